Source: an optimization exercise on an open RTL-to-GDS flow (aim: a short achievable clock period and few clock cycles). Production flows keep margins and buffers that such runs may drop. Where RTL was checked, it was by simulation tests only, not by an equivalence proof against the original. The runs stand in the order in which they began. Some may have run side by side, so a run need not build on the results above it, and the first need not be the original design. Some runs may be left out. An edit can pass the tests and still lose a function that they never use. Only the layout flow was run in runs 1 and 2; the RTL was not checked for function there. The flow treats the clock pin as an ideal source, which a real chip does not have. Power is estimated from default activity; no workload was simulated.

**flow/run.sh**
```bash
#!/bin/bash
# synth_recipe.tcl (not shown) runs the flow's synth.tcl, then flattens the netlist and writes it again
# the make line also repeats each setting of config.mk as NAME=value (left out here)
make -C /OpenROAD-flow-scripts/flow DESIGN_CONFIG=/design/flow/config.mk WORK_HOME=/design/flow/orfs CLKGATE_MAP_FILE= SYNTH_SCRIPT=/design/flow/synth_recipe.tcl finish
```
**flow/config.mk**
```make
export PLATFORM = sky130hd
export DESIGN_NAME = RV32core
export DESIGN_NICKNAME = RV32core
export VERILOG_FILES = /design/flow/design.v
export SDC_FILE = /design/flow/constraint.sdc
export NUM_CORES = 4
export LEC_CHECK = 0
export CAP_MARGIN = 20
export CORE_MARGIN = 2
export CORE_UTILIZATION = 40
export PLACE_DENSITY = 0.6
export SLEW_MARGIN = 20
```
**flow/constraint.sdc**
```tcl
create_clock -name core_clock -period 10.0 [get_ports {clk}]
set_input_delay 2.0000 -clock core_clock [delete_from_list [all_inputs] [get_ports {clk}]]
set_output_delay 2.0000 -clock core_clock [all_outputs]
set_load 0.01 [all_outputs]
```
**flow/design.v**
```verilog
`timescale 1ns / 1ps
module REG32(
                    input clk,
					input rst,
					input CE,
					input [31:0]D,
					output reg[31:0]Q
					);
	always @(posedge clk)
		if (rst==1)  Q <= 32'h00000000;
		else if (CE) Q <= D;
endmodule
`timescale 1ns / 1ps
module add_32(    input [31:0] a, 
				  input [31:0] b, 
				  output [31:0]c
    );
    assign c=a+b;
endmodule
`timescale 1ns / 1ps
module MUX2T1_32(input[31:0]I0,
				 input[31:0]I1,
				 input s,
				 output[31:0]o
    );
    assign o = s ? I1 : I0;
endmodule
`timescale 1ns / 1ps
module MUX4T1_32(
    input [1:0]s,
    input [31:0]I0, I1, I2, I3,
    output [31:0]o
    );
    wire s0 = s == 2'b00;
    wire s1 = s == 2'b01;
    wire s2 = s == 2'b10;
    wire s3 = s == 2'b11;
    assign o =  {32{s0}} & I0 |
                {32{s1}} & I1 |
                {32{s2}} & I2 |
                {32{s3}} & I3 ;
endmodule
`timescale 1ns / 1ps
module cmp_32(  input [31:0] a,
                input [31:0] b,
                input [2:0] ctrl,
                output c
    );
    parameter cmp_EQ  = 3'b001;
    parameter cmp_NE  = 3'b010;
    parameter cmp_LT  = 3'b011;
    parameter cmp_LTU = 3'b100;
    parameter cmp_GE  = 3'b101;
    parameter cmp_GEU = 3'b110;
    wire res_EQ  = a == b;
    wire res_NE  = ~res_EQ;
    wire res_LT  = (a[31] & ~b[31]) || (~(a[31] ^ b[31]) && a < b);
    wire res_LTU = a < b;
    wire res_GE  = ~res_LT;
    wire res_GEU = ~res_LTU;
    wire EQ  = ctrl == cmp_EQ ; 
    wire NE  = ctrl == cmp_NE ; 
    wire LT  = ctrl == cmp_LT ; 
    wire LTU = ctrl == cmp_LTU;
    wire GE  = ctrl == cmp_GE ; 
    wire GEU = ctrl == cmp_GEU;
    assign c = EQ  & res_EQ  |
               NE  & res_NE  |
               LT  & res_LT  |
               LTU & res_LTU |
               GE  & res_GE  |
               GEU & res_GEU ;
endmodule
`timescale 1ns / 1ps
module ALU(
    input[31:0] A, B,
    input[3:0] Control,
    output[31:0] res,
    output zero, overflow
);
    parameter ALU_ADD  = 4'b0001;
    parameter ALU_SUB  = 4'b0010;
    parameter ALU_AND  = 4'b0011;
    parameter ALU_OR   = 4'b0100;
    parameter ALU_XOR  = 4'b0101;
    parameter ALU_SLL  = 4'b0110;
    parameter ALU_SRL  = 4'b0111;
    parameter ALU_SLT  = 4'b1000;
    parameter ALU_SLTU = 4'b1001;
    parameter ALU_SRA  = 4'b1010;
    parameter ALU_Ap4  = 4'b1011;
    parameter ALU_Bout = 4'b1100;
    wire[4:0] shamt = B[4:0];
    wire[32:0] res_subu = {1'b0,A} - {1'b0,B};
    wire[31:0] res_ADD  = A + B;
    wire[31:0] res_SUB  = A - B;
    wire[31:0] res_AND  = A & B;
    wire[31:0] res_OR   = A | B;
    wire[31:0] res_XOR  = A ^ B;
    wire[31:0] res_SLL  = A << shamt;
    wire[31:0] res_SRL  = A >> shamt;
    wire add_of = A[31] & B[31] & ~res_ADD[31] |  
                  ~A[31] & ~B[31] & res_ADD[31];  
    wire sub_of = ~A[31] & B[31] & res_SUB[31] |  
                  A[31] & ~B[31] & ~res_SUB[31];  
    wire[31:0] res_SLT  = {31'b0, res_SUB[31] ^ sub_of};
    wire[31:0] res_SLTU = {31'b0, res_subu[32]};
    wire[31:0] res_SRA  = {{32{A[31]}}, A} >> shamt;
    wire[31:0] res_Ap4  = A + 4;
    wire[31:0] res_Bout = B;
    wire ADD  = Control == ALU_ADD ;
    wire SUB  = Control == ALU_SUB ;
    wire AND  = Control == ALU_AND ;
    wire OR   = Control == ALU_OR  ;
    wire XOR  = Control == ALU_XOR ;
    wire SLL  = Control == ALU_SLL ;
    wire SRL  = Control == ALU_SRL ;
    wire SLT  = Control == ALU_SLT ;
    wire SLTU = Control == ALU_SLTU;
    wire SRA  = Control == ALU_SRA ;
    wire Ap4  = Control == ALU_Ap4 ;
    wire Bout = Control == ALU_Bout;
    assign zero = ~|res;
    assign overflow = (Control == ALU_ADD && add_of) | 
                    (Control == ALU_SUB && sub_of);
    assign res = {32{ADD }} & res_ADD  |
                 {32{SUB }} & res_SUB  |
                 {32{AND }} & res_AND  |
                 {32{OR  }} & res_OR   |
                 {32{XOR }} & res_XOR  |
                 {32{SLL }} & res_SLL  |
                 {32{SRL }} & res_SRL  |
                 {32{SLT }} & res_SLT  |
                 {32{SLTU}} & res_SLTU |
                 {32{SRA }} & res_SRA  |
                 {32{Ap4 }} & res_Ap4  |
                 {32{Bout}} & res_Bout ;
endmodule
`timescale 1ns / 1ps
module ImmGen(
            input  wire [2:0] ImmSel,
            input  wire [31:0] inst_field,
            output[31:0] Imm_out
    );
    parameter Imm_type_I = 3'b001;
    parameter Imm_type_B = 3'b010;
    parameter Imm_type_J = 3'b011;
    parameter Imm_type_S = 3'b100;
    parameter Imm_type_U = 3'b101;
    wire I = ImmSel == Imm_type_I;
    wire B = ImmSel == Imm_type_B;
    wire J = ImmSel == Imm_type_J;
    wire S = ImmSel == Imm_type_S;
    wire U = ImmSel == Imm_type_U;
    wire[31:0] Imm_I = {{20{inst_field[31]}}, inst_field[31:20]};
    wire[31:0] Imm_B = {{20{inst_field[31]}}, inst_field[7], inst_field[30:25], inst_field[11:8], 1'b0};
    wire[31:0] Imm_J = {{12{inst_field[31]}}, inst_field[19:12], inst_field[20], inst_field[30:21],1'b0};
    wire[31:0] Imm_S = {{20{inst_field[31]}}, inst_field[31:25], inst_field[11:7]};
    wire[31:0] Imm_U = {inst_field[31:12], 12'b0};
    assign Imm_out = {32{I}} & Imm_I |
                     {32{B}} & Imm_B |
                     {32{J}} & Imm_J |
                     {32{S}} & Imm_S |
                     {32{U}} & Imm_U ;
endmodule
`timescale 1ns / 1ps
module CtrlUnit(
    input[31:0] inst,
    input cmp_res,
    output Branch, ALUSrc_A, ALUSrc_B, DatatoReg, RegWrite, mem_w,
        MIO, rs1use, rs2use,
    output [1:0] hazard_optype,
    output [2:0] ImmSel, cmp_ctrl,
    output [3:0] ALUControl,
    output JALR
);
    wire[6:0] funct7 = inst[31:25];
    wire[2:0] funct3 = inst[14:12];
    wire[6:0] opcode = inst[6:0];
    wire Rop = opcode == 7'b0110011;
    wire Iop = opcode == 7'b0010011;
    wire Bop = opcode == 7'b1100011;
    wire Lop = opcode == 7'b0000011;
    wire Sop = opcode == 7'b0100011;
    wire funct7_0  = funct7 == 7'h0;
    wire funct7_32 = funct7 == 7'h20;
    wire funct3_0 = funct3 == 3'h0;
    wire funct3_1 = funct3 == 3'h1;
    wire funct3_2 = funct3 == 3'h2;
    wire funct3_3 = funct3 == 3'h3;
    wire funct3_4 = funct3 == 3'h4;
    wire funct3_5 = funct3 == 3'h5;
    wire funct3_6 = funct3 == 3'h6;
    wire funct3_7 = funct3 == 3'h7;
    wire ADD  = Rop & funct3_0 & funct7_0;
    wire SUB  = Rop & funct3_0 & funct7_32;
    wire SLL  = Rop & funct3_1 & funct7_0;
    wire SLT  = Rop & funct3_2 & funct7_0;
    wire SLTU = Rop & funct3_3 & funct7_0;
    wire XOR  = Rop & funct3_4 & funct7_0;
    wire SRL  = Rop & funct3_5 & funct7_0;
    wire SRA  = Rop & funct3_5 & funct7_32;
    wire OR   = Rop & funct3_6 & funct7_0;
    wire AND  = Rop & funct3_7 & funct7_0;
    wire ADDI  = Iop & funct3_0;	
    wire SLTI  = Iop & funct3_2;
    wire SLTIU = Iop & funct3_3;
    wire XORI  = Iop & funct3_4;
    wire ORI   = Iop & funct3_6;
    wire ANDI  = Iop & funct3_7;
    wire SLLI  = Iop & funct3_1 & funct7_0;
    wire SRLI  = Iop & funct3_5 & funct7_0;
    wire SRAI  = Iop & funct3_5 & funct7_32;
    wire BEQ = Bop & funct3_0;
    wire BNE = Bop & funct3_1;
    wire BLT = Bop & funct3_4;
    wire BGE = Bop & funct3_5;
    wire BLTU = Bop & funct3_6;
    wire BGEU = Bop & funct3_7;
    wire LB =  Lop & funct3_0;
    wire LH =  Lop & funct3_1;
    wire LW =  Lop & funct3_2;
    wire LBU = Lop & funct3_4;
    wire LHU = Lop & funct3_5;
    wire SB = Sop & funct3_0;
    wire SH = Sop & funct3_1;
    wire SW = Sop & funct3_2;
    wire LUI   = opcode == 7'b0110111;
    wire AUIPC = opcode == 7'b0010111;
    wire JAL  =  opcode == 7'b1101111;
    assign JALR = (opcode == 7'b1100111) && funct3_0;
    wire R_valid = AND | OR | ADD | XOR | SLL | SRL | SRA | SUB | SLT | SLTU;
    wire I_valid = ANDI | ORI | ADDI | XORI | SLLI | SRLI | SRAI | SLTI | SLTIU;
    wire B_valid = BEQ | BNE | BLT | BGE | BLTU | BGEU;
    wire L_valid = LW | LH | LB | LHU | LBU;
    wire S_valid = SW | SH | SB;
    assign Branch = JAL | JALR | B_valid & cmp_res;
    parameter Imm_type_I = 3'b001;
    parameter Imm_type_B = 3'b010;
    parameter Imm_type_J = 3'b011;
    parameter Imm_type_S = 3'b100;
    parameter Imm_type_U = 3'b101;
    assign ImmSel = {3{I_valid | JALR | L_valid}} & Imm_type_I |
                    {3{B_valid}}                  & Imm_type_B |
                    {3{JAL}}                      & Imm_type_J |
                    {3{S_valid}}                  & Imm_type_S |
                    {3{LUI | AUIPC}}              & Imm_type_U ;
    parameter cmp_EQ  = 3'b001;
    parameter cmp_NE  = 3'b010;
    parameter cmp_LT  = 3'b011;
    parameter cmp_LTU = 3'b100;
    parameter cmp_GE  = 3'b101;
    parameter cmp_GEU = 3'b110;
    assign cmp_ctrl = {3{BEQ }} & cmp_EQ  |
                      {3{BNE }} & cmp_NE  |
                      {3{BLT }} & cmp_LT  |
                      {3{BLTU}} & cmp_LTU |
                      {3{BGE }} & cmp_GE  |
                      {3{BGEU}} & cmp_GEU ;
    assign ALUSrc_A = JAL | JALR | AUIPC;
    assign ALUSrc_B = I_valid | L_valid | S_valid | LUI | AUIPC;
    parameter ALU_ADD  = 4'b0001;
    parameter ALU_SUB  = 4'b0010;
    parameter ALU_AND  = 4'b0011;
    parameter ALU_OR   = 4'b0100;
    parameter ALU_XOR  = 4'b0101;
    parameter ALU_SLL  = 4'b0110;
    parameter ALU_SRL  = 4'b0111;
    parameter ALU_SLT  = 4'b1000;
    parameter ALU_SLTU = 4'b1001;
    parameter ALU_SRA  = 4'b1010;
    parameter ALU_Ap4  = 4'b1011;
    parameter ALU_Bout = 4'b1100;
    assign ALUControl = {4{ADD | ADDI | L_valid | S_valid | AUIPC}} & ALU_ADD  |
                        {4{SUB}}                                    & ALU_SUB  |
                        {4{AND | ANDI}}                             & ALU_AND  |
                        {4{OR | ORI}}                               & ALU_OR   |
                        {4{XOR | XORI}}                             & ALU_XOR  |
                        {4{SLL | SLLI}}                             & ALU_SLL  |
                        {4{SRL | SRLI}}                             & ALU_SRL  |
                        {4{SLT | SLTI}}                             & ALU_SLT  |
                        {4{SLTU | SLTIU}}                           & ALU_SLTU |
                        {4{SRA | SRAI}}                             & ALU_SRA  |
                        {4{JAL | JALR}}                             & ALU_Ap4  |
                        {4{LUI}}                                    & ALU_Bout ;
    assign DatatoReg = L_valid;
    assign RegWrite = R_valid | I_valid | JAL | JALR | L_valid | LUI | AUIPC;
    assign mem_w = S_valid;
    assign MIO = L_valid | S_valid;
    assign rs1use = R_valid | I_valid | B_valid | JALR | L_valid | S_valid ;
    assign rs2use = R_valid | B_valid | S_valid;
    parameter hazard_optype_ALU = 2'd1;
    parameter hazard_optype_LOAD = 2'd2;
    parameter hazard_optype_STORE = 2'd3;
    assign hazard_optype = {2{R_valid | I_valid | JAL | JALR | LUI | AUIPC}} & hazard_optype_ALU  | 
                            {2{L_valid}}                                     & hazard_optype_LOAD |
                            {2{S_valid}}                                     & hazard_optype_STORE;
endmodule
`timescale 1ns / 1ps
module     Regs(input clk,
				input rst,
				input [4:0] R_addr_A, 
				input [4:0] R_addr_B, 
				input [4:0] Wt_addr, 
				input [31:0]Wt_data, 
				input L_S, 
				output [31:0] rdata_A, 
				output [31:0] rdata_B,
				input [4:0] Debug_addr,          
				output[31:0] Debug_regs         
			  );
reg [31:0] register [1:31]; 				 
integer i;
	wire wt_en = (Wt_addr != 0) && (L_S == 1);
	assign rdata_A = (R_addr_A == 0)? 0 : (wt_en && R_addr_A == Wt_addr) ? Wt_data : register[R_addr_A]; 	  
	assign rdata_B = (R_addr_B == 0)? 0 : (wt_en && R_addr_B == Wt_addr) ? Wt_data : register[R_addr_B];     
	always @(posedge clk )
      begin
		if (rst==1) 	 begin 			 
		    for (i=1; i<32; i=i+1)
		    register[i] <= 0;	 
		end
		else begin
		     if (wt_en) 	 
		     register[Wt_addr] <= Wt_data;
		end
	end
    assign Debug_regs = (Debug_addr == 0) ? 0 : register[Debug_addr];                
endmodule
`timescale 1ps/1ps
module HazardDetectionUnit(
    input clk,
    input Branch_ID, rs1use_ID, rs2use_ID,
    input[1:0] hazard_optype_ID,
    input[4:0] rd_EXE, rd_MEM, rs1_ID, rs2_ID, rs2_EXE,
    output PC_EN_IF, reg_FD_EN, reg_FD_stall, reg_FD_flush,
        reg_DE_EN, reg_DE_flush, reg_EM_EN, reg_EM_flush, reg_MW_EN,
    output forward_ctrl_ls,
    output[1:0] forward_ctrl_A, forward_ctrl_B
);
    assign reg_FD_EN = 1'b1;
    assign reg_DE_EN = 1'b1;
    assign reg_EM_EN = 1'b1;
    assign reg_MW_EN = 1'b1;
    assign reg_EM_flush = 0;
    reg[1:0] hazard_optype_EXE, hazard_optype_MEM;
    always@(posedge clk) begin
        hazard_optype_MEM <= hazard_optype_EXE & {2{~reg_EM_flush}};
        hazard_optype_EXE <= hazard_optype_ID & {2{~reg_DE_flush}};
    end
    parameter hazard_optype_ALU = 2'd1;
    parameter hazard_optype_LOAD = 2'd2;
    parameter hazard_optype_STORE = 2'd3;
    wire prod_EXE = hazard_optype_EXE == hazard_optype_ALU || hazard_optype_EXE == hazard_optype_LOAD;
    wire rs1_match_EXE     = rs1use_ID && rs1_ID == rd_EXE && rd_EXE && prod_EXE;
    wire rs1_forward_1     = rs1_match_EXE && hazard_optype_EXE == hazard_optype_ALU;
    wire rs1_forward_stall = rs1_match_EXE && hazard_optype_EXE == hazard_optype_LOAD;
    wire rs1_forward_2     = ~rs1_match_EXE && rs1use_ID && rs1_ID == rd_MEM && rd_MEM && hazard_optype_MEM == hazard_optype_ALU;
    wire rs1_forward_3     = ~rs1_match_EXE && rs1use_ID && rs1_ID == rd_MEM && rd_MEM && hazard_optype_MEM == hazard_optype_LOAD;
    wire rs2_match_EXE     = rs2use_ID && rs2_ID == rd_EXE && rd_EXE && prod_EXE;
    wire rs2_forward_1     = rs2_match_EXE && hazard_optype_EXE == hazard_optype_ALU;
    wire rs2_forward_stall = rs2_match_EXE && hazard_optype_EXE == hazard_optype_LOAD
                             && hazard_optype_ID != hazard_optype_STORE;
    wire rs2_forward_2     = ~rs2_match_EXE && rs2use_ID && rs2_ID == rd_MEM && rd_MEM && hazard_optype_MEM == hazard_optype_ALU;
    wire rs2_forward_3     = ~rs2_match_EXE && rs2use_ID && rs2_ID == rd_MEM && rd_MEM && hazard_optype_MEM == hazard_optype_LOAD;
    wire load_stall = rs1_forward_stall | rs2_forward_stall;
    assign PC_EN_IF = ~load_stall;
    assign reg_FD_stall = load_stall;
    assign reg_FD_flush = Branch_ID;
    assign reg_DE_flush = load_stall;
    assign forward_ctrl_A = {2{rs1_forward_1}} & 2'd1 |
                            {2{rs1_forward_2}} & 2'd2 |
                            {2{rs1_forward_3}} & 2'd3 ;
    assign forward_ctrl_B = {2{rs2_forward_1}} & 2'd1 |
                            {2{rs2_forward_2}} & 2'd2 |
                            {2{rs2_forward_3}} & 2'd3 ;
    assign forward_ctrl_ls = rs2_EXE == rd_MEM && rd_MEM && hazard_optype_EXE == hazard_optype_STORE
                            && hazard_optype_MEM == hazard_optype_LOAD;
endmodule
`timescale 1ns / 1ps
module    REG_IF_ID(input clk,                                       
                    input rst,
                    input EN,
                    input Data_stall,
                    input flush,
                    input [31:0] PCOUT,
                    input [31:0] IR,
                    output reg[31:0] IR_ID,
                    output reg[31:0] PCurrent_ID
                );
    always @(posedge clk) begin
        if(rst) begin
             IR_ID <= 32'h00000000;
             PCurrent_ID <= 32'h00000000;
            end
        else if(EN)begin
                if(Data_stall)begin
                    IR_ID <= IR_ID;                           
                    PCurrent_ID <= PCurrent_ID;  end          
                else if(flush)begin
                        IR_ID <= 32'h00000013;               
                        PCurrent_ID <= PCurrent_ID;  end     
                else begin
                        IR_ID <= IR;                        
                        PCurrent_ID <= PCOUT;  end          
            end
            else begin
                IR_ID <= IR_ID;
                PCurrent_ID <= PCurrent_ID;
            end
    end
endmodule
`timescale 1ns / 1ps
module    REG_ID_EX(input clk,                                          
                    input rst,
                    input EN,                                           
                    input flush,                                        
                    input [31:0] IR_ID,                                 
                    input [31:0] PCurrent_ID,                           
                    input [4:0] rs1_addr,                                
                    input [4:0] rs2_addr,                                
                    input [31:0] rs1_data,                              
                    input [31:0] rs2_data,                              
                    input [31:0] Imm32,                                 
                    input [4:0]  rd_addr,                               
                    input ALUSrc_A,                              
                    input ALUSrc_B,                              
                    input [3:0]  ALUC,                                  
                    input DatatoReg,                             
                    input RegWrite,                                     
                    input WR,
                    input [2:0] u_b_h_w,
                    input MIO,
                    output reg[31:0] PCurrent_EX,
                    output reg[31:0] IR_EX,                             
                    output reg[4:0]  rs1_EX,
                    output reg[4:0]  rs2_EX,
                    output reg[31:0] A_EX,                              
                    output reg[31:0] B_EX,                              
                    output reg[31:0] Imm32_EX,                           
                    output reg[4:0]  rd_EX,
                    output reg       ALUSrc_A_EX,                       
                    output reg       ALUSrc_B_EX,                       
                    output reg[3:0]  ALUC_EX,                           
                    output reg       DatatoReg_EX,                      
                    output reg       RegWrite_EX,
                    output reg       WR_EX,                             
                    output reg[2:0]  u_b_h_w_EX,
                    output reg       MIO_EX
                );
    always @(posedge clk ) begin                            
    if(rst) begin
        rd_EX        <= 0;
        RegWrite_EX  <= 0;
        WR_EX        <= 0;
        IR_EX        <= 32'h00000000;
        PCurrent_EX  <= 32'h00000000 ;
        rs1_EX       <= 0;
        rs2_EX       <= 0;
        ALUC_EX      <= 0;
        MIO_EX       <= 0;
    end
    else if(EN)begin
            if(flush)begin                                
                IR_EX       <= 32'h00000000;              
                rd_EX       <= 0;                         
                RegWrite_EX <= 0;                         
                WR_EX       <= 0;                         
                PCurrent_EX <= PCurrent_ID;               
                MIO_EX       <= 0;
            end
            else begin                                    
                PCurrent_EX <= PCurrent_ID;               
                IR_EX       <= IR_ID;                     
                A_EX        <= rs1_data;                  
                B_EX        <= rs2_data;                  
                Imm32_EX    <= Imm32;                     
                rd_EX       <= rd_addr;                   
                rs1_EX      <= rs1_addr;
                rs2_EX      <= rs2_addr;
                ALUSrc_A_EX <= ALUSrc_A;                  
                ALUSrc_B_EX <= ALUSrc_B;                  
                ALUC_EX     <= ALUC;                      
                DatatoReg_EX<= DatatoReg;                
                RegWrite_EX <= RegWrite;                  
                WR_EX       <= WR;                        
                u_b_h_w_EX    <= u_b_h_w;
                MIO_EX       <= MIO;
                end
        end
    end
endmodule
`timescale 1ns / 1ps
module   REG_EX_MEM(input clk,                                       
                    input rst,
                    input EN,                                        
                    input flush,                                     
                    input [31:0] IR_EX,                              
                    input [31:0] PCurrent_EX,                        
                    input [31:0] ALUO_EX,                            
                    input [31:0] B_EX,                               
                    input [4:0]  rd_EX,                              
                    input DatatoReg_EX,                       
                    input RegWrite_EX,                               
                    input WR_EX,                                     
                    input[2:0] u_b_h_w_EX,
                    input MIO_EX,
                    output reg[31:0] PCurrent_MEM,                   
                    output reg[31:0] IR_MEM,                         
                    output reg[31:0] ALUO_MEM,                       
                    output reg[31:0] Datao_MEM,                      
                    output reg[4:0]  rd_MEM,                         
                    output reg       DatatoReg_MEM,                  
                    output reg       RegWrite_MEM,                   
                    output reg       WR_MEM,                          
                    output reg[2:0]  u_b_h_w_MEM,
                    output reg       MIO_MEM
                );
    always @(posedge clk) begin
        if(rst) begin
            IR_MEM       <= 0;
            PCurrent_MEM <= 0;
            rd_MEM       <= 0;
            RegWrite_MEM <= 0;
            WR_MEM       <= 0;
            MIO_MEM      <= 0;
            ALUO_MEM     <= 0;
        end
        else if(EN) begin                                       
                IR_MEM       <= IR_EX;
                PCurrent_MEM <= PCurrent_EX;                   
                ALUO_MEM     <= ALUO_EX;                       
                Datao_MEM    <= B_EX;                          
                DatatoReg_MEM <= DatatoReg_EX;                       
                RegWrite_MEM  <= RegWrite_EX;                  
                WR_MEM        <= WR_EX;                        
                rd_MEM        <= rd_EX;                        
                u_b_h_w_MEM   <= u_b_h_w_EX;
                MIO_MEM       <= MIO_EX;
        end
    end
endmodule
`timescale 1ns / 1ps
module   REG_MEM_WB(input clk,                                       
                    input rst,
                    input EN,
                    input [31:0] IR_MEM,                              
                    input [31:0] PCurrent_MEM,
                    input [31:0] ALUO_MEM,                            
                    input [31:0] Datai,                               
                    input [4:0]  rd_MEM,
                    input DatatoReg_MEM,                       
                    input RegWrite_MEM,
                    output reg[31:0] PCurrent_WB,
                    output reg[31:0] IR_WB,                         
                    output reg[31:0] ALUO_WB,                       
                    output reg[31:0] MDR_WB,                        
                    output reg[4:0]  rd_WB,
                    output reg       DatatoReg_WB,                  
                    output reg       RegWrite_WB
                );
    always @(posedge clk) begin
        if(rst) begin
            rd_WB       <= 0;
            RegWrite_WB <= 0;
            IR_WB       <= 0;
            PCurrent_WB <= 0;
        end
        else if(EN)begin                                       
                IR_WB       <= IR_MEM;
                PCurrent_WB <= PCurrent_MEM;             
                ALUO_WB     <= ALUO_MEM;                     
                MDR_WB      <= Datai;
                rd_WB       <= rd_MEM;
                RegWrite_WB <= RegWrite_MEM;
                DatatoReg_WB <= DatatoReg_MEM;           
            end
    end
endmodule
`timescale 1ns / 1ps
module  RV32core(
        input clk,   
        input rst,   
        output[31:0] imem_addr,
        input [31:0] imem_rdata,
        output[31:0] dmem_addr,
        output[31:0] dmem_wdata,
        output[3:0]  dmem_wstrb,
        output       dmem_we,
        input [31:0] dmem_rdata,
        input [4:0]  debug_addr,   
        output[31:0] debug_data    
	);
	wire debug_clk = clk;
    wire Branch_ctrl, JALR, RegWrite_ctrl, mem_w_ctrl, MIO_ctrl,
        ALUSrc_A_ctrl, ALUSrc_B_ctrl, DatatoReg_ctrl, rs1use_ctrl, rs2use_ctrl;
    wire[1:0] hazard_optype_ctrl;
    wire[2:0] ImmSel_ctrl, cmp_ctrl;
    wire[3:0] ALUControl_ctrl;
    wire forward_ctrl_ls;
    wire[1:0] forward_ctrl_A, forward_ctrl_B;
	wire PC_EN_IF;
	wire [31:0] PC_IF, next_PC_IF, PC_4_IF, inst_IF;
    wire reg_FD_EN,reg_FD_stall,reg_FD_flush, cmp_res_ID;
    wire [31:0] jump_PC_ID, PC_ID, inst_ID, Debug_regs, rs1_data_reg, rs2_data_reg,
        Imm_out_ID, rs1_data_ID, rs2_data_ID, addA_ID;
    wire reg_DE_EN, reg_DE_flush, RegWrite_EXE, mem_w_EXE, MIO_EXE,
        ALUSrc_A_EXE, ALUSrc_B_EXE, ALUzero_EXE, ALUoverflow_EXE, DatatoReg_EXE;
    wire[2:0] u_b_h_w_EXE;
    wire[3:0] ALUControl_EXE;
    wire[4:0] rs1_EXE, rs2_EXE, rd_EXE;
    wire[31:0] ALUout_EXE, PC_EXE, inst_EXE, rs1_data_EXE, rs2_data_EXE, Imm_EXE,
        ALUA_EXE, ALUB_EXE, Dataout_EXE;
    wire reg_EM_EN, reg_EM_flush, RegWrite_MEM, DatatoReg_MEM, mem_w_MEM, MIO_MEM;
    wire[2:0] u_b_h_w_MEM;
    wire[4:0] rd_MEM;
    wire[31:0] ALUout_MEM, PC_MEM, inst_MEM, Dataout_MEM, Datain_MEM;
    wire reg_MW_EN, RegWrite_WB, DatatoReg_WB;
    wire[4:0] rd_WB;
    wire [31:0] wt_data_WB, PC_WB, inst_WB, ALUout_WB, Datain_WB;
	REG32 REG_PC(.clk(debug_clk),.rst(rst),.CE(PC_EN_IF),.D(next_PC_IF),.Q(PC_IF));
    add_32 add_IF(.a(PC_IF),.b(32'd4),.c(PC_4_IF));
    MUX2T1_32 mux_IF(.I0(PC_4_IF),.I1(jump_PC_ID),.s(Branch_ctrl),.o(next_PC_IF));
    assign imem_addr = PC_IF;
    assign inst_IF = imem_rdata;
    REG_IF_ID reg_IF_ID(.clk(debug_clk),.rst(rst),.EN(reg_FD_EN),.Data_stall(reg_FD_stall),
        .flush(reg_FD_flush),.PCOUT(PC_IF),.IR(inst_IF),
        .IR_ID(inst_ID),.PCurrent_ID(PC_ID));
    CtrlUnit ctrl(.inst(inst_ID),.cmp_res(cmp_res_ID),.Branch(Branch_ctrl),.ALUSrc_A(ALUSrc_A_ctrl),
        .ALUSrc_B(ALUSrc_B_ctrl),.DatatoReg(DatatoReg_ctrl),.RegWrite(RegWrite_ctrl),
        .mem_w(mem_w_ctrl),.MIO(MIO_ctrl),.rs1use(rs1use_ctrl),.rs2use(rs2use_ctrl),
        .hazard_optype(hazard_optype_ctrl),.ImmSel(ImmSel_ctrl),.cmp_ctrl(cmp_ctrl),
        .ALUControl(ALUControl_ctrl),.JALR(JALR));
    Regs register(.clk(debug_clk),.rst(rst),.L_S(RegWrite_WB),.R_addr_A(inst_ID[19:15]),
        .R_addr_B(inst_ID[24:20]),.rdata_A(rs1_data_reg),.rdata_B(rs2_data_reg),
        .Wt_addr(rd_WB),.Wt_data(wt_data_WB),
        .Debug_addr(debug_addr[4:0]),.Debug_regs(Debug_regs));
    ImmGen imm_gen(.ImmSel(ImmSel_ctrl),.inst_field(inst_ID),.Imm_out(Imm_out_ID));
    MUX4T1_32 mux_forward_A(.I0(rs1_data_reg),.I1(ALUout_EXE),.I2(ALUout_MEM),.I3(Datain_MEM),
        .s(forward_ctrl_A),.o(rs1_data_ID));
    MUX4T1_32 mux_forward_B(.I0(rs2_data_reg),.I1(ALUout_EXE),.I2(ALUout_MEM),.I3(Datain_MEM),
        .s(forward_ctrl_B),.o(rs2_data_ID));
    MUX2T1_32 mux_branch_ID(.I0(PC_ID),.I1(rs1_data_ID),.s(JALR),.o(addA_ID));
    add_32 add_branch_ID(.a(addA_ID),.b(Imm_out_ID),.c(jump_PC_ID));
    cmp_32 cmp_ID(.a(rs1_data_ID),.b(rs2_data_ID),.ctrl(cmp_ctrl),.c(cmp_res_ID));
    HazardDetectionUnit hazard_unit(.clk(debug_clk),.Branch_ID(Branch_ctrl),.rs1use_ID(rs1use_ctrl),
        .rs2use_ID(rs2use_ctrl),.hazard_optype_ID(hazard_optype_ctrl),.rd_EXE(rd_EXE),
        .rd_MEM(rd_MEM),.rs1_ID(inst_ID[19:15]),.rs2_ID(inst_ID[24:20]),.rs2_EXE(rs2_EXE),
        .PC_EN_IF(PC_EN_IF),.reg_FD_EN(reg_FD_EN),.reg_FD_stall(reg_FD_stall),
        .reg_FD_flush(reg_FD_flush),.reg_DE_EN(reg_DE_EN),.reg_DE_flush(reg_DE_flush),
        .reg_EM_EN(reg_EM_EN),.reg_EM_flush(reg_EM_flush),.reg_MW_EN(reg_MW_EN),
        .forward_ctrl_ls(forward_ctrl_ls),.forward_ctrl_A(forward_ctrl_A),
        .forward_ctrl_B(forward_ctrl_B));
    REG_ID_EX reg_ID_EX(.clk(debug_clk),.rst(rst),.EN(reg_DE_EN),.flush(reg_DE_flush),.IR_ID(inst_ID),
		.PCurrent_ID(PC_ID),.rs1_addr(inst_ID[19:15]),.rs2_addr(inst_ID[24:20]),.rs1_data(rs1_data_ID),
		.rs2_data(rs2_data_ID),.Imm32(Imm_out_ID),.rd_addr(inst_ID[11:7]),.ALUSrc_A(ALUSrc_A_ctrl),
		.ALUSrc_B(ALUSrc_B_ctrl),.ALUC(ALUControl_ctrl),.DatatoReg(DatatoReg_ctrl),
        .RegWrite(RegWrite_ctrl),.WR(mem_w_ctrl),.u_b_h_w(inst_ID[14:12]),.MIO(MIO_ctrl),
        .PCurrent_EX(PC_EXE),.IR_EX(inst_EXE),.rs1_EX(rs1_EXE),.rs2_EX(rs2_EXE),
        .A_EX(rs1_data_EXE),.B_EX(rs2_data_EXE),.Imm32_EX(Imm_EXE),.rd_EX(rd_EXE),
        .ALUSrc_A_EX(ALUSrc_A_EXE),.ALUSrc_B_EX(ALUSrc_B_EXE),.ALUC_EX(ALUControl_EXE),
        .DatatoReg_EX(DatatoReg_EXE),.RegWrite_EX(RegWrite_EXE),.WR_EX(mem_w_EXE),
        .u_b_h_w_EX(u_b_h_w_EXE),.MIO_EX(MIO_EXE));
    MUX2T1_32 mux_A_EXE(.I0(rs1_data_EXE),.I1(PC_EXE),.s(ALUSrc_A_EXE),.o(ALUA_EXE));
    MUX2T1_32 mux_B_EXE(.I0(rs2_data_EXE),.I1(Imm_EXE),.s(ALUSrc_B_EXE),.o(ALUB_EXE));
    ALU alu(.A(ALUA_EXE),.B(ALUB_EXE),.Control(ALUControl_EXE),
        .res(ALUout_EXE),.zero(ALUzero_EXE),.overflow(ALUoverflow_EXE));
    MUX2T1_32 mux_forward_EXE(.I0(rs2_data_EXE),.I1(Datain_MEM),.s(forward_ctrl_ls),.o(Dataout_EXE));
    REG_EX_MEM reg_EXE_MEM(.clk(debug_clk),.rst(rst),.EN(reg_EM_EN),.flush(reg_EM_flush),
        .IR_EX(inst_EXE),.PCurrent_EX(PC_EXE),.ALUO_EX(ALUout_EXE),.B_EX(Dataout_EXE),
        .rd_EX(rd_EXE),.DatatoReg_EX(DatatoReg_EXE),.RegWrite_EX(RegWrite_EXE),
        .WR_EX(mem_w_EXE),.u_b_h_w_EX(u_b_h_w_EXE),.MIO_EX(MIO_EXE),
        .PCurrent_MEM(PC_MEM),.IR_MEM(inst_MEM),.ALUO_MEM(ALUout_MEM),.Datao_MEM(Dataout_MEM),
        .rd_MEM(rd_MEM),.DatatoReg_MEM(DatatoReg_MEM),.RegWrite_MEM(RegWrite_MEM),
        .WR_MEM(mem_w_MEM),.u_b_h_w_MEM(u_b_h_w_MEM),.MIO_MEM(MIO_MEM));
    wire[1:0] byte_sel_MEM = ALUout_MEM[1:0];
    wire[7:0] ld_byte_MEM = dmem_rdata >> {byte_sel_MEM, 3'b000};
    wire[15:0] ld_half_MEM = byte_sel_MEM[1] ? dmem_rdata[31:16] : dmem_rdata[15:0];
    assign Datain_MEM =
        u_b_h_w_MEM[1] ? dmem_rdata :
        u_b_h_w_MEM[0] ? {u_b_h_w_MEM[2] ? 16'b0 : {16{ld_half_MEM[15]}}, ld_half_MEM} :
        {u_b_h_w_MEM[2] ? 24'b0 : {24{ld_byte_MEM[7]}}, ld_byte_MEM};
    assign dmem_addr = ALUout_MEM;
    assign dmem_we = mem_w_MEM;
    assign dmem_wdata =
        u_b_h_w_MEM[1] ? Dataout_MEM :
        u_b_h_w_MEM[0] ? {2{Dataout_MEM[15:0]}} : {4{Dataout_MEM[7:0]}};
    assign dmem_wstrb =
        u_b_h_w_MEM[1] ? 4'b1111 :
        u_b_h_w_MEM[0] ? (byte_sel_MEM[1] ? 4'b1100 : 4'b0011) :
        (4'b0001 << byte_sel_MEM);
    REG_MEM_WB reg_MEM_WB(.clk(debug_clk),.rst(rst),.EN(reg_MW_EN),.IR_MEM(inst_MEM),
        .PCurrent_MEM(PC_MEM),.ALUO_MEM(ALUout_MEM),.Datai(Datain_MEM),.rd_MEM(rd_MEM),
        .DatatoReg_MEM(DatatoReg_MEM),.RegWrite_MEM(RegWrite_MEM),
        .PCurrent_WB(PC_WB),.IR_WB(inst_WB),.ALUO_WB(ALUout_WB),.MDR_WB(Datain_WB),
        .rd_WB(rd_WB),.DatatoReg_WB(DatatoReg_WB),.RegWrite_WB(RegWrite_WB));
    MUX2T1_32 mux_WB(.I0(ALUout_WB),.I1(Datain_WB),.s(DatatoReg_WB),.o(wt_data_WB));
	assign debug_data = Debug_regs;
endmodule
```
==> summary.md, run 1 <==
| Metric | Value |
|---|---|
| Status | no timing/DRC/antenna violations |
| DIE AREA | 230100 um^2 |
| CTS tree | yes |
| Final setup fails | 0 |
| Area growth from synthesis to layout | 13.54% |
| CTS max path bufs | 3 |
| Met1 GRT Util | 0.4300 |
| Multi-input gate area | 47070 um^2 |
| Row count | around 170 |
| Synth area leader | edfxtp_1 |
| Die Ht | about 480 um |
| Pre-CTS setup slack | 1199 ps |
| GPL Wtd Cong | 1.046 |
| Vias in the first global route | 69350 |
| Critical hold path startpoint | hazard_unit.hazard_optype_EXE[1] |
| Post-synth EDFFs | 1227 |
| Initial Util | 0.4024 |
| Initial antenna violation count | 40 |
| Remaining antenna violation count | 0 |
| Crit path max fanout | 33 |
| Library cells used by synthesis | roughly 110 |
| Final Cycle Share | 0.8906 |
| First-pass GRT wire length | 573000 um |
| CTS Buf Count | 165 |
| Most used routing layer in global routing | met2 |
| GR Util All Layers | 0.3581 |
| Sequential fraction of the synthesis area | 0.4520 |
| CP arrival | a little under 10000 ps |
| FF/Latch Area | 40950 um^2 |
| Crit path time final | 8906 ps |
| Cell with the most instances after synthesis | nor2_1 |
| Core box area | 224900 um^2 |
| Nets | 7530 |
| Clock skew | 71.74 ps |
| Worst vdd ir | 0.1815 mV |
| Post-cts hold buffer count | 0 |
| Pre-antenna DRT Iters | 11 |
| Tightest Pin Transition | 1160 ps |
| Largest net degree at the start of global routing | about 90 |
| Static Leak | roughly 37 nW |
| Hpwl dp | 297500 um |
| Share of cells above drive strength 1 | 0.2504 |
| Layout fillers | around 20000 |
| Setup bufs post-CTS | 0 |
| Mapped Cells | between 7000 and 8000 |
| Number of synthesis warnings | 7 |
| CP endpoint kind | flop |
| Seq cells post-synth | 1430 |
| Reg2reg start | reg_ID_EX.ALUSrc_A_EX |
| Wire length per cell | 40.19 um |
| RSZ-0062 raised after global routing | no |
| Final WS setup | 1094 ps |
| GR Util met2 | 0.5708 |
| Mapped cell area | 90500 um^2 |
| PwrDens | 160.2 nW/um^2 |
| Clock-pin slew on the worst setup and hold paths | 60 ps |
| Vias | 71840 |
| Main area contributors after synthesis | edfxtp_1 (41%), mux4_2 (24%), nor2_1 (5.5%) |
| Critical Path Start | reg_ID_EX.ALUSrc_A_EX |
| Critical path's slowest cell | edfxtp_1 |
| TNS Setup | 0 ps |
| Ys flop type | edfxtp_1 |
| GRT Residual Overflow | 0 |
| Synthesized area per cell | between 10 and 15 um^2 |
| Initial DRC Count | between 10000 and 15000 |
| Critical setup path kind | reg -> reg |
| Post-CTS resize count | 0 |
| FFs w/ async S/R, synth | 0 |
| Vias/cell | 6.887 |
| Die Wd | 479.7 um |
| Final hold viol count | 0 |
| Drt drc | 0 |
| Fmax | 0.1123 GHz |
| Fin. max-slew vios | 0 |
| Setup crit start kind | flop |
| TritonCTS Sinks | 1430 |
| Yosys top cell area share | 0.4071 |
| Synth top cells by count | nor2_1 (1329), edfxtp_1 (1227), mux4_2 (963), clkbuf_1 (518), nand2_1 (340) |
| Root buffer cell | clkbuf_16 |
| Hold crit path type | reg -> reg |
| Clock latency at the later pin of the worst-skew pair | roughly 860 ps |
| WP data required | 10710 ps |
| Io pins | 204 |
| Routed Wire Length | roughly 420000 um |
| Largest stage delay on the critical path | 750 ps |
| Maximum Capacitance Violations | 0 |
| H-tree levels | 4 |
| Max-slew headroom | 0.2209 |
| Buffers on Ports | slightly above 200 |
| GR Util met3 | 0.08243 |
==> cells by family after synthesis <==
group | Yosys count | share of synthesized area
DFF | 1430 | 0.4520
xor gates and xnor gates | 86 | 0.008488
adders and majority gates | 169 | 0.02361
other | 1 | 0.00004143
muxes | 1289 | 0.2789
and+or+nand+nor | 2167 | 0.1035
AOI/OAI and AO/OA | 1227 | 0.09482
buffers and inverters | 876 | 0.03865
==> report_power, final <==
part | switching (mW) | internal [mW]
clock network | 2.70 | 3.35
registers | 0.319 | 6.75
logic | 2.09 | 1.27
total | 5.10 | 11.4
==> metrics by stage <==
step / instance area (um^2) / hold slack (ps) / instances / util / total power, mW
floorplan: 90620 / 370.7 / 7276 / - / 8.904
global placement: 97290 / 402.0 / 10110 / 0.4326 / 10.40
detailed placement: 97330 / 395.2 / 10110 / 0.4328 / 10.42
CTS: 102600 / 410.8 / 10420 / 0.4564 / 16.39
global route: 102700 / 417.3 / 10430 / 0.4569 / 16.83
finish: 102800 / 415.6 / 10430 / 0.4569 / 16.47
==> cell usage in the layout, fill, tap and decap left out, drive strengths merged, types with 166 or more instances in the layout <==
| master | n |
|---|---|
| a21oi | 262 |
| buf | 348 |
| clkbuf | 218 |
| clkdlybuf4s50 | 197 |
| dfxtp | 203 |
| edfxtp | 1227 |
| ha | 166 |
| inv | 180 |
| mux2i | 245 |
| mux4 | 963 |
| nand2 | 340 |
| nor2 | 1329 |
| o21ai | 211 |
==> path summary, 6_finish.rpt <==
kind / slack [ps] / depth (start not counted) / endpoint
hold reg to reg: 420 / 0 / hazard_unit.hazard_optype_MEM[1]
hold / removal: 420 / 0 / hazard_unit.hazard_optype_MEM[1]
setup / recovery: 1090 / 28 / reg_IF_ID.PCurrent_ID[28]
setup reg to reg: 1090 / 28 / reg_IF_ID.PCurrent_ID[28]
==> sequential cells by signal, summed over array words and instances, names as in the netlist, 2 cells and up, named ones only <==
signal,cells
reg_ID_EX.PCurrent_EX,32
reg_ID_EX.B_EX,32
hazard_unit.hazard_optype_EXE,2
reg_ID_EX.rd_EX,5
reg_ID_EX.rs2_EX,5
reg_IF_ID.IR_ID,32
reg_ID_EX.ALUC_EX,4
reg_ID_EX.A_EX,32
reg_EXE_MEM.ALUO_MEM,32
reg_EXE_MEM.Datao_MEM,32
reg_ID_EX.u_b_h_w_EX,3
register.register,1024
reg_EXE_MEM.rd_MEM,5
reg_MEM_WB.MDR_WB,32
reg_ID_EX.Imm32_EX,32
reg_IF_ID.PCurrent_ID,32
reg_MEM_WB.ALUO_WB,32
reg_EXE_MEM.u_b_h_w_MEM,3
reg_MEM_WB.rd_WB,5
REG_PC.Q,32
hazard_unit.hazard_optype_MEM,2
==> per-layer routing <==
metal	part of all wire	up-vias
li1	-	28370
met5	0.00044	-
met2	0.46	5534
met4	0.087	26
met3	0.11	1257
met1	0.34	36660
==> layout make-up <==
type                    instances  area share
diodes                         11   0.0002679
clock buffers                 217     0.04327
repair buffers                546     0.04847
multi-input cells            4970      0.4581
well taps                    2992     0.03643
flip-flops and latches       1430      0.3985
clock inverters                89    0.008450
inverters                     177    0.006538
==> worst max-delay path: cells and delay by family (launching register included) <==
family	cells	cell delay, ps
buffers and inverters	6	1380
and+or+nand+nor	3	660
DFF	1	750
muxes	1	730
AOI/OAI and AO/OA	16	4410
adders and majority gates	2	780
==> run 2: changes to the inputs <==
==> flow/design.v (replaced) <==
`timescale 1ns / 1ps
module add_32(
    input  [31:0] a,
    input  [31:0] b,
    input         cin,
    output [31:0] s
);
    genvar i, k;
    wire [31:0] p0, g0;
    generate
        for (i = 0; i < 32; i = i + 1) begin : l0
            g_xor2 p(.a(a[i]), .b(b[i]), .y(p0[i]));
            if (i == 0) begin : c
                g_maj3 g(.a(a[i]), .b(b[i]), .c(cin), .y(g0[i]));
            end else begin : n
                g_and2 g(.a(a[i]), .b(b[i]), .y(g0[i]));
            end
        end
    endgenerate
    wire [31:0] gg [0:5];
    wire [31:0] pp [0:5];
    assign gg[0] = g0;
    assign pp[0] = p0;
    generate
        for (k = 1; k <= 5; k = k + 1) begin : lv
            for (i = 0; i < 32; i = i + 1) begin : b
                if (i >= (1 << (k - 1))) begin : m
                    if (k % 2 == 1) begin : o
                        g_a21oi g(.a1(pp[k-1][i]), .a2(gg[k-1][i - (1 << (k-1))]), .b1(gg[k-1][i]), .y(gg[k][i]));
                        g_nand2 p(.a(pp[k-1][i]), .b(pp[k-1][i - (1 << (k-1))]), .y(pp[k][i]));
                    end else begin : e
                        g_o21ai g(.a1(pp[k-1][i]), .a2(gg[k-1][i - (1 << (k-1))]), .b1(gg[k-1][i]), .y(gg[k][i]));
                        g_nor2  p(.a(pp[k-1][i]), .b(pp[k-1][i - (1 << (k-1))]), .y(pp[k][i]));
                    end
                end else begin : t
                    g_inv g(.a(gg[k-1][i]), .y(gg[k][i]));
                    assign pp[k][i] = 1'b0;    
                end
            end
        end
    endgenerate
    generate
        for (i = 0; i < 32; i = i + 1) begin : sm
            if (i == 0) begin : z
                g_xor2  x(.a(p0[0]), .b(cin), .y(s[0]));
            end else begin : n
                g_xnor2 x(.a(p0[i]), .b(gg[5][i-1]), .y(s[i]));
            end
        end
    endgenerate
endmodule
`timescale 1ns / 1ps
module g_inv  (input a, output y);                     assign y = ~a;                    endmodule
module g_nand2(input a, input b, output y);            assign y = ~(a & b);              endmodule
module g_nand3(input a, input b, input c, output y);   assign y = ~(a & b & c);          endmodule
module g_nand4(input a, input b, input c, input d, output y); assign y = ~(a & b & c & d); endmodule
module g_nor2 (input a, input b, output y);            assign y = ~(a | b);              endmodule
module g_xnor2(input a, input b, output y);            assign y = ~(a ^ b);              endmodule
module g_a22oi(input a1, input a2, input b1, input b2, output y); assign y = ~(a1 & a2 | b1 & b2); endmodule
module g_a21oi(input a1, input a2, input b1, output y); assign y = ~(a1 & a2 | b1);      endmodule
module g_o21ai(input a1, input a2, input b1, output y); assign y = ~((a1 | a2) & b1);    endmodule
module g_xor2 (input a, input b, output y);            assign y = a ^ b;                 endmodule
module g_and2 (input a, input b, output y);            assign y = a & b;                 endmodule
module g_maj3 (input a, input b, input c, output y);   assign y = a & b | a & c | b & c; endmodule
`timescale 1ns / 1ps
module cmp_32(
    input  [31:0] a,
    input  [31:0] b,
    input  [2:0]  f3,
    output        c
);
    genvar i;
    wire [31:0] nb, l0, e0;
    generate
        for (i = 0; i < 32; i = i + 1) begin : l0g
            g_inv   ib(.a(b[i]), .y(nb[i]));
            g_xnor2 ex(.a(a[i]), .b(b[i]), .y(e0[i]));
            if (i < 31) begin : u
                g_nor2 lt(.a(a[i]), .b(nb[i]), .y(l0[i]));
            end
        end
    endgenerate
    assign l0[31] = f3[1] ? (~a[31] & b[31]) : (a[31] & ~b[31]);
    wire [15:0] l1n, e1n;
    generate
        for (i = 0; i < 16; i = i + 1) begin : t1
            g_a21oi l(.a1(e0[2*i+1]), .a2(l0[2*i]), .b1(l0[2*i+1]), .y(l1n[i]));
            g_nand2 e(.a(e0[2*i+1]), .b(e0[2*i]), .y(e1n[i]));
        end
    endgenerate
    wire [7:0] l2, e2;
    generate
        for (i = 0; i < 8; i = i + 1) begin : t2
            g_o21ai l(.a1(e1n[2*i+1]), .a2(l1n[2*i]), .b1(l1n[2*i+1]), .y(l2[i]));
            g_nor2  e(.a(e1n[2*i+1]), .b(e1n[2*i]), .y(e2[i]));
        end
    endgenerate
    wire [3:0] l3n, e3n;
    generate
        for (i = 0; i < 4; i = i + 1) begin : t3
            g_a21oi l(.a1(e2[2*i+1]), .a2(l2[2*i]), .b1(l2[2*i+1]), .y(l3n[i]));
            g_nand2 e(.a(e2[2*i+1]), .b(e2[2*i]), .y(e3n[i]));
        end
    endgenerate
    wire [1:0] l4, e4;
    generate
        for (i = 0; i < 2; i = i + 1) begin : t4
            g_o21ai l(.a1(e3n[2*i+1]), .a2(l3n[2*i]), .b1(l3n[2*i+1]), .y(l4[i]));
            g_nor2  e(.a(e3n[2*i+1]), .b(e3n[2*i]), .y(e4[i]));
        end
    endgenerate
    wire l5n, e5n;
    g_a21oi l5(.a1(e4[1]), .a2(l4[0]), .b1(l4[1]), .y(l5n));
    g_nand2 e5(.a(e4[1]), .b(e4[0]), .y(e5n));
    assign c = (f3[2] ? l5n : e5n) ^ ~f3[0];
endmodule
`timescale 1ns / 1ps
module Regs(
    input  [991:0] q,       
    input  [4:0]   addr,
    output [31:0]  data
);
    genvar i, b;
    wire [4:0] na;
    wire [3:0] lo_n;        
    wire [7:0] hi_n;        
    wire [31:0] line;       
    generate
        for (i = 0; i < 5; i = i + 1) begin : inv
            g_inv u(.a(addr[i]), .y(na[i]));
        end
        for (i = 0; i < 4; i = i + 1) begin : lo
            g_nand2 u(.a((i % 2) ? addr[0] : na[0]), .b((i / 2) ? addr[1] : na[1]), .y(lo_n[i]));
        end
        for (i = 0; i < 8; i = i + 1) begin : hi
            g_nand3 u(.a((i % 2) ? addr[2] : na[2]), .b(((i / 2) % 2) ? addr[3] : na[3]),
                      .c((i / 4) ? addr[4] : na[4]), .y(hi_n[i]));
        end
        for (i = 0; i < 32; i = i + 1) begin : ln
            g_nor2 u(.a(lo_n[i % 4]), .b(hi_n[i / 4]), .y(line[i]));
        end
        for (b = 0; b < 32; b = b + 1) begin : bt
            wire [15:0] t;      
            wire [3:0]  w;      
            wire [1:0]  v;      
            g_nand2 t0(.a(line[1]), .b(q[b]), .y(t[0]));
            for (i = 1; i < 16; i = i + 1) begin : p
                g_a22oi n(.a1(line[2*i]), .a2(q[32*(2*i-1) + b]),
                          .b1(line[2*i+1]), .b2(q[32*(2*i) + b]), .y(t[i]));
            end
            for (i = 0; i < 4; i = i + 1) begin : e
                g_nand4 n(.a(t[4*i]), .b(t[4*i+1]), .c(t[4*i+2]), .d(t[4*i+3]), .y(w[i]));
            end
            g_nor2  v0(.a(w[0]), .b(w[1]), .y(v[0]));
            g_nor2  v1(.a(w[2]), .b(w[3]), .y(v[1]));
            g_nand2 o (.a(v[0]), .b(v[1]), .y(data[b]));
        end
    endgenerate
endmodule
`timescale 1ns / 1ps
module  RV32core(
        input clk,   
        input rst,   
        output[31:0] imem_addr,
        input [31:0] imem_rdata,
        output[31:0] dmem_addr,
        output[31:0] dmem_wdata,
        output[3:0]  dmem_wstrb,
        output       dmem_we,
        input [31:0] dmem_rdata,
        input [4:0]  debug_addr,
        output[31:0] debug_data
	);
    reg [31:0] seq_pc, tgt_pc;
    reg        sel_tgt;
    wire [31:0] pc = sel_tgt ? tgt_pc : seq_pc;
    reg [31:0] rf [1:31];
    reg        e_wen;         
    reg [4:0]  e_rd;
    reg [31:0] e_a, e_b;      
    reg        e_cin;
    reg [31:0] e_sa, e_sb;    
    reg        e_add, e_slt, e_sltu, e_xor, e_or, e_and, e_sll, e_srl, e_sra, e_link;
    reg        e_load, e_store;
    reg [2:0]  e_mf3;         
    reg [31:0] e_sd;          
    reg [31:0] e_pc4;         
    wire [991:0] rfq;
    genvar gi;
    generate
        for (gi = 1; gi < 32; gi = gi + 1) begin : rfv
            assign rfq[32*gi-1 -: 32] = rf[gi];
        end
    endgenerate
    wire [31:0] sum;
    add_32 e_adder(.a(e_a), .b(e_b), .cin(e_cin), .s(sum));
    wire lt  = (e_a[31] ^ ~e_b[31]) ? e_a[31]  : sum[31];
    wire ltu = (e_a[31] ^ ~e_b[31]) ? ~e_b[31] : sum[31];
    wire [31:0] sra = $signed(e_sa) >>> e_sb[4:0];
    wire [31:0] srl = e_sa >> e_sb[4:0];
    wire [31:0] sll = e_sa << e_sb[4:0];
    wire [1:0]  bo = sum[1:0];
    wire [7:0]  ld_b = bo[1] ? (bo[0] ? dmem_rdata[31:24] : dmem_rdata[23:16])
                             : (bo[0] ? dmem_rdata[15:8]  : dmem_rdata[7:0]);
    wire [15:0] ld_h = bo[1] ? dmem_rdata[31:16] : dmem_rdata[15:0];
    wire [31:0] ld   = e_mf3[1] ? dmem_rdata :
                       e_mf3[0] ? {e_mf3[2] ? 16'd0 : {16{ld_h[15]}}, ld_h} :
                                  {e_mf3[2] ? 24'd0 : {24{ld_b[7]}}, ld_b};
    wire [31:0] e_res = {32{e_add}}  & sum |
                        {32{e_slt}}  & {31'd0, lt} |
                        {32{e_sltu}} & {31'd0, ltu} |
                        {32{e_xor}}  & (e_sa ^ e_sb) |
                        {32{e_or}}   & (e_sa | e_sb) |
                        {32{e_and}}  & (e_sa & e_sb) |
                        {32{e_sll}}  & sll |
                        {32{e_srl}}  & srl |
                        {32{e_sra}}  & sra |
                        {32{e_link}} & e_pc4 |
                        {32{e_load}} & ld;
    assign dmem_addr  = sum;
    assign dmem_we    = e_store;
    assign dmem_wdata = e_mf3[1] ? e_sd : e_mf3[0] ? {2{e_sd[15:0]}} : {4{e_sd[7:0]}};
    assign dmem_wstrb = e_mf3[1] ? 4'b1111 : e_mf3[0] ? (bo[1] ? 4'b1100 : 4'b0011) :
                        (4'b0001 << bo);
    wire [31:0] inst = imem_rdata;
    assign imem_addr = pc;
    wire [4:0] op  = inst[6:2];
    wire [2:0] f3  = inst[14:12];
    wire [4:0] rs1 = inst[19:15];
    wire [4:0] rs2 = inst[24:20];
    wire [4:0] rd  = inst[11:7];
    wire is_lui   = op == 5'b01101;
    wire is_auipc = op == 5'b00101;
    wire is_jal   = op == 5'b11011;
    wire is_jalr  = op == 5'b11001;
    wire is_br    = op == 5'b11000;
    wire is_load  = op == 5'b00000;
    wire is_store = op == 5'b01000;
    wire is_opimm = op == 5'b00100;
    wire is_op    = op == 5'b01100;
    wire is_alu   = is_op | is_opimm;
    wire [31:0] imm_i = {{20{inst[31]}}, inst[31:20]};
    wire [31:0] imm_s = {{20{inst[31]}}, inst[31:25], inst[11:7]};
    wire [31:0] imm_b = {{20{inst[31]}}, inst[7], inst[30:25], inst[11:8], 1'b0};
    wire [31:0] imm_u = {inst[31:12], 12'd0};
    wire [31:0] imm_j = {{12{inst[31]}}, inst[19:12], inst[20], inst[30:21], 1'b0};
    wire [31:0] rf1, rf2;
    Regs read1(.q(rfq), .addr(rs1), .data(rf1));
    Regs read2(.q(rfq), .addr(rs2), .data(rf2));
    wire [31:0] rs1v = (e_wen && e_rd == rs1) ? e_res : rf1;
    wire [31:0] rs2v = (e_wen && e_rd == rs2) ? e_res : rf2;
    wire byp1 = e_wen && e_rd == rs1;
    wire byp2 = e_wen && e_rd == rs2;
    wire c_rr, c_er, c_re;
    cmp_32 cmp_rr(.a(rf1),   .b(rf2),   .f3(f3), .c(c_rr));
    cmp_32 cmp_er(.a(e_res), .b(rf2),   .f3(f3), .c(c_er));
    cmp_32 cmp_re(.a(rf1),   .b(e_res), .f3(f3), .c(c_re));
    wire c_ee = ~f3[2] ^ f3[0];    
    wire taken = byp1 ? (byp2 ? c_ee : c_er) : (byp2 ? c_re : c_rr);
    wire [31:0] pc4, pc_tgt;
    add_32 pc_inc(.a(pc), .b(32'd4), .cin(1'b0), .s(pc4));
    add_32 pc_add(.a(pc), .b(is_jal ? imm_j : imm_b), .cin(1'b0), .s(pc_tgt));
    wire [31:0] jr_tgt;
    add_32 jr_add(.a(rs1v), .b(imm_i), .cin(1'b0), .s(jr_tgt));
    wire [31:0] opb  = is_op ? rs2v : imm_i;
    wire        sub  = is_op & inst[30] & f3 == 3'd0;
    wire        cmpf = is_alu & (f3 == 3'd2 || f3 == 3'd3);
    wire        inv  = sub | cmpf;
    wire        fadd = is_alu & f3 == 3'd0;
    always @(posedge clk) begin
        if (rst) begin
            seq_pc  <= 32'd0;
            sel_tgt <= 1'b0;
            e_wen   <= 1'b0;
            e_store <= 1'b0;
        end else begin
            seq_pc  <= pc4;
            sel_tgt <= is_jalr | is_jal | is_br & taken;
            e_wen   <= ~(is_br | is_store) & rd != 5'd0;
            e_store <= is_store;
        end
        tgt_pc <= is_jalr ? {jr_tgt[31:1], 1'b0} : pc_tgt;
        e_rd   <= rd;
        e_a    <= is_auipc ? pc : is_lui ? 32'd0 : rs1v;
        e_b    <= is_alu ? (inv ? ~opb : opb) :
                  is_store ? imm_s : (is_lui | is_auipc) ? imm_u : imm_i;
        e_cin  <= is_alu & inv;
        e_sa   <= rs1v;
        e_sb   <= opb;
        e_add  <= fadd | is_lui | is_auipc;
        e_slt  <= is_alu & f3 == 3'd2;
        e_sltu <= is_alu & f3 == 3'd3;
        e_xor  <= is_alu & f3 == 3'd4;
        e_or   <= is_alu & f3 == 3'd6;
        e_and  <= is_alu & f3 == 3'd7;
        e_sll  <= is_alu & f3 == 3'd1;
        e_srl  <= is_alu & f3 == 3'd5 & ~inst[30];
        e_sra  <= is_alu & f3 == 3'd5 & inst[30];
        e_link <= is_jal | is_jalr;
        e_load <= is_load;
        e_mf3  <= f3;
        e_sd   <= rs2v;
        e_pc4  <= pc4;
    end
    integer i;
    always @(posedge clk) begin
        if (rst) begin
            for (i = 1; i < 32; i = i + 1) rf[i] <= 32'd0;
        end else if (e_wen) begin
            rf[e_rd] <= e_res;
        end
    end
    Regs dbg(.q(rfq), .addr(debug_addr), .data(debug_data));
endmodule
--- a/flow/config.mk
+++ b/flow/config.mk
@@ -9,4 +9,6 @@
 export CORE_MARGIN = 2
 export CORE_UTILIZATION = 40
 export PLACE_DENSITY = 0.6
+export SETUP_SLACK_MARGIN = 5
 export SLEW_MARGIN = 20
+export SYNTH_HIERARCHICAL = 1
==> run 2 against run 1 <==
  * Die area decreased by 4.8%
  * Critical path depth down 16
  * Sequential power down 5.4%
  * Sequential share of layout area decreased by 8.6 points
  * Worst hold slack improved by 390 ps
  * Critical path type is now in -> out
  * Critical endpoint is now debug_data[4]
  * Largest power group is now combinational cells
==> summary.md, run 2 <==
| Metric | Value |
|---|---|
| CTS tree | yes (unchanged) |
| Hpwl dp | 302700 um (was 297500 um) |
| Max reg flops | 992 (was 1024) |
| Area growth from synthesis to layout | 31.84% (was 13.54%) |
| Mapped cell area | 86120 um^2 (was 90500 um^2) |
| Row count | 170 (was 174) |
| Status | no timing/DRC/antenna violations (unchanged) |
| Post-cts hold buffer count | 0 (unchanged) |
| Root buffer cell | clkbuf_16 (unchanged) |
| Worst path cell trace | buf_12 > clkinvlp_4 > nand2_8 > nor2_4 > buf_4 > buf_16 > buf_12 > a22oi_2 > nand4_1 > nor2_4 > nand2_2 > buf_6 |
| Maximum Capacitance Violations | 0 (unchanged) |
| RSZ-0062 raised after global routing | yes (was no) |
| Die Wd | 468.0 um (was 479.7 um) |
| Number of synthesis warnings | 8 (was 7) |
| Most frequent cells in the layout | a22oi_2 (1440), nor2_1 (1377), edfxtp_1 (992) (was nor2_1 (1322), edfxtp_1 (1227), mux4_2 (963)) |
| Initial Util | 0.4017 (was 0.4024) |
| Largest Register | rf (was register.register) |
| CP endpoint kind | output pin (was flop) |
| Static Leak | 38.27 nW (was 36.71 nW) |
| Final hold viol count | 0 (unchanged) |
| Sw Pwr | 7.674 mW (was 5.105 mW) |
| Combinational share of power | 0.370 (was 0.204) |
| Clock skew | 88.79 ps (was 71.74 ps) |
| GRT Residual Overflow | 0 (unchanged) |
| Worst Reg-to-Reg Cells | 28 (unchanged) |
| GR Util All Layers | 0.4226 (was 0.3581) |
| Remaining antenna violation count | 0 (unchanged) |
| Die Ht | 468.0 um (was 479.7 um) |
| Routed Wire Length | 486700 um (was 419300 um) |
| Min Hold Slack | 801.8 ps (was 415.6 ps) |
| Worst vdd ir | 0.2001 mV (was 0.1815 mV) |
| CP arrival | 4430 ps (was 9620 ps) |
| Crit path time final | 6435 ps (was 8906 ps) |
| Share of cells above drive strength 1 | 0.4411 (was 0.2504) |
| Initial DRC Count | 13350 (was 11210) |
| Hold path cells | 3 (was 0) |
| Clock latency at the later pin of the worst-skew pair | 890 ps (was 860 ps) |
| Largest stage delay on the critical path | 510 ps (was 750 ps) |
| Max-slew headroom | 0.1758 (was 0.2209) |
| Initial antenna violation count | 28 (was 40) |
| R2R Setup Slk | 4760 ps (was 1090 ps) |
| Fmax | 0.1554 GHz (was 0.1123 GHz) |
| Clk pwr share | 0.287 (was 0.367) |
| Core box area | 214400 um^2 (was 224900 um^2) |
| DIE AREA | 219000 um^2 (was 230100 um^2) |
| Vias/cell | 6.803 (was 6.887) |
| Final Cycle Share | 0.6435 (was 0.8906) |
| CTS max path bufs | 3 (unchanged) |
| Buffers on Ports | 201 (was 203) |
| GPL Wtd Cong | 1.041 (was 1.046) |
| Crit path depth | 12 (was 28) |
| Io pins | 204 (unchanged) |
| Critical setup path kind | in -> out (was reg -> reg) |
| Final setup fails | 0 (unchanged) |
| First-pass GRT wire length | 643700 um (was 573000 um) |
| Commonest non-fill, non-tap cell in the layout | a22oi_2 (was nor2_1) |
| Vias | 85170 (was 71840) |
| Final core occ | 0.5296 (was 0.4569) |
| TNS Setup | 0 ps (unchanged) |
| Total internal power | 11.79 mW (was 11.36 mW) |
| H-tree levels | 4 (unchanged) |
| Clock-pin slew on the worst setup and hold paths | 60 ps (about the same) |
| Setup crit start kind | primary input (was flop) |
| Tightest Pin Transition | 1232 ps (was 1160 ps) |
| TritonCTS Sinks | 1271 (was 1430) |
| Wire length per cell | 38.88 um (was 40.19 um) |
| Synthesized area per cell | 10.13 um^2 (was 12.49 um^2) |
| Sequential share of power | 0.344 (was 0.429) |
| Mapped Cells | 8498 (was 7245) |
| Layout fillers | 18500 (was 20100) |
| PwrDens | 171.4 nW/um^2 (was 160.2 nW/um^2) |
| Critical path's slowest cell | nor2_4 (was edfxtp_1) |
| Drt drc | 0 (unchanged) |
| Vias in the first global route | 78280 (was 69350) |
| Switching share of power | 0.3944 (was 0.3100) |
| Pre-antenna DRT Iters | 10 (was 11) |
| CTS Buf Count | 151 (was 165) |
| CP delay by family, top | simple AND/OR/NAND/NOR gates (was compound AO/OA/AOI/OAI gates) |
| Hold crit path type | reg -> reg (unchanged) |
| Nets | 9674 (was 7530) |
| Crit path max fanout | 7 (was 33) |
| WP data required | 8000 ps (was 10710 ps) |
| CP Buf/Inv Count | 6 (unchanged) |
| Largest net degree at the start of global routing | 64 (was 88) |
| Fin. max-slew vios | 0 (unchanged) |
run 2: cell count changes in the layout (fill, tap and decap cells not counted), sizes merged, moves of 170 or more:
| cell | change |
|---|---|
| a21oi | +193 |
| nand4 | +350 |
| nand2 | +338 |
| buf | +674 |
| a22oi | +1421 |
| edfxtp | -235 |
| nor2 | +411 |
| mux4 | -898 |
| xnor2 | +170 |
run 2: worst paths after layout:
kind                   end     startpoint
max          debug_data[4]  debug_addr[1]
min                 e_a[1]      tgt_pc[1]
max reg2reg        sel_tgt         e_b[0]
min reg2reg         e_a[1]      tgt_pc[1]
run 2: power by group through the flow:
stage | clock network [mW] | registers, mW | logic (mW)
finish | 5.58 | 6.69 | 7.19
global route | 5.77 | 6.70 | 7.35
CTS | 5.56 | 6.66 | 6.38
detailed placement | 0 | 6.74 | 5.56
global placement | 0 | 6.73 | 5.57
floorplan | 0 | 6.47 | 3.37
run 2: cell type report:
cell class	instances	area, um^2	area share
multi-input cells	6546	55110	0.4854
well taps	2838	3551	0.03127
clock inverters	83	902.1	0.007945
diodes	21	52.55	0.0004628
clock buffers	192	4014	0.03535
inverters	362	1470	0.01295
flip-flops and latches	1271	35440	0.3121
repair buffers	1206	13000	0.1145
run 2: timing repair:
item                                    4_1_cts  5_1_grt
resized for setup                          1346      478
pin swaps                                   424      399
cloned                                       48       16
endpoints found under the setup margin      291      105
buffers inserted                            440      216
run 2: per-stage QoR:
| stage | setup slack (ps) | cells | power (mW) | area (um^2) |
|---|---|---|---|---|
| global route | 3673 | 12500 | 19.82 | 113500 |
| global placement | 1703 | 11500 | 12.29 | 94370 |
| detailed placement | 1679 | 11500 | 12.31 | 94400 |
| CTS | 3863 | 12270 | 18.60 | 109200 |
| finish | 3566 | 12520 | 19.46 | 113500 |
| floorplan | 4642 | 8566 | 9.839 | 88030 |
run 2: worst reg2reg max path, delay by kind of cell, from the launching register on:
kind | cells | cell delay, ps
flip-flops | 1 | 380
XOR/XNOR | 3 | 500
AND/OR/NAND/NOR | 3 | 1050
AO/OA/AOI/OAI | 11 | 1790
adder cells (fa/ha/maj) | 1 | 350
buffers and inverters | 9 | 1000
multiplexers | 1 | 100
run 2: layer usage:
metal  vias to the layer above  track usage  part of all wire  wire length, um
met5                         -     0.003733           0.00059              289
met4                        26       0.3211              0.10            50600
met3                      1956       0.1780              0.15            73820
met2                      7308       0.5923              0.40           193400
met1                     41870       0.5111              0.35           168700
li1                      34010            -                 -                -
==> run 3: changes to the inputs <==
--- a/flow/design.v
+++ b/flow/design.v
@@ -196,7 +196,8 @@
     add_32 e_adder(.a(e_a), .b(e_b), .cin(e_cin), .s(sum));
     wire lt  = (e_a[31] ^ ~e_b[31]) ? e_a[31]  : sum[31];
     wire ltu = (e_a[31] ^ ~e_b[31]) ? ~e_b[31] : sum[31];
-    wire [31:0] sra = $signed(e_sa) >>> e_sb[4:0];
+    wire [63:0] sra_x = {{32{e_sa[31]}}, e_sa} >> e_sb[4:0];
+    wire [31:0] sra = sra_x[31:0];
     wire [31:0] srl = e_sa >> e_sb[4:0];
     wire [31:0] sll = e_sa << e_sb[4:0];
     wire [1:0]  bo = sum[1:0];
==> run 3 against run 2 <==
  * Combinational power about the same
  * Clock skew unchanged
  * Cell count unchanged
  * Sequential cell count unchanged
  * Register-to-register slack about the same
  * Sequential power about the same
  * Die area unchanged
  * Area after synthesis unchanged
  * Worst hold slack unchanged
  * Utilization unchanged
  * Clock power about the same
  * Fmax unchanged
  * Critical path type unchanged
==> summary.md, run 3 <==
| Metric | Value |
|---|---|
| Hold EP | e_a[1] (unchanged) |
| Worst Reg-to-Reg Cells | 28 (unchanged) |
| Area growth from synthesis to layout | 31.84% (unchanged) |
| Commonest non-fill, non-tap cell in the layout | a22oi_2 (unchanged) |
| Hold path cells | 3 (unchanged) |
| Final hold viol count | 0 (unchanged) |
| Largest stage delay on the critical path | 510 ps (about the same) |
| Setup crit start kind | primary input (unchanged) |
| Maximum Capacitance Violations | 0 (unchanged) |
| CP delay by family, top | simple AND/OR/NAND/NOR gates (unchanged) |
| Row count | 170 (unchanged) |
| GR Util All Layers | 0.4226 (unchanged) |
| Synthesized area per cell | 10.13 um^2 (unchanged) |
| Crit path time final | 6435 ps (unchanged) |
| Vias | 85170 (unchanged) |
| TritonCTS Sinks | 1271 (unchanged) |
| Vias in the first global route | 78280 (unchanged) |
| Mapped Cells | 8498 (unchanged) |
| Hpwl dp | 302700 um (unchanged) |
| Initial antenna violation count | 28 (unchanged) |
| Clock latency at the later pin of the worst-skew pair | 890 ps (about the same) |
| Pre-antenna DRT Iters | 10 (unchanged) |
| Max reg flops | 992 (unchanged) |
| Buffers on Ports | 201 (unchanged) |
| Die Ht | 468.0 um (unchanged) |
| Worst vdd ir | 0.2001 mV (unchanged) |
| Initial DRC Count | 13350 (unchanged) |
| Io pins | 204 (unchanged) |
| Root buffer cell | clkbuf_16 (unchanged) |
| Remaining antenna violation count | 0 (unchanged) |
| H-tree levels | 4 (unchanged) |
| Largest net degree at the start of global routing | 64 (unchanged) |
| Final setup fails | 0 (unchanged) |
| Critical hold path startpoint | tgt_pc[1] (unchanged) |
| Worst path cell trace | buf_12 > clkinvlp_4 > nand2_8 > nor2_4 > buf_4 > buf_16 > buf_12 > a22oi_2 > nand4_1 > nor2_4 > nand2_2 > buf_6 (unchanged) |
| Number of synthesis warnings | 8 (unchanged) |
| WP data required | 8000 ps (about the same) |
| Core box area | 214400 um^2 (unchanged) |
| CP endpoint kind | output pin (unchanged) |
| Critical path's slowest cell | nor2_4 (unchanged) |
| Min Hold Slack | 801.8 ps (unchanged) |
| CTS tree | yes (unchanged) |
| DIE AREA | 219000 um^2 (unchanged) |
| Metal3 WL | 73820 um (unchanged) |
| R2R Setup Slk | 4760 ps (about the same) |
| Status | no timing/DRC/antenna violations (unchanged) |
| Multi-input gate area | 55110 um^2 (unchanged) |
| Final Cycle Share | 0.6435 (unchanged) |
| Max-slew headroom | 0.1758 (unchanged) |
| Crit path max fanout | 7 (unchanged) |
| RR Endpoint | sel_tgt (unchanged) |
| CP arrival | 4430 ps (about the same) |
| Clock skew | 88.79 ps (unchanged) |
| Max Used Layer | met5 (unchanged) |
| Met2 wire length | 193400 um (unchanged) |
| Routed Wire Length | 486700 um (unchanged) |
| Layout fillers | 18500 (unchanged) |
| Final core occ | 0.5296 (unchanged) |
| Mapped cell area | 86120 um^2 (unchanged) |
| Wire length per cell | 38.88 um (unchanged) |
| Clock-pin slew on the worst setup and hold paths | 60 ps (about the same) |
| GPL Wtd Cong | 1.041 (unchanged) |
| Met1 wire length | 168700 um (unchanged) |
| Nets | 9674 (unchanged) |
| PwrDens | 171.4 nW/um^2 (unchanged) |
| Reg2reg start | e_b[0] (unchanged) |
| Most frequent cells in the layout | a22oi_2 (1440), nor2_1 (1377), edfxtp_1 (992) (unchanged) |
| Fin. max-slew vios | 0 (unchanged) |
| CTS max path bufs | 3 (unchanged) |
| First-pass GRT wire length | 643700 um (unchanged) |
| Die Wd | 468.0 um (unchanged) |
| Drt drc | 0 (unchanged) |
| CP Buf/Inv Count | 6 (unchanged) |
| Critical Path Start | debug_addr[1] (unchanged) |
| Initial Util | 0.4017 (unchanged) |
| TNS Setup | 0 ps (unchanged) |
| Critical setup path kind | in -> out (unchanged) |
| CTS Buf Count | 151 (unchanged) |
| RSZ-0062 raised after global routing | yes (unchanged) |
| GRT Residual Overflow | 0 (unchanged) |
| Vias/cell | 6.803 (unchanged) |
| Static Leak | 38.27 nW (unchanged) |
| FF/Latch Area | 35440 um^2 (unchanged) |
| Tightest Pin Transition | 1232 ps (unchanged) |
| Share of cells above drive strength 1 | 0.4411 (unchanged) |
| Hold crit path type | reg -> reg (unchanged) |
| Largest Register | rf (unchanged) |
| Fmax | 0.1554 GHz (unchanged) |
## run 3: cell counts in the layout (fill, tap and decap cells not counted)
No cell type changed its count.
## run 3: metal layers
layer,vias to the layer above,GRT usage
met3,1956,0.1780
met5,-,0.003733
met1,41870,0.5111
met2,7308,0.5923
met4,26,0.3211
li1,34010,-
## run 3: layout make-up
| type | count | share of cell area |
|---|---|---|
| Antenna cell | 21 | 0.0004628 |
| Clock buffer | 192 | 0.03535 |
| Clock inverter | 83 | 0.007945 |
| Inverter | 362 | 0.01295 |
| Multi-Input combinational cell | 6546 | 0.4854 |
| Sequential cell | 1271 | 0.3121 |
| Tap cell | 2838 | 0.03127 |
| Timing Repair Buffer | 1206 | 0.1145 |
## run 3: worst max path at each step
stage	slack [ps]	cells after the start	end
global route	3670	10	debug_data[8]
finish	3570	12	debug_data[4]
detailed placement	1680	19	tgt_pc[31]
global placement	1700	19	tgt_pc[31]
floorplan	4640	7	debug_data[4]
CTS	3860	10	debug_data[21]
## run 3: stage by stage
stage | power [mW] | setup slack (ps) | cells | area (um^2)
CTS | 18.60 | 3863 | 12270 | 109200
global route | 19.82 | 3673 | 12500 | 113500
detailed placement | 12.31 | 1679 | 11500 | 94400
floorplan | 9.839 | 4642 | 8566 | 88030
finish | 19.46 | 3566 | 12520 | 113500
global placement | 12.29 | 1703 | 11500 | 94370
## run 3: where the power goes
part           switching, mW  internal, mW
Clock                   2.51          3.07
Combinational           4.61          2.58
Sequential             0.551          6.14
## run 3: repair_timing
| item | in CTS | in global routing |
|---|---|---|
| cloned | 48 | 16 |
| buffers inserted | 440 | 216 |
| gates resized for setup | 1346 | 478 |
| pin swaps | 424 | 399 |
| setup endpoints to repair | 291 | 105 |
| hold buffers | 0 | 0 |
## run 3: tightest hold or removal path, stage by stage, from the launching register on
cell and delay, ps:
dfxtp_1 300, mux2_2 240, and3_1 170, a21o_1 80
Testbench counts for the RTL of run 3, summed over its fixed seeds: cycles 1,712,525.
==> run 4: changes to the inputs <==
==> flow/flow/run.sh (new file) <==
#!/bin/bash
# Own layout flow: the standard flow with a gate-sizing step after CTS.
# Each tool's output goes to a log file in the folder this runs in.
set -euo pipefail
export FLOW_FLOW_DIR="$PWD/flow"
export POST_CTS_TCL="$FLOW_FLOW_DIR/post_cts.tcl"
bash standard.sh > standard.log 2>&1
==> flow/flow/gsize.tcl (new file) <==
# Greedy gate sizing on the worst paths. For each cell on a path, try every drive
# strength (and the plain buffer/inverter families for buffers and inverters) and keep
# the one that gives the path's endpoint the most slack without lowering the worst slack.
proc ws {} { return [sta::worst_slack_cmd max] }
proc cands {ref} {
  if {[regexp {^sky130_fd_sc_hd__(buf|clkbuf|dlygate|dlymetal|clkdly|bufbuf)} $ref]} {
    set b "sky130_fd_sc_hd__buf"
  } elseif {[regexp {^sky130_fd_sc_hd__(inv|clkinv|clkinvlp)_} $ref]} {
    set b "sky130_fd_sc_hd__inv"
  } else {
    regsub {_[0-9]+$} $ref {} b
  }
  set out {}
  foreach lc [get_lib_cells */${b}_*] {
    set n [get_name $lc]
    if {[regexp "^${b}_\[0-9\]+\$" $n]} { lappend out $n }
  }
  return $out
}
proc reest {inst} {
  foreach pin [get_pins -of_objects $inst] {
    set net [get_nets -quiet -of_objects $pin]
    if {$net ne ""} { est::estimate_parasitic_net $net }
  }
}
proc ep_obj {name} {
  set p [get_ports -quiet $name]
  if {$p ne ""} { return $p }
  return [get_pins $name]
}
proc gsize {rounds npaths} {
  set libname [get_name [lindex [get_libs *] 0]]
  set flat 0; set wprev [ws]
  for {set r 0} {$r < $rounds} {incr r} {
    set changed 0
    set work {}
    foreach pe [find_timing_paths -path_delay max -group_path_count $npaths -unique_paths_to_endpoint] {
      set insts {}
      foreach pt [get_property $pe points] {
        set pin [get_property $pt pin]
        if {[catch {set inst [get_cells -of_objects $pin]}]} continue
        set name [get_full_name $inst]
        if {[lsearch -exact $insts $name] < 0} { lappend insts $name }
      }
      lappend work [list [get_full_name [get_property $pe endpoint]] $insts]
    }
    foreach w $work {
      set ep [lindex $w 0]
      foreach name [lindex $w 1] {
        set inst [get_cells $name]
        set ref [get_property $inst ref_name]
        set w0 [ws]
        set best $ref; set bs [get_property [ep_obj $ep] slack_max]
        foreach c [cands $ref] {
          if {$c eq $ref} continue
          replace_cell $inst $libname/$c
          reest $inst
          set s [get_property [ep_obj $ep] slack_max]
          if {$s > $bs + 1e-13 && [ws] >= $w0 - 1e-13} { set best $c; set bs $s }
        }
        if {$best ne [get_property $inst ref_name]} { replace_cell $inst $libname/$best; reest $inst }
        if {$best ne $ref} { incr changed }
      }
    }
    puts "gsize round $r: ws [format %.4f [expr [ws]*1e9]] changed $changed"
    if {$changed == 0} break
    if {$r > 0 && [ws] < $wprev + 1e-12} { incr flat } else { set flat 0 }
    set wprev [ws]
    if {$flat >= 2} break
  }
}
==> flow/flow/post_cts.tcl (new file) <==
# Hook run by ORFS at the end of CTS (POST_CTS_TCL): greedy gate sizing on the
# worst paths, then legalize the placement again.
source [file join [file dirname [info script]] gsize.tcl]
estimate_parasitics -placement
puts "post_cts: worst slack before sizing [sta::worst_slack_cmd max]"
gsize 12 40
puts "post_cts: worst slack after sizing [sta::worst_slack_cmd max]"
detailed_placement
check_placement -verbose
estimate_parasitics -placement
puts "post_cts: worst slack after legalizing [sta::worst_slack_cmd max]"
repair_design -match_cell_footprint -verbose
estimate_parasitics -placement
puts "post_cts: worst slack after repair_design [sta::worst_slack_cmd max]"
gsize 4 40
detailed_placement
check_placement -verbose
estimate_parasitics -placement
puts "post_cts: worst slack at the end [sta::worst_slack_cmd max]"
==> flow/standard.sh (new file) <==
#!/bin/bash
# synth_recipe.tcl (not shown) runs the flow's synth.tcl, then flattens the netlist and writes it again
# the make line also repeats each setting of config.mk as NAME=value (left out here)
make -C /OpenROAD-flow-scripts/flow DESIGN_CONFIG=/design/flow/config.mk WORK_HOME=/design/flow/orfs CLKGATE_MAP_FILE= SYNTH_SCRIPT=/design/flow/synth_recipe.tcl "${@:-finish}"
removed: flow/run.sh
==> run 4 against run 3 <==
  * Utilization is 2.0 points higher
  * Largest power group unchanged
  * Non-clock buffer count is 55 higher
  * Clock power is essentially flat
  * Worst hold slack better by 14 ps
  * Global-route usage is 0.51 points higher
  * Still clean on timing, DRC and antenna
  * First-iteration DRC count fell by 0.47%
  * Cell count up 0.42%
  * Highest routed layer unchanged
  * Via count up 0.65%
==> summary.md, run 4 <==
| Metric | Value |
|---|---|
| Status | no timing/DRC/antenna violations (unchanged) |
| Pre-antenna DRT Iters | 10 (unchanged) |
| Largest Register | rf (unchanged) |
| Wire length per cell | 39.42 um (was 38.88 um) |
| Area growth from synthesis to layout | 36.94% (was 31.84%) |
| Synthesized area per cell | 10.13 um^2 (unchanged) |
| Clock-pin slew on the worst setup and hold paths | 60 ps (about the same) |
| Setup crit start kind | primary input (unchanged) |
| R2R Setup Slk | 4720 ps (was 4760 ps) |
| Crit path time final | 5864 ps (was 6435 ps) |
| Number of synthesis warnings | 8 (unchanged) |
| Min Hold Slack | 815.7 ps (was 801.8 ps) |
| Combinational share of power | 0.376 (was 0.370) |
| DIE AREA | 219000 um^2 (unchanged) |
| Drt drc | 0 (unchanged) |
| WP data required | 8000 ps (about the same) |
| Initial DRC Count | 13290 (was 13350) |
| FF/Latch Area | 35480 um^2 (was 35440 um^2) |
| Final Cycle Share | 0.5864 (was 0.6435) |
| Layout fillers | 17910 (was 18500) |
| Vias in the first global route | 79540 (was 78280) |
| Crit path max fanout | 16 (was 7) |
| RSZ-0062 raised after global routing | yes (unchanged) |
| Buffers on Ports | 201 (unchanged) |
| Multi-input gate area | 58120 um^2 (was 55110 um^2) |
| Switching share of power | 0.3959 (was 0.3944) |
| GRT Residual Overflow | 0 (unchanged) |
| Clock latency at the later pin of the worst-skew pair | 920 ps (was 890 ps) |
| Most frequent cells in the layout | nor2_1 (1373), a22oi_2 (1335), edfxtp_1 (992) (was a22oi_2 (1440), nor2_1 (1377), edfxtp_1 (992)) |
| Static Leak | 42.05 nW (was 38.27 nW) |
| Critical setup path kind | in -> out (unchanged) |
| Initial Util | 0.4017 (unchanged) |
| Die Wd | 468.0 um (unchanged) |
| Fmax | 0.1705 GHz (was 0.1554 GHz) |
| Hold crit path type | reg -> reg (unchanged) |
| CP arrival | 3860 ps (was 4430 ps) |
| Die Ht | 468.0 um (unchanged) |
| Max-slew headroom | 0.1453 (was 0.1758) |
| Sw Pwr | 7.803 mW (was 7.674 mW) |
| Remaining antenna violation count | 0 (unchanged) |
| First-pass GRT wire length | 652600 um (was 643700 um) |
| Io pins | 204 (unchanged) |
| GR Util All Layers | 0.4277 (was 0.4226) |
| Largest net degree at the start of global routing | 64 (unchanged) |
| Final setup fails | 0 (unchanged) |
| CTS tree | yes (unchanged) |
| Max reg flops | 992 (unchanged) |
| Tightest Pin Transition | 1278 ps (was 1232 ps) |
| Maximum Capacitance Violations | 0 (unchanged) |
| RR Endpoint | sel_tgt (unchanged) |
| CP endpoint kind | output pin (unchanged) |
| Row count | 170 (unchanged) |
| Nets | 9729 (was 9674) |
| Initial antenna violation count | 25 (was 28) |
| Sequential share of power | 0.340 (was 0.344) |
| TritonCTS Sinks | 1271 (unchanged) |
| Critical Path Sink | debug_data[20] (was debug_data[4]) |
| Hpwl dp | 302700 um (unchanged) |
| Critical Path Start | debug_addr[1] (unchanged) |
| Mapped Cells | 8498 (unchanged) |
| Total internal power | 11.90 mW (was 11.79 mW) |
| Clk pwr share | 0.284 (was 0.287) |
| Reg2reg start | e_a[10] (was e_b[0]) |
| Worst vdd ir | 0.2044 mV (was 0.2001 mV) |
| TNS Setup | 0 ps (unchanged) |
| Worst Reg-to-Reg Cells | 27 (was 28) |
| Core box area | 214400 um^2 (unchanged) |
| Fin. max-slew vios | 0 (unchanged) |
| Final hold viol count | 0 (unchanged) |
| GPL Wtd Cong | 1.041 (unchanged) |
| Mapped cell area | 86120 um^2 (unchanged) |
| Routed Wire Length | 495600 um (was 486700 um) |
| PwrDens | 167.1 nW/um^2 (was 171.4 nW/um^2) |
| Vias/cell | 6.819 (was 6.803) |
| Clock skew | 99.89 ps (was 88.79 ps) |
| Vias | 85730 (was 85170) |
| Commonest non-fill, non-tap cell in the layout | nor2_1 (was a22oi_2) |
| Share of cells above drive strength 1 | 0.4584 (was 0.4411) |
## run 4: how the worst min path moves through the flow
stage,to,slack (ps),start,cells past startpoint
2_1_floorplan,e_sd[29],620,e_wen,3
3_3_place_gp,e_a[6],820,tgt_pc[6],2
3_5_place_dp,e_a[6],810,tgt_pc[6],2
5_1_grt,e_a[6],830,tgt_pc[6],2
6_report,e_a[1],820,tgt_pc[1],3
## run 4: cell type report
type | count | share of cell area
antenna | 18 | 0.0003820
clock buffer | 192 | 0.03404
clock inverter | 83 | 0.007650
inverter | 362 | 0.01288
multi-input combinational | 6546 | 0.4929
sequential | 1271 | 0.3008
tap | 2838 | 0.03011
timing repair buffer | 1261 | 0.1212
## run 4: metrics by stage
step / area (um^2) / worst slack (ps) / total power [mW] / util / cells
after global routing: 117900 / 4109 / 20.06 / 0.5499 / 12560
after floorplan: 88030 / 4642 / 9.839 / - / 8566
final: 117900 / 4136 / 19.71 / 0.5500 / 12570
after global placement: 94370 / 1703 / 12.29 / 0.4401 / 11500
after detailed placement: 94400 / 1679 / 12.31 / 0.4403 / 11500
## run 4: power by group through the flow
stage               sequential (mW)  clock [mW]  combinational [mW]
floorplan                      6.47           0                3.37
global placement               6.73           0                5.57
detailed placement             6.74           0                5.56
global route                   6.72        5.78                7.56
finish                         6.71        5.59                7.41
## run 4: routing by layer
layer	global-route usage	wire length, um	vias to the layer above
met1	0.5126	169700	42150
met3	0.1840	76650	2096
met4	0.3389	53590	20
li1	-	-	34090
met5	0	150	-
met2	0.5960	195500	7377
## run 4: worst max-delay path, stage by stage
cell	delay, ps
buf_12	130
buf_8	130
nand2_8	160
buf_12	140
nor2_8	50
buf_8	140
buf_12	170
a22oi_2	250
nand4_4	260
nor2_4	210
nand2_2	70
buf_6	110
==> run 5: changes to the inputs <==
--- a/flow/design.v
+++ b/flow/design.v
@@ -121,25 +121,13 @@
     output [31:0]  data
 );
     genvar i, b;
-    wire [4:0] na;
-    wire [3:0] lo_n;        
-    wire [7:0] hi_n;        
-    wire [31:0] line;       
+    wire [31:0] lines [0:7];
     generate
-        for (i = 0; i < 5; i = i + 1) begin : inv
-            g_inv u(.a(addr[i]), .y(na[i]));
-        end
-        for (i = 0; i < 4; i = i + 1) begin : lo
-            g_nand2 u(.a((i % 2) ? addr[0] : na[0]), .b((i / 2) ? addr[1] : na[1]), .y(lo_n[i]));
-        end
-        for (i = 0; i < 8; i = i + 1) begin : hi
-            g_nand3 u(.a((i % 2) ? addr[2] : na[2]), .b(((i / 2) % 2) ? addr[3] : na[3]),
-                      .c((i / 4) ? addr[4] : na[4]), .y(hi_n[i]));
-        end
-        for (i = 0; i < 32; i = i + 1) begin : ln
-            g_nor2 u(.a(lo_n[i % 4]), .b(hi_n[i / 4]), .y(line[i]));
+        for (i = 0; i < 8; i = i + 1) begin : dc
+            RegDecode dec(.addr(addr), .line(lines[i]));
         end
         for (b = 0; b < 32; b = b + 1) begin : bt
+            wire [31:0] line = lines[b / 4];
             wire [15:0] t;      
             wire [3:0]  w;      
             wire [1:0]  v;      
@@ -157,6 +145,30 @@
         end
     endgenerate
 endmodule
+module RegDecode(
+    input  [4:0]  addr,
+    output [31:0] line      
+);
+    genvar i;
+    wire [4:0] na;
+    wire [3:0] lo_n;        
+    wire [7:0] hi_n;        
+    generate
+        for (i = 0; i < 5; i = i + 1) begin : inv
+            g_inv u(.a(addr[i]), .y(na[i]));
+        end
+        for (i = 0; i < 4; i = i + 1) begin : lo
+            g_nand2 u(.a((i % 2) ? addr[0] : na[0]), .b((i / 2) ? addr[1] : na[1]), .y(lo_n[i]));
+        end
+        for (i = 0; i < 8; i = i + 1) begin : hi
+            g_nand3 u(.a((i % 2) ? addr[2] : na[2]), .b(((i / 2) % 2) ? addr[3] : na[3]),
+                      .c((i / 4) ? addr[4] : na[4]), .y(hi_n[i]));
+        end
+        for (i = 0; i < 32; i = i + 1) begin : ln
+            g_nor2 u(.a(lo_n[i % 4]), .b(hi_n[i / 4]), .y(line[i]));
+        end
+    endgenerate
+endmodule
 `timescale 1ns / 1ps
 module  RV32core(
         input clk,   
--- a/flow/flow/gsize.tcl
+++ b/flow/flow/gsize.tcl
@@ -23,10 +23,11 @@
     if {$net ne ""} { est::estimate_parasitic_net $net }
   }
 }
+proc esc {name} { return [string map {\[ \\[ \] \\] * \\* ? \\?} $name] }
 proc ep_obj {name} {
   set p [get_ports -quiet $name]
-  if {$p ne ""} { return $p }
-  return [get_pins $name]
+  if {[llength $p] == 1} { return $p }
+  return [get_pins [esc $name]]
 }
 proc gsize {rounds npaths} {
   set libname [get_name [lindex [get_libs *] 0]]
@@ -39,6 +40,9 @@
       foreach pt [get_property $pe points] {
         set pin [get_property $pt pin]
         if {[catch {set inst [get_cells -of_objects $pin]}]} continue
+        if {[llength $inst] != 1} continue
+        if {[catch {set ref [get_property $inst ref_name]}]} continue
+        if {![string match sky130_fd_sc_hd__* $ref]} continue
         set name [get_full_name $inst]
         if {[lsearch -exact $insts $name] < 0} { lappend insts $name }
       }
@@ -47,7 +51,8 @@
     foreach w $work {
       set ep [lindex $w 0]
       foreach name [lindex $w 1] {
-        set inst [get_cells $name]
+        set inst [get_cells [esc $name]]
+        if {[llength $inst] != 1} continue
         set ref [get_property $inst ref_name]
         set w0 [ws]
         set best $ref; set bs [get_property [ep_obj $ep] slack_max]
==> run 5 against run 4 <==
  * Still clean on timing, DRC and antenna
  * Sequential share of layout area up 0.17 points
  * Area after synthesis up 4.6%
  * Via count up 2.4%
  * Design area down 0.50%
  * Highest routed layer unchanged
==> summary.md, run 5 <==
| Metric | Value |
|---|---|
| Crit path time final | 5593 ps (was 5864 ps) |
| Crit path max fanout | 6 (was 16) |
| Hold crit path type | reg -> reg (unchanged) |
| TNS Setup | 0 ps (unchanged) |
| Max reg flops | 992 (unchanged) |
| Mapped cell area | 90110 um^2 (was 86120 um^2) |
| Die Ht | 478.6 um (was 468.0 um) |
| First-pass GRT wire length | 663000 um (was 652600 um) |
| Status | no timing/DRC/antenna violations (unchanged) |
| Placed Instance Area | 95870 um^2 (was 94400 um^2) |
| Vias | 87770 (was 85730) |
| CP endpoint kind | output pin (unchanged) |
| Number of synthesis warnings | 9 (was 8) |
| Synthesized area per cell | 9.479 um^2 (was 10.13 um^2) |
| Io pins | 204 (unchanged) |
| Final core occ | 0.5227 (was 0.5500) |
| Initial DRC Count | 12580 (was 13290) |
| Core box area | 224500 um^2 (was 214400 um^2) |
| Cells after DPL | 12520 (was 11500) |
| Share of cells above drive strength 1 | 0.4281 (was 0.4584) |
| Commonest non-fill, non-tap cell in the layout | nor2_1 (unchanged) |
| TritonCTS Sinks | 1271 (unchanged) |
| Largest net degree at the start of global routing | 60 (was 64) |
| Initial antenna violation count | 30 (was 25) |
| Max-slew headroom | 0.2109 (was 0.1453) |
| Clock latency at the later pin of the worst-skew pair | 860 ps (was 920 ps) |
| Mapped Cells | 9506 (was 8498) |
| Final WS setup | 4407 ps (was 4136 ps) |
| GR Util All Layers | 0.4080 (was 0.4277) |
| PwrDens | 170.5 nW/um^2 (was 167.1 nW/um^2) |
| Maximum Capacitance Violations | 0 (unchanged) |
| Static Leak | 40.17 nW (was 42.05 nW) |
| Die Wd | 478.6 um (was 468.0 um) |
| Row count | 174 (was 170) |
| Largest Register | rf (unchanged) |
| GRT Residual Overflow | 0 (unchanged) |
| Most frequent cells in the layout | nor2_1 (1761), a22oi_2 (1337), edfxtp_1 (992) (was nor2_1 (1373), a22oi_2 (1335), edfxtp_1 (992)) |
| Min Hold Slack | 815.7 ps (about the same) |
| Vias/cell | 6.680 (was 6.819) |
| Drt drc | 0 (unchanged) |
| Final setup fails | 0 (unchanged) |
| Routed Wire Length | 489200 um (was 495600 um) |
| Worst vdd ir | 0.1490 mV (was 0.2044 mV) |
| Final Cycle Share | 0.5593 (was 0.5864) |
| Power Total | 20.00 mW (was 19.71 mW) |
| CTS tree | yes (unchanged) |
| Post-Layout Cell Count | 13140 (was 12570) |
| Fmax | 0.1788 GHz (was 0.1705 GHz) |
| Worst Reg-to-Reg Cells | 26 (was 27) |
| Wire length per cell | 37.23 um (was 39.42 um) |
| WP data required | 8000 ps (about the same) |
| Critical setup path kind | in -> out (unchanged) |
| DIE AREA | 229100 um^2 (was 219000 um^2) |
| Vias in the first global route | 84430 (was 79540) |
| CP arrival | 3590 ps (was 3860 ps) |
| Tightest Pin Transition | 1180 ps (was 1278 ps) |
| GPL Wtd Cong | 1.036 (was 1.041) |
| Nets | 10150 (was 9729) |
| Pre-antenna DRT Iters | 9 (was 10) |
| Area growth from synthesis to layout | 30.21% (was 36.94%) |
| Final hold viol count | 0 (unchanged) |
| Final instance area | 117300 um^2 (was 117900 um^2) |
| Clock skew | 31.06 ps (was 99.89 ps) |
| RSZ-0062 raised after global routing | yes (unchanged) |
| Remaining antenna violation count | 0 (unchanged) |
| Hold path cells | 2 (was 3) |
| Initial Util | 0.4015 (was 0.4017) |
| Hpwl dp | 325100 um (was 302700 um) |
| Clock-pin slew on the worst setup and hold paths | 70 ps (was 60 ps) |
| Setup crit start kind | primary input (unchanged) |
| Fin. max-slew vios | 0 (unchanged) |
| Buffers on Ports | 201 (unchanged) |
| Pre-CTS setup slack | 2151 ps (was 1679 ps) |
==> run 5: worst paths after layout <==
| path | slack (ps) | to | start |
|---|---|---|---|
| max reg2reg | 4630 | sel_tgt | e_a[10] |
| max | 4410 | debug_data[23] | debug_addr[2] |
| min | 820 | e_a[6] | tgt_pc[6] |
| min reg2reg | 820 | e_a[6] | tgt_pc[6] |
==> run 5: power breakdown <==
| group | leakage [nW] | internal, mW | switching [mW] | total (mW) |
|---|---|---|---|---|
| registers | 12.6 | 6.14 | 0.576 | 6.72 |
| logic | 25.1 | 2.62 | 4.79 | 7.41 |
| clock network | 2.47 | 3.37 | 2.51 | 5.88 |
| total | 40.2 | 12.1 | 7.87 | 20.0 |
==> run 5: layer usage <==
layer	routed length [um]	global-route usage
met1	186800	0.5185
met2	203800	0.5938
met3	55170	0.1192
met4	43110	0.2858
met5	263	0
==> run 5: worst max-delay path, cell delays in order <==
cell and delay (ps):
buf_16 160, buf_16 230, inv_12 50, buf_1 100
buf_6 110, nand3_4 140, nor2_4 80, a22oi_4 200
nand4_2 130, nor2_2 110, nand2_2 70, buf_6 120
==> run 5: area by class of cell <==
cell class	count	area (um^2)
well taps	2992	3744
flip-flops and latches	1271	35500
diodes	12	30.03
clock buffers	185	4073
fillers	20000	107100
multi-input cells	7441	62630
inverters	467	2240
repair buffers	680	8039
clock inverters	92	1085
Testbench counts for the RTL of run 5, summed over its fixed seeds: cycles 1,712,525.
==> run 6: changes to the inputs <==
==> flow/flow/run.sh (replaced) <==
#!/bin/bash
# Own layout flow: the standard flow with a gate-sizing and buffer-removal step after CTS.
# Each tool's output goes to a log file in the folder this runs in.
set -euo pipefail
export FLOW_FLOW_DIR="$PWD/flow"
export POST_CTS_TCL="$FLOW_FLOW_DIR/post_cts.tcl"
bash standard.sh > standard.log 2>&1
--- a/flow/flow/gsize.tcl
+++ b/flow/flow/gsize.tcl
@@ -74,3 +74,62 @@
     if {$flat >= 2} break
   }
 }
+# Try removing each buffer on the worst paths; put it back when the path's endpoint
+# loses slack or the worst slack drops.
+proc gunbuf {npaths} {
+  set libname [get_name [lindex [get_libs *] 0]]
+  set work {}
+  foreach pe [find_timing_paths -path_delay max -group_path_count $npaths -unique_paths_to_endpoint] {
+    set bufs {}
+    foreach pt [get_property $pe points] {
+      set pin [get_property $pt pin]
+      if {[catch {set inst [get_cells -of_objects $pin]}]} continue
+      if {[llength $inst] != 1} continue
+      if {[catch {set ref [get_property $inst ref_name]}]} continue
+      if {![regexp {^sky130_fd_sc_hd__buf_} $ref]} continue
+      set name [get_full_name $inst]
+      if {[string match input* $name] || [string match output* $name]} continue
+      if {[lsearch -exact $bufs $name] < 0} { lappend bufs $name }
+    }
+    lappend work [list [get_full_name [get_property $pe endpoint]] $bufs]
+  }
+  set removed 0
+  foreach w $work {
+    set ep [lindex $w 0]
+    foreach name [lindex $w 1] {
+      set inst [get_cells -quiet [esc $name]]
+      if {[llength $inst] != 1} continue
+      set ref [get_property $inst ref_name]
+      set inpin [get_pins [esc $name]/A]
+      set outpin [get_pins [esc $name]/X]
+      set innet [get_nets -of_objects $inpin]
+      set outnet [get_nets -of_objects $outpin]
+      set loads {}
+      foreach p [get_pins -of_objects $outnet] {
+        if {[get_full_name $p] ne [get_full_name $outpin]} { lappend loads [get_full_name $p] }
+      }
+      # keep the buffers next to the ports: every port keeps its own buffer
+      if {[llength [get_ports -quiet -of_objects $outnet]] > 0} continue
+      if {[llength [get_ports -quiet -of_objects $innet]] > 0} continue
+      set odbi [[ord::get_db_block] findInst $name]
+      set loc [$odbi getLocation]
+      set w0 [ws]; set s0 [get_property [ep_obj $ep] slack_max]
+      set innet_name [get_full_name $innet]
+      if {[catch {remove_buffers $inst} err]} { puts "gunbuf: $name not removed: $err"; continue }
+      set mnet [get_nets -of_objects [get_pins [esc [lindex $loads 0]]]]
+      est::estimate_parasitic_net $mnet
+      set s1 [get_property [ep_obj $ep] slack_max]; set w1 [ws]
+      if {$s1 > $s0 + 1e-13 && $w1 >= $w0 - 1e-13} {
+        incr removed
+      } else {
+        set lp {}
+        foreach l $loads { lappend lp [get_pins [esc $l]] }
+        insert_buffer -buffer_cell $libname/$ref -net $mnet -load_pins $lp -location [list [expr [lindex $loc 0]/1000.0] [expr [lindex $loc 1]/1000.0]]
+        est::estimate_parasitic_net $mnet
+        foreach l $lp { est::estimate_parasitic_net [get_nets -of_objects $l] }
+        if {[ws] < $w0 - 1e-12} { puts "gunbuf: restore of $name left ws [ws] < $w0" }
+      }
+    }
+  }
+  puts "gunbuf: removed $removed, ws [format %.4f [expr [ws]*1e9]]"
+}
--- a/flow/flow/post_cts.tcl
+++ b/flow/flow/post_cts.tcl
@@ -1,9 +1,13 @@
-# Hook run by ORFS at the end of CTS (POST_CTS_TCL): greedy gate sizing on the
-# worst paths, then legalize the placement again.
+# Hook run by ORFS at the end of CTS (POST_CTS_TCL): greedy gate sizing and
+# buffer removal on the worst paths, then legalize the placement again.
 source [file join [file dirname [info script]] gsize.tcl]
 estimate_parasitics -placement
 puts "post_cts: worst slack before sizing [sta::worst_slack_cmd max]"
 gsize 12 40
+for {set k 0} {$k < 4} {incr k} {
+  gunbuf 40
+  gsize 3 40
+}
 puts "post_cts: worst slack after sizing [sta::worst_slack_cmd max]"
 detailed_placement
 check_placement -verbose
==> run 6 against run 5 <==
  * Still clean
  * Area after synthesis unchanged
  * Die area unchanged
  * Fmax up 0.19%
  * Highest routed layer unchanged
==> summary.md, run 6 <==
| Metric | Value |
|---|---|
| Status | no timing/DRC/antenna violations (unchanged) |
| Final hold viol count | 0 (unchanged) |
| Pre-antenna DRT Iters | 9 (unchanged) |
| Drt drc | 0 (unchanged) |
| CP arrival | 3580 ps (was 3590 ps) |
| Final Cycle Share | 0.5583 (was 0.5593) |
| Crit path max fanout | 7 (was 6) |
| Crit path time final | 5583 ps (was 5593 ps) |
| Clock skew | 34.39 ps (was 31.06 ps) |
| Vias | 87880 (was 87770) |
| Worst path cell trace | buf_16 > buf_4 > buf_12 > nand3_4 > nor2_4 > a22oi_2 > nand4_1 > nor2_2 > nand2_4 > buf_6 (was buf_16 > buf_16 > inv_12 > buf_1 > buf_6 > nand3_4 > nor2_4 > a22oi_4 > nand4_2 > nor2_2 > nand2_2 > buf_6) |
| Setup crit start kind | primary input (unchanged) |
| Die Ht | 478.6 um (unchanged) |
| Critical setup path kind | in -> out (unchanged) |
| RSZ-0062 raised after global routing | yes (unchanged) |
| Final WS setup | 4417 ps (was 4407 ps) |
| Number of synthesis warnings | 9 (unchanged) |
| Largest stage delay on the critical path | 230 ps (about the same) |
| DIE AREA | 229100 um^2 (unchanged) |
| Core box area | 224500 um^2 (unchanged) |
| Largest net degree at the start of global routing | 60 (unchanged) |
| Final setup fails | 0 (unchanged) |
| Nets | 10150 (about the same) |
| Mapped Cells | 9506 (unchanged) |
| CTS tree | yes (unchanged) |
| Clock latency at the later pin of the worst-skew pair | 860 ps (about the same) |
| Max reg flops | 992 (unchanged) |
| Max-slew headroom | 0.2296 (was 0.2109) |
| TNS Setup | 0 ps (unchanged) |
| Fin. max-slew vios | 0 (unchanged) |
| Initial DRC Count | 12290 (was 12580) |
| Remaining antenna violation count | 0 (unchanged) |
| Initial antenna violation count | 29 (was 30) |
| GPL Wtd Cong | 1.036 (unchanged) |
| Critical path's slowest cell | nand4_1 (was buf_16) |
| Commonest non-fill, non-tap cell in the layout | nor2_1 (unchanged) |
| Buffers on Ports | 201 (unchanged) |
| Power Total | 20.03 mW (was 20.00 mW) |
| PwrDens | 169.7 nW/um^2 (was 170.5 nW/um^2) |
| Area growth from synthesis to layout | 30.99% (was 30.21%) |
| Static Leak | 41.19 nW (was 40.17 nW) |
| Share of cells above drive strength 1 | 0.4266 (was 0.4281) |
| Synthesized area per cell | 9.479 um^2 (unchanged) |
| Largest Register | rf (unchanged) |
| Io pins | 204 (unchanged) |
| Hold crit path type | reg -> reg (unchanged) |
| Pre-CTS setup slack | 2151 ps (unchanged) |
| TritonCTS Sinks | 1271 (unchanged) |
| Wire length per cell | 37.31 um (was 37.23 um) |
| GR Util All Layers | 0.4088 (was 0.4080) |
| Worst vdd ir | 0.1469 mV (was 0.1490 mV) |
| Vias in the first global route | 84990 (was 84430) |
| Row count | 174 (unchanged) |
| Mapped cell area | 90110 um^2 (unchanged) |
| Hpwl dp | 325100 um (unchanged) |
| Clock-pin slew on the worst setup and hold paths | 70 ps (about the same) |
| Cells after DPL | 12520 (unchanged) |
| Fmax | 0.1791 GHz (was 0.1788 GHz) |
| Vias/cell | 6.689 (was 6.680) |
| Tightest Pin Transition | 1153 ps (was 1180 ps) |
| Layout fillers | 19910 (was 20000) |
| Die Wd | 478.6 um (unchanged) |
| Min Hold Slack | 820.8 ps (was 815.7 ps) |
| Most frequent cells in the layout | nor2_1 (1781), a22oi_2 (1300), edfxtp_1 (992) (was nor2_1 (1761), a22oi_2 (1337), edfxtp_1 (992)) |
| Routed Wire Length | 490100 um (was 489200 um) |
| First-pass GRT wire length | 664400 um (was 663000 um) |
| CP endpoint kind | output pin (unchanged) |
| GRT Residual Overflow | 0 (unchanged) |
| Maximum Capacitance Violations | 0 (unchanged) |
| Post-Layout Cell Count | 13140 (about the same) |
| Initial Util | 0.4015 (unchanged) |
| WP data required | 8000 ps (about the same) |
## run 6: changes by cell type in the layout (fill, tap and decap cells not counted), moves of 9 or more
| cell | previous run | this run |
|---|---|---|
| a22oi_2 | 1337 | 1300 |
| a22oi_4 | 103 | 140 |
| nand2_2 | 155 | 164 |
| nand2_4 | 95 | 77 |
| nand4_4 | 59 | 71 |
| nor2_1 | 1761 | 1781 |
| nor2_2 | 310 | 284 |
## run 6: final timing paths
path | cells past startpoint | slack, ps | endpoint | start
setup / recovery | 10 | 4420 | debug_data[8] | debug_addr[2]
hold / removal | 2 | 820 | e_a[6] | tgt_pc[6]
setup reg to reg | 24 | 4730 | tgt_pc[26] | e_b[0]
hold reg to reg | 2 | 820 | e_a[6] | tgt_pc[6]
## run 6: per-layer routing
layer / vias to the layer above / track usage / wire, um
met4: 24 / 0.2915 / 44120
met3: 1700 / 0.1191 / 56340
met5: - / 0.001864 / 358
met1: 44070 / 0.5192 / 185800
li1: 36080 / - / -
met2: 6013 / 0.5929 / 203500
## run 6: critical path: cells and delay by family
kind / cells / cell delay [ps]
buffers and inverters: 4 / 580
AO/OA/AOI/OAI: 1 / 190
AND/OR/NAND/NOR: 5 / 780
## run 6: cell type report, without the clock buffers
type	instances	area, um^2	share of cell area
antenna	11	27.53	0.0002332
inverter	467	2308	0.01956
timing repair buffer	679	8050	0.06820
clock inverter	92	1085	0.009191
multi-input combinational	7441	63250	0.5359
tap	2992	3744	0.03172
sequential	1271	35500	0.3007
## run 6: power breakdown
| group | internal, mW | leakage [nW] | total [mW] | switching (mW) |
|---|---|---|---|---|
| clock | 3.37 | 2.47 | 5.87 | 2.50 |
| sequential | 6.14 | 12.6 | 6.72 | 0.581 |
| combinational | 2.63 | 26.1 | 7.43 | 4.80 |
| total | 12.1 | 41.2 | 20.0 | 7.88 |
## run 6: stage by stage
step / area (um^2) / util
6_report: 118000 / 0.5259
5_1_grt: 118000 / 0.5258
3_5_place_dp: 95870 / 0.4271
3_3_place_gp: 95860 / 0.4271
2_1_floorplan: 90440 / -
==> run 7: changes to the inputs <==
--- a/flow/config.mk
+++ b/flow/config.mk
@@ -7,8 +7,8 @@
 export LEC_CHECK = 0
 export CAP_MARGIN = 20
 export CORE_MARGIN = 2
-export CORE_UTILIZATION = 40
-export PLACE_DENSITY = 0.6
+export CORE_UTILIZATION = 50
+export PLACE_DENSITY = 0.7
 export SETUP_SLACK_MARGIN = 5
 export SLEW_MARGIN = 20
 export SYNTH_HIERARCHICAL = 1
==> run 7 against run 6 <==
  * Combinational power increased by 2%
  * Utilization up 14 points
  * Largest cell class unchanged
  * Critical path depth up 2
  * Still clean
  * Sequential cell count is the same
  * Worst hold slack improved by 79 ps
  * Design area rose by 0.41%
  * Via count up 2.9%
  * First-iteration DRC count up 23%
  * Cell count down 4.7%
  * Register-to-register slack got worse by 50 ps
==> summary.md, run 7 <==
| Metric | Value |
|---|---|
| Most used cell along the critical path | buf_12 |
| Crit path max fanout | 4 (was 7) |
| Die Ht | 428.5 um (was 478.6 um) |
| Critical setup path kind | in -> out (unchanged) |
| Hpwl dp | 305400 um (was 325100 um) |
| CP endpoint kind | output pin (unchanged) |
| Maximum Capacitance Violations | 0 (unchanged) |
| Clock-pin slew on the worst setup and hold paths | 60 ps (was 70 ps) |
| Core box area | 178800 um^2 (was 224500 um^2) |
| Initial antenna violation count | 31 (was 29) |
| Largest stage delay on the critical path | 230 ps (about the same) |
| Initial DRC Count | 15130 (was 12290) |
| Mapped cell area | 90110 um^2 (unchanged) |
| GRT Residual Overflow | 0 (unchanged) |
| TNS Setup | 0 ps (unchanged) |
| Buffers on Ports | 201 (unchanged) |
| Max-slew headroom | 0.1453 (was 0.2296) |
| Vias in the first global route | 86070 (was 84990) |
| Share of cells above drive strength 1 | 0.4337 (was 0.4266) |
| Synthesized area per cell | 9.479 um^2 (unchanged) |
| Clock latency at the later pin of the worst-skew pair | 850 ps (was 860 ps) |
| Vias/cell | 7.218 (was 6.689) |
| Post-Layout Cell Count | 12520 (was 13140) |
| RSZ-0062 raised after global routing | yes (unchanged) |
| Mapped Cells | 9506 (unchanged) |
| Die Wd | 428.5 um (was 478.6 um) |
| Fmax | 0.1747 GHz (was 0.1791 GHz) |
| Critical path's slowest cell | a22oi_2 (was nand4_1) |
| First-pass GRT wire length | 644600 um (was 664400 um) |
| GR Util All Layers | 0.4894 (was 0.4088) |
| Power Total | 19.85 mW (was 20.03 mW) |
| CP Buf/Inv Count | 6 (was 4) |
| Largest net degree at the start of global routing | 73 (was 60) |
| TritonCTS Sinks | 1271 (unchanged) |
| WP data required | 8000 ps (about the same) |
| Vias | 90400 (was 87880) |
| Most frequent cells in the layout | nor2_1 (1713), a22oi_2 (1306), edfxtp_1 (992) (was nor2_1 (1781), a22oi_2 (1300), edfxtp_1 (992)) |
| Final setup fails | 0 (unchanged) |
| Max reg flops | 992 (unchanged) |
| Worst path cell trace | buf_12 > buf_8 > buf_12 > buf_12 > buf_8 > nand3_4 > nor2_4 > a22oi_2 > nand4_4 > nor2_8 > nand2_4 > buf_6 (was buf_16 > buf_4 > buf_12 > nand3_4 > nor2_4 > a22oi_2 > nand4_1 > nor2_2 > nand2_4 > buf_6) |
| Drt drc | 0 (unchanged) |
| Remaining antenna violation count | 0 (unchanged) |
| Number of synthesis warnings | 9 (unchanged) |
| Largest Register | rf (unchanged) |
| Wire length per cell | 37.43 um (was 37.31 um) |
| Tightest Pin Transition | 1274 ps (was 1153 ps) |
| Static Leak | 41.81 nW (was 41.19 nW) |
| Pre-antenna DRT Iters | 10 (was 9) |
| Row count | 155 (was 174) |
| GPL Wtd Cong | 1.104 (was 1.036) |
| CP arrival | 3720 ps (was 3580 ps) |
| CP delay by family, top | buffers and inverters (was simple AND/OR/NAND/NOR gates) |
| Setup crit start kind | primary input (unchanged) |
| Nets | 10170 (was 10150) |
| Clock skew | 45.01 ps (was 34.39 ps) |
| Status | no timing/DRC/antenna violations (unchanged) |
| Final hold viol count | 0 (unchanged) |
| Initial Util | 0.5039 (was 0.4015) |
| CTS tree | yes (unchanged) |
| Io pins | 204 (unchanged) |
| Crit path time final | 5724 ps (was 5583 ps) |
| Routed Wire Length | 468700 um (was 490100 um) |
| Area growth from synthesis to layout | 31.52% (was 30.99%) |
| Final Cycle Share | 0.5724 (was 0.5583) |
| Hold crit path type | reg -> reg (unchanged) |
| Commonest non-fill, non-tap cell in the layout | nor2_1 (unchanged) |
| PwrDens | 167.5 nW/um^2 (was 169.7 nW/um^2) |
| Fin. max-slew vios | 0 (unchanged) |
| Cells after DPL | 11870 (was 12520) |
| DIE AREA | 183600 um^2 (was 229100 um^2) |
| Worst vdd ir | 0.1550 mV (was 0.1469 mV) |
[run 7: layout make-up, without the clock buffers]
class	count	area, um^2
diodes	20	50.05
repair buffers	709	8603
flip-flops and latches	1271	35460
clock inverters	84	985.9
fillers	13560	60290
multi-input cells	7442	64270
inverters	467	2349
well taps	2355	2947
[run 7: final timing paths]
path,start,end,slack [ps],cells after the start
worst max-delay path,debug_addr[3],debug_data[23],4280,12
worst min-delay path,seq_pc[31],e_a[31],900,3
worst max register to register,e_a[12],sel_tgt,4680,25
worst min register to register,seq_pc[31],e_a[31],900,3
[run 7: tightest hold or removal path, cell delays in order (launching register included)]
cell,delay [ps]
dfxtp_1,300
mux2_2,290
and3_1,200
a21o_1,80
[run 7: power breakdown]
part / total (mW) / leakage, nW / internal, mW / switching [mW]
Clock: 5.59 / 2.32 / 3.18 / 2.41
Sequential: 6.70 / 12.6 / 6.14 / 0.557
Combinational: 7.57 / 26.9 / 2.70 / 4.87
Total: 19.9 / 41.8 / 12.0 / 7.83
[run 7: metrics by stage]
stage	instance area (um^2)	hold WS, ps	utilization	setup slack (ps)
2_1_floorplan	90440	623.7	-	4792
3_3_place_gp	95050	859.0	0.5316	2466
5_1_grt	118500	904.5	0.6626	4267
3_5_place_dp	95050	864.1	0.5316	2493
6_report	118500	899.6	0.6628	4276
[run 7: layer usage]
| layer | up-vias | routed length [um] | track usage |
|---|---|---|---|
| li1 | 36150 | - | - |
| met1 | 44130 | 164800 | 0.6053 |
| met2 | 7830 | 190800 | 0.6975 |
| met3 | 2271 | 65930 | 0.1686 |
| met4 | 24 | 46920 | 0.3788 |
| met5 | - | 334 | 0.005464 |

==> what the ideal ports hide <==
The results above use ideal ports. As a check the final layouts listed here were re-extracted and re-timed, cells and wires unchanged. Step 1 sets driving cells, clkbuf_16 on the clock port and buf_2 on the other inputs (assumed; they add their load-dependent delay and slew). Step 2 adds t to the input delays and takes it off the output delays; t is the mean of the earliest and latest rising clock arrival at the registers after step 1. Input paths then give back, and output paths get back, about the clock's delay inside the block. Slacks: no drivers / after step 1 / after step 2; pairs: no drivers / after step 1.
run | t, ns | setup WS [ns] | worst hold slack (ns) | worst setup path after step 2 | clock arrival spread, ns
run 1 | 0.911 | 1.094 / 1.094 / 1.014 | 0.416 / 0.416 / 0.416 | input to register | 0.075 / 0.076
run 2 | 0.945 | 3.566 / 3.409 / 3.409 | 0.802 / 0.802 / 0.802 | input to output | 0.089 / 0.089
run 3 | 0.945 | 3.566 / 3.409 / 3.409 | 0.802 / 0.802 / 0.802 | input to output | 0.089 / 0.089
run 4 | 0.968 | 4.136 / 4.008 / 3.552 | 0.816 / 0.816 / 0.816 | input to register | 0.100 / 0.101
run 5 | 0.950 | 4.407 / 4.057 / 3.713 | 0.816 / 0.816 / 0.816 | input to register | 0.032 / 0.031
run 6 | 0.943 | 4.417 / 4.038 / 3.706 | 0.821 / 0.821 / 0.821 | input to register | 0.034 / 0.035
run 7 | 0.926 | 4.276 / 3.999 / 3.723 | 0.900 / 0.900 / 0.900 | input to register | 0.046 / 0.046
After both steps setup and hold are still met in every run listed. For run 6, which loses most, drivers alone change the setup slack by -0.379 ns; drivers and shift together by -0.711 ns.
